Background: an optimization exercise with open tools, aiming at small area, a short achievable clock period and few clock cycles per item. Do not read the settings as production practice.
At most, simulation tests tie the RTL to the original design; equivalence was not proved.
Order is by start time. A run may have started before the one above it ended, and the first run may already hold edits.
Some runs may be left out. An edit can pass the tests and still lose a function that they never use.
No functional check of the RTL was part of runs 2 to 4.
Power is estimated from default activity; no workload was simulated.

==> flow/config.mk <==
export PLATFORM = sky130hd
export DESIGN_NAME = axilxbar
export DESIGN_NICKNAME = axilxbar
export VERILOG_FILES = /design/flow/design.v
export SDC_FILE = /design/flow/constraint.sdc
export NUM_CORES = 4
export LEC_CHECK = 0
export CAP_MARGIN = 20
export CORE_MARGIN = 2
export CORE_UTILIZATION = 40
export PLACE_DENSITY = 0.6
export SLEW_MARGIN = 20
==> flow/constraint.sdc <==
create_clock -name core_clock -period 5.5 [get_ports {S_AXI_ACLK}]
set_input_delay 1.1000 -clock core_clock [delete_from_list [all_inputs] [get_ports {S_AXI_ACLK}]]
set_output_delay 1.1000 -clock core_clock [all_outputs]
set_load 0.01 [all_outputs]
==> flow/design.v <==
`resetall
`timescale 1ns / 1ps
`default_nettype none
module skidbuffer #(
		parameter	[0:0]	OPT_LOWPOWER = 0,
		parameter	[0:0]	OPT_OUTREG = 1,
		parameter	[0:0]	OPT_PASSTHROUGH = 0,
		parameter		DW = 8,
		parameter	[0:0]	OPT_INITIAL = 1'b1
	) (
		input	wire			i_clk, i_reset,
		input	wire			i_valid,
		output	wire			o_ready,
		input	wire	[DW-1:0]	i_data,
		output	wire			o_valid,
		input	wire			i_ready,
		output	reg	[DW-1:0]	o_data
	);
	wire	[DW-1:0]	w_data;
	generate if (OPT_PASSTHROUGH)
	begin : PASSTHROUGH
		assign	{ o_valid, o_ready } = { i_valid, i_ready };
		always @(*)
		if (!i_valid && OPT_LOWPOWER)
			o_data = 0;
		else
			o_data = i_data;
		assign	w_data = 0;
		/*verilator lint_off UNUSED*/
		wire	unused_passthrough;
		assign	unused_passthrough = &{ 1'b0, i_clk, i_reset };
		/*verilator lint_on UNUSED*/
	end else begin : LOGIC
		reg			r_valid;
		reg	[DW-1:0]	r_data;
		always @(posedge i_clk)
		if (i_reset)
			r_valid <= 0;
		else if ((i_valid && o_ready) && (o_valid && !i_ready))
			r_valid <= 1;
		else if (i_ready)
			r_valid <= 0;
		always @(posedge i_clk)
		if (OPT_LOWPOWER && i_reset)
			r_data <= 0;
		else if (OPT_LOWPOWER && (!o_valid || i_ready))
			r_data <= 0;
		else if ((!OPT_LOWPOWER || !OPT_OUTREG || i_valid) && o_ready)
			r_data <= i_data;
		assign	w_data = r_data;
		assign o_ready = !r_valid;
		if (!OPT_OUTREG)
		begin : NET_OUTPUT
			assign	o_valid = !i_reset && (i_valid || r_valid);
			always @(*)
			if (r_valid)
				o_data = r_data;
			else if (!OPT_LOWPOWER || i_valid)
				o_data = i_data;
			else
				o_data = 0;
		end else begin : REG_OUTPUT
			reg	ro_valid;
			always @(posedge i_clk)
			if (i_reset)
				ro_valid <= 0;
			else if (!o_valid || i_ready)
				ro_valid <= (i_valid || r_valid);
			assign	o_valid = ro_valid;
			always @(posedge i_clk)
			if (OPT_LOWPOWER && i_reset)
				o_data <= 0;
			else if (!o_valid || i_ready)
			begin
				if (r_valid)
					o_data <= r_data;
				else if (!OPT_LOWPOWER || i_valid)
					o_data <= i_data;
				else
					o_data <= 0;
			end
		end
	end endgenerate
	/*verilator lint_off UNUSED*/
	wire	unused;
	assign	unused = &{ 1'b0, w_data };
	/*verilator lint_on UNUSED*/
endmodule
`resetall
`timescale 1ns / 1ps
`default_nettype	none
module	addrdecode #(
		parameter	NS=8,
		parameter	AW = 32, DW=32+32/8+1+1,
		parameter	[NS*AW-1:0]	SLAVE_ADDR = {
				{ 3'b111,  {(AW-3){1'b0}} },
				{ 3'b110,  {(AW-3){1'b0}} },
				{ 3'b101,  {(AW-3){1'b0}} },
				{ 3'b100,  {(AW-3){1'b0}} },
				{ 3'b011,  {(AW-3){1'b0}} },
				{ 3'b010,  {(AW-3){1'b0}} },
				{ 4'b0010, {(AW-4){1'b0}} },
				{ 4'b0000, {(AW-4){1'b0}} }},
		parameter	[NS*AW-1:0]	SLAVE_MASK = (NS <= 1) ? 0
			: { {(NS-2){ 3'b111, {(AW-3){1'b0}} }},
				{(2){ 4'b1111, {(AW-4){1'b0}} }} },
		parameter	[NS-1:0]	ACCESS_ALLOWED = -1,
		parameter [0:0]	OPT_REGISTERED = 0,
		parameter [0:0]	OPT_LOWPOWER = 0
	) (
		input	wire			i_clk, i_reset,
		input	wire			i_valid,
		output	reg			o_stall,
		input	wire	[AW-1:0]	i_addr,
		input	wire	[DW-1:0]	i_data,
		output	reg			o_valid,
		input	wire			i_stall,
		output	reg	[NS:0]		o_decode,
		output	reg	[AW-1:0]	o_addr,
		output	reg	[DW-1:0]	o_data
	);
	localparam [0:0] OPT_NONESEL = (!ACCESS_ALLOWED[0])
					|| (SLAVE_MASK[AW-1:0] != 0);
	wire	[NS:0]		request;
	reg	[NS-1:0]	prerequest;
	integer			iM;
	always @(*)
	for(iM=0; iM<NS; iM=iM+1)
		prerequest[iM] = (((i_addr ^ SLAVE_ADDR[iM*AW +: AW])
				&SLAVE_MASK[iM*AW +: AW])==0)
			&&(ACCESS_ALLOWED[iM]);
	generate if (OPT_NONESEL)
	begin : NO_DEFAULT_REQUEST
		reg	[NS-1:0]	r_request;
		always @(*)
		begin
			for(iM=0; iM<NS; iM=iM+1)
				r_request[iM] = i_valid && prerequest[iM];
			if (!OPT_NONESEL && (NS > 1 && |prerequest[NS-1:1]))
				r_request[0] = 1'b0;
		end
		assign	request[NS-1:0] = r_request;
	end else if (NS == 1)
	begin : SINGLE_SLAVE
		assign request[0] = i_valid;
	end else begin : GENERAL_CASE
		reg	[NS-1:0]	r_request;
		always @(*)
		begin
			for(iM=0; iM<NS; iM=iM+1)
				r_request[iM] = i_valid && prerequest[iM];
			if (!OPT_NONESEL && (NS > 1 && |prerequest[NS-1:1]))
				r_request[0] = 1'b0;
		end
		assign	request[NS-1:0] = r_request;
	end endgenerate
	generate if (OPT_NONESEL)
	begin : GENERATE_NONSEL_SLAVE
		reg	r_request_NS, r_none_sel;
		always @(*)
		begin
			r_none_sel = i_valid && (prerequest == 0);
			r_request_NS = r_none_sel;
		end
		assign request[NS] = r_request_NS;
	end else begin : NO_NONESEL_SLAVE
		assign request[NS] = 1'b0;
	end endgenerate
	generate if (OPT_REGISTERED)
	begin : GEN_REG_OUTPUTS
		always @(posedge i_clk)
		if (i_reset)
			o_valid <= 0;
		else if (!o_stall)
			o_valid <= i_valid;
		always @(posedge i_clk)
		if (i_reset && OPT_LOWPOWER)
		begin
			o_addr   <= 0;
			o_data   <= 0;
		end else if ((!o_valid || !i_stall)
				 && (i_valid || !OPT_LOWPOWER))
		begin
			o_addr   <= i_addr;
			o_data   <= i_data;
		end else if (OPT_LOWPOWER && !i_stall)
		begin
			o_addr   <= 0;
			o_data   <= 0;
		end
		always @(posedge i_clk)
		if (i_reset)
			o_decode <= 0;
		else if ((!o_valid || !i_stall)
				 && (i_valid || !OPT_LOWPOWER))
			o_decode <= request;
		else if (OPT_LOWPOWER && !i_stall)
			o_decode <= 0;
		always @(*)
			o_stall = (o_valid && i_stall);
	end else begin : GEN_COMBINATORIAL_OUTPUTS
		always @(*)
		begin
			o_valid = i_valid;
			o_stall = i_stall;
			o_addr  = i_addr;
			o_data  = i_data;
			o_decode = request;
		end
		/*verilator lint_off UNUSED*/
		wire	unused;
		assign	unused = &{ 1'b0,
				i_clk,
				i_reset };
		/*verilator lint_on UNUSED*/
	end endgenerate
endmodule
`default_nettype wire
`default_nettype none
module	axilxbar #(
		parameter integer C_AXI_DATA_WIDTH = 32,
		parameter integer C_AXI_ADDR_WIDTH = 32,
		parameter	NM = 4,
		parameter	NS = 8
	) (
		input	wire	S_AXI_ACLK,
		input	wire	S_AXI_ARESETN,
		input	wire	[NM-1:0]			S_AXI_AWVALID,
		output	wire	[NM-1:0]			S_AXI_AWREADY,
		input	wire	[NM*C_AXI_ADDR_WIDTH-1:0]	S_AXI_AWADDR,
		input	wire	[NM*3-1:0]			S_AXI_AWPROT,
		input	wire	[NM-1:0]			S_AXI_WVALID,
		output	wire	[NM-1:0]			S_AXI_WREADY,
		input	wire	[NM*C_AXI_DATA_WIDTH-1:0]	S_AXI_WDATA,
		input	wire	[NM*C_AXI_DATA_WIDTH/8-1:0]	S_AXI_WSTRB,
		output	wire	[NM-1:0]			S_AXI_BVALID,
		input	wire	[NM-1:0]			S_AXI_BREADY,
		output	wire	[NM*2-1:0]			S_AXI_BRESP,
		input	wire	[NM-1:0]			S_AXI_ARVALID,
		output	wire	[NM-1:0]			S_AXI_ARREADY,
		input	wire	[NM*C_AXI_ADDR_WIDTH-1:0]	S_AXI_ARADDR,
		input	wire	[NM*3-1:0]			S_AXI_ARPROT,
		output	wire	[NM-1:0]			S_AXI_RVALID,
		input	wire	[NM-1:0]			S_AXI_RREADY,
		output	wire	[NM*C_AXI_DATA_WIDTH-1:0]	S_AXI_RDATA,
		output	wire	[NM*2-1:0]			S_AXI_RRESP,
		output	wire	[NS*C_AXI_ADDR_WIDTH-1:0]	M_AXI_AWADDR,
		output	wire	[NS*3-1:0]			M_AXI_AWPROT,
		output	wire	[NS-1:0]			M_AXI_AWVALID,
		input	wire	[NS-1:0]			M_AXI_AWREADY,
		output	wire	[NS*C_AXI_DATA_WIDTH-1:0]	M_AXI_WDATA,
		output	wire	[NS*C_AXI_DATA_WIDTH/8-1:0]	M_AXI_WSTRB,
		output	wire	[NS-1:0]			M_AXI_WVALID,
		input	wire	[NS-1:0]			M_AXI_WREADY,
		input	wire	[NS*2-1:0]			M_AXI_BRESP,
		input	wire	[NS-1:0]			M_AXI_BVALID,
		output	wire	[NS-1:0]			M_AXI_BREADY,
		output	wire	[NS*C_AXI_ADDR_WIDTH-1:0]	M_AXI_ARADDR,
		output	wire	[NS*3-1:0]			M_AXI_ARPROT,
		output	wire	[NS-1:0]			M_AXI_ARVALID,
		input	wire	[NS-1:0]			M_AXI_ARREADY,
		input	wire	[NS*C_AXI_DATA_WIDTH-1:0]	M_AXI_RDATA,
		input	wire	[NS*2-1:0]			M_AXI_RRESP,
		input	wire	[NS-1:0]			M_AXI_RVALID,
		output	wire	[NS-1:0]			M_AXI_RREADY
	);
	localparam	AW = C_AXI_ADDR_WIDTH;
	localparam	DW = C_AXI_DATA_WIDTH;
	localparam	SW = DW/8;
	localparam	NT = NS+1;	 
	localparam	ERR = NS;
	integer	m, s, k;
	function [NT-1:0] decode;
		input	[3:0]	a;
		begin
			decode = 0;
			casez (a)
			4'b0000: decode[0] = 1'b1;
			4'b0001: decode[1] = 1'b1;
			4'b001?: decode[ERR] = 1'b1;
			default: decode[a[3:1]] = 1'b1;
			endcase
		end
	endfunction
	reg	[NT-1:0]	wt	[0:NM-1];	 
	reg	[1:0]		acnt	[0:NM-1];	 
	reg	[1:0]		wd	[0:NM-1];	 
	reg	[NM-1:0]	wlead;			 
	reg	[NM-1:0]	apend;			 
	reg	[NM-1:0]	wrr	[0:NS-1];	 
	reg	[NS-1:0]	wwait;			 
	reg	[NT-1:0]	wdec	[0:NM-1];
	reg	[NM-1:0]	wbound, wbvalid, wbhs, wdrain, wfree;
	reg	[NS-1:0]	wown	[0:NM-1];
	reg	[NS-1:0]	woexist, wodrain, wsfree;
	reg	[NT-1:0]	wcand	[0:NM-1];
	reg	[NT-1:0]	wgrant	[0:NM-1];
	reg	[NT-1:0]	wsel	[0:NM-1];
	reg	[NM-1:0]	awready, wready, awhs, whs;
	reg	[NS-1:0]	mawvalid, mwvalid, mbready;
	reg	[1:0]		bresp	[0:NM-1];
	reg	[NM-1:0]	rq, cd, gr;
	always @(*)
	begin
		for(m=0; m<NM; m=m+1)
		begin
			wdec[m]   = decode(S_AXI_AWADDR[m*AW+AW-4 +: 4]);
			wbound[m] = (acnt[m] != 0) || apend[m];
			wown[m]   = (acnt[m] != 0) ? wt[m][NS-1:0] : {(NS){1'b0}};
			if (wt[m][ERR])
				wbvalid[m] = (acnt[m] > wd[m]);
			else
				wbvalid[m] = (acnt[m] != 0)
					&& |(wt[m][NS-1:0] & M_AXI_BVALID);
			bresp[m] = 2'b11;
			for(s=0; s<NS; s=s+1)
			if (wt[m][s])
				bresp[m] = M_AXI_BRESP[s*2 +: 2];
			wbhs[m]   = wbvalid[m] && S_AXI_BREADY[m];
			wdrain[m] = (acnt[m] == 1) && (wd[m] == 0) && !apend[m]
					&& wbhs[m];
			wfree[m]  = !wbound[m] || wdrain[m];
		end
		for(s=0; s<NS; s=s+1)
		begin
			woexist[s] = 1'b0;
			wodrain[s] = 1'b0;
			for(m=0; m<NM; m=m+1)
			begin
				woexist[s] = woexist[s] || (wbound[m] && wt[m][s]);
				wodrain[s] = wodrain[s] || (wown[m][s] && wdrain[m]);
			end
			wsfree[s] = !woexist[s] || wodrain[s];
		end
		for(m=0; m<NM; m=m+1)
		begin
			for(s=0; s<NS; s=s+1)
			begin
				if (apend[m])
					wcand[m][s] = wt[m][s];
				else if (wown[m][s])
					wcand[m][s] = (!wwait[s] && acnt[m] != 3)
							|| wdrain[m];
				else
					wcand[m][s] = wfree[m] && wsfree[s];
			end
			if (wbound[m] && wt[m][ERR])
				wcand[m][ERR] = (acnt[m] != 3);
			else
				wcand[m][ERR] = wfree[m];
			wcand[m] = wcand[m] & wdec[m]
					& {(NT){S_AXI_AWVALID[m]}};
		end
		for(s=0; s<NS; s=s+1)
		begin
			for(m=0; m<NM; m=m+1)
				cd[m] = wcand[m][s];
			gr = 0;
			for(k=NM-1; k>=0; k=k-1)
			for(m=0; m<NM; m=m+1)
			if (wrr[s][(m+NM-k)%NM] && cd[m])
				gr = 0 | (1 << m);
			for(m=0; m<NM; m=m+1)
				wgrant[m][s] = gr[m];
		end
		for(m=0; m<NM; m=m+1)
			wgrant[m][ERR] = wcand[m][ERR];
		for(s=0; s<NS; s=s+1)
		begin
			mawvalid[s] = 1'b0;
			for(m=0; m<NM; m=m+1)
				mawvalid[s] = mawvalid[s] || wgrant[m][s];
		end
		for(m=0; m<NM; m=m+1)
		begin
			awready[m] = wgrant[m][ERR]
				|| |(wgrant[m][NS-1:0] & M_AXI_AWREADY);
			awhs[m] = awready[m];
			if (wd[m] != 0)
				wsel[m] = wt[m];
			else if (!wlead[m])
				wsel[m] = wgrant[m];
			else
				wsel[m] = 0;
			wready[m] = wsel[m][ERR]
				|| |(wsel[m][NS-1:0] & M_AXI_WREADY);
			whs[m] = wready[m] && S_AXI_WVALID[m];
		end
		for(s=0; s<NS; s=s+1)
		begin
			mwvalid[s] = 1'b0;
			mbready[s] = 1'b0;
			for(m=0; m<NM; m=m+1)
			begin
				mwvalid[s] = mwvalid[s]
					|| (wsel[m][s] && S_AXI_WVALID[m]);
				mbready[s] = mbready[s]
					|| (wown[m][s] && S_AXI_BREADY[m]);
			end
		end
	end
	always @(posedge S_AXI_ACLK)
	if (!S_AXI_ARESETN)
	begin
		for(m=0; m<NM; m=m+1)
		begin
			wt[m]   <= 0;
			acnt[m] <= 0;
			wd[m]   <= 0;
		end
		wlead <= 0;
		apend <= 0;
		wwait <= 0;
		for(s=0; s<NS; s=s+1)
			wrr[s] <= 1;
	end else begin
		for(m=0; m<NM; m=m+1)
		begin
			if (|wgrant[m])
				wt[m] <= wdec[m];
			acnt[m] <= acnt[m] + (awhs[m] ? 2'd1 : 2'd0)
					- (wbhs[m] ? 2'd1 : 2'd0);
			if (wlead[m])
			begin
				if (awhs[m])
					wlead[m] <= 1'b0;
			end else if (wd[m] == 0 && whs[m] && !awhs[m])
				wlead[m] <= 1'b1;
			else
				wd[m] <= wd[m] + (awhs[m] ? 2'd1 : 2'd0)
					- (whs[m] ? 2'd1 : 2'd0);
			apend[m] <= |(wgrant[m][NS-1:0] & ~M_AXI_AWREADY);
		end
		for(s=0; s<NS; s=s+1)
		begin
			wwait[s] <= 1'b0;
			for(m=0; m<NM; m=m+1)
			begin
				if (S_AXI_AWVALID[m] && wdec[m][s] && !wgrant[m][s]
						&& !wown[m][s])
					wwait[s] <= 1'b1;
				if (wgrant[m][s] && M_AXI_AWREADY[s])
					wrr[s] <= 1 << ((m+1)%NM);
			end
		end
	end
	reg	[NT-1:0]	rt	[0:NM-1];
	reg	[1:0]		rcnt	[0:NM-1];
	reg	[NM-1:0]	rpend;
	reg	[NM-1:0]	rrr	[0:NS-1];
	reg	[NS-1:0]	rwait;
	reg	[NT-1:0]	rdec	[0:NM-1];
	reg	[NM-1:0]	rbound, rrvalid, rrhs, rdrain, rfree;
	reg	[NS-1:0]	rown	[0:NM-1];
	reg	[NS-1:0]	roexist, rodrain, rsfree;
	reg	[NT-1:0]	rcand	[0:NM-1];
	reg	[NT-1:0]	rgrant	[0:NM-1];
	reg	[NM-1:0]	arready;
	reg	[NS-1:0]	marvalid, mrready;
	reg	[1:0]		rresp	[0:NM-1];
	reg	[DW-1:0]	rdata	[0:NM-1];
	reg	[NM-1:0]	rcd, rgr;
	always @(*)
	begin
		for(m=0; m<NM; m=m+1)
		begin
			rdec[m]   = decode(S_AXI_ARADDR[m*AW+AW-4 +: 4]);
			rbound[m] = (rcnt[m] != 0) || rpend[m];
			rown[m]   = (rcnt[m] != 0) ? rt[m][NS-1:0] : {(NS){1'b0}};
			if (rt[m][ERR])
				rrvalid[m] = (rcnt[m] != 0);
			else
				rrvalid[m] = (rcnt[m] != 0)
					&& |(rt[m][NS-1:0] & M_AXI_RVALID);
			rresp[m] = 2'b11;
			rdata[m] = 0;
			for(s=0; s<NS; s=s+1)
			if (rt[m][s])
			begin
				rresp[m] = M_AXI_RRESP[s*2 +: 2];
				rdata[m] = M_AXI_RDATA[s*DW +: DW];
			end
			rrhs[m]   = rrvalid[m] && S_AXI_RREADY[m];
			rdrain[m] = (rcnt[m] == 1) && !rpend[m] && rrhs[m];
			rfree[m]  = !rbound[m] || rdrain[m];
		end
		for(s=0; s<NS; s=s+1)
		begin
			roexist[s] = 1'b0;
			rodrain[s] = 1'b0;
			for(m=0; m<NM; m=m+1)
			begin
				roexist[s] = roexist[s] || (rbound[m] && rt[m][s]);
				rodrain[s] = rodrain[s] || (rown[m][s] && rdrain[m]);
			end
			rsfree[s] = !roexist[s] || rodrain[s];
		end
		for(m=0; m<NM; m=m+1)
		begin
			for(s=0; s<NS; s=s+1)
			begin
				if (rpend[m])
					rcand[m][s] = rt[m][s];
				else if (rown[m][s])
					rcand[m][s] = (!rwait[s] && rcnt[m] != 3)
							|| rdrain[m];
				else
					rcand[m][s] = rfree[m] && rsfree[s];
			end
			if (rbound[m] && rt[m][ERR])
				rcand[m][ERR] = (rcnt[m] != 3);
			else
				rcand[m][ERR] = rfree[m];
			rcand[m] = rcand[m] & rdec[m]
					& {(NT){S_AXI_ARVALID[m]}};
		end
		for(s=0; s<NS; s=s+1)
		begin
			for(m=0; m<NM; m=m+1)
				rcd[m] = rcand[m][s];
			rgr = 0;
			for(k=NM-1; k>=0; k=k-1)
			for(m=0; m<NM; m=m+1)
			if (rrr[s][(m+NM-k)%NM] && rcd[m])
				rgr = 0 | (1 << m);
			for(m=0; m<NM; m=m+1)
				rgrant[m][s] = rgr[m];
		end
		for(m=0; m<NM; m=m+1)
			rgrant[m][ERR] = rcand[m][ERR];
		for(s=0; s<NS; s=s+1)
		begin
			marvalid[s] = 1'b0;
			mrready[s] = 1'b0;
			for(m=0; m<NM; m=m+1)
			begin
				marvalid[s] = marvalid[s] || rgrant[m][s];
				mrready[s] = mrready[s]
					|| (rown[m][s] && S_AXI_RREADY[m]);
			end
		end
		for(m=0; m<NM; m=m+1)
			arready[m] = rgrant[m][ERR]
				|| |(rgrant[m][NS-1:0] & M_AXI_ARREADY);
	end
	always @(posedge S_AXI_ACLK)
	if (!S_AXI_ARESETN)
	begin
		for(m=0; m<NM; m=m+1)
		begin
			rt[m]   <= 0;
			rcnt[m] <= 0;
		end
		rpend <= 0;
		rwait <= 0;
		for(s=0; s<NS; s=s+1)
			rrr[s] <= 1;
	end else begin
		for(m=0; m<NM; m=m+1)
		begin
			if (|rgrant[m])
				rt[m] <= rdec[m];
			rcnt[m] <= rcnt[m] + (arready[m] ? 2'd1 : 2'd0)
					- (rrhs[m] ? 2'd1 : 2'd0);
			rpend[m] <= |(rgrant[m][NS-1:0] & ~M_AXI_ARREADY);
		end
		for(s=0; s<NS; s=s+1)
		begin
			rwait[s] <= 1'b0;
			for(m=0; m<NM; m=m+1)
			begin
				if (S_AXI_ARVALID[m] && rdec[m][s] && !rgrant[m][s]
						&& !rown[m][s])
					rwait[s] <= 1'b1;
				if (rgrant[m][s] && M_AXI_ARREADY[s])
					rrr[s] <= 1 << ((m+1)%NM);
			end
		end
	end
	reg	[AW-1:0]	awaddr	[0:NS-1];
	reg	[2:0]		awprot	[0:NS-1];
	reg	[DW-1:0]	wdata	[0:NS-1];
	reg	[SW-1:0]	wstrb	[0:NS-1];
	reg	[AW-1:0]	araddr	[0:NS-1];
	reg	[2:0]		arprot	[0:NS-1];
	always @(*)
	for(s=0; s<NS; s=s+1)
	begin
		awaddr[s] = 0; awprot[s] = 0;
		wdata[s]  = 0; wstrb[s]  = 0;
		araddr[s] = 0; arprot[s] = 0;
		for(m=0; m<NM; m=m+1)
		begin
			if (wgrant[m][s])
			begin
				awaddr[s] = awaddr[s] | S_AXI_AWADDR[m*AW +: AW];
				awprot[s] = awprot[s] | S_AXI_AWPROT[m*3 +: 3];
			end
			if (wsel[m][s])
			begin
				wdata[s] = wdata[s] | S_AXI_WDATA[m*DW +: DW];
				wstrb[s] = wstrb[s] | S_AXI_WSTRB[m*SW +: SW];
			end
			if (rgrant[m][s])
			begin
				araddr[s] = araddr[s] | S_AXI_ARADDR[m*AW +: AW];
				arprot[s] = arprot[s] | S_AXI_ARPROT[m*3 +: 3];
			end
		end
		if (s < 2)
		begin
			awaddr[s][AW-1:AW-4] = s;
			araddr[s][AW-1:AW-4] = s;
		end else begin
			awaddr[s][AW-1:AW-3] = s;
			araddr[s][AW-1:AW-3] = s;
		end
	end
	genvar	gs, gm;
	generate for(gs=0; gs<NS; gs=gs+1)
	begin : SLAVE_PORTS
		assign	M_AXI_AWVALID[gs]           = mawvalid[gs];
		assign	M_AXI_AWADDR[gs*AW +: AW]   = awaddr[gs];
		assign	M_AXI_AWPROT[gs*3 +: 3]     = awprot[gs];
		assign	M_AXI_WVALID[gs]            = mwvalid[gs];
		assign	M_AXI_WDATA[gs*DW +: DW]    = wdata[gs];
		assign	M_AXI_WSTRB[gs*SW +: SW]    = wstrb[gs];
		assign	M_AXI_BREADY[gs]            = mbready[gs];
		assign	M_AXI_ARVALID[gs]           = marvalid[gs];
		assign	M_AXI_ARADDR[gs*AW +: AW]   = araddr[gs];
		assign	M_AXI_ARPROT[gs*3 +: 3]     = arprot[gs];
		assign	M_AXI_RREADY[gs]            = mrready[gs];
	end endgenerate
	generate for(gm=0; gm<NM; gm=gm+1)
	begin : MASTER_PORTS
		assign	S_AXI_AWREADY[gm]           = awready[gm];
		assign	S_AXI_WREADY[gm]            = wready[gm];
		assign	S_AXI_BVALID[gm]            = wbvalid[gm];
		assign	S_AXI_BRESP[gm*2 +: 2]      = bresp[gm];
		assign	S_AXI_ARREADY[gm]           = arready[gm];
		assign	S_AXI_RVALID[gm]            = rrvalid[gm];
		assign	S_AXI_RDATA[gm*DW +: DW]    = rdata[gm];
		assign	S_AXI_RRESP[gm*2 +: 2]      = rresp[gm];
	end endgenerate
endmodule
==> flow/run.sh <==
#!/bin/bash
# synth_recipe.tcl (not shown) runs the flow's synth.tcl, then flattens the netlist and writes it again
# the make line also repeats each setting of config.mk as NAME=value (left out here)
make -C /OpenROAD-flow-scripts/flow DESIGN_CONFIG=/design/flow/config.mk WORK_HOME=/design/flow/orfs CLKGATE_MAP_FILE= SYNTH_SCRIPT=/design/flow/synth_recipe.tcl finish
==> impl_metrics.ini, run 1 <==
[synth]
yosysSeqAreaShare_pct = 7.82
yosys_warnings = 26
avgSynthCellArea_um2 = 5.92
synth-main-ff-cell = dfxtp_1
syn_area_um2 = 48100
synthArstFlopShare_pct = 0
ys_seq_elements = 188
syn_inst = 8120
synth-edff-count = 0
synth.distinct_cells = 116

[floorplanning]
rows = 127
die_h_um = 351
start_util_pct = 40.2
die_x_um = 351

[status]
status = did not finish
haltStage = 3_2_place_iop
error_line = [ERROR PPL-0024] Number of IO pins (1826) exceeds maximum number of available positions (1266). Increase the die perimeter from 1403.16um to 2483.36um.
cell families after synthesis:
logic type               Yosys count  synth area share (%)
AO/OA/AOI/OAI                   2944                  46.0
multiplexers                     140                  2.93
adder cells (fa/ha/maj)           62                  1.61
buffers and inverters           1455                  12.1
other                              2                0.0156
flip-flops                       188                  7.82
AND/OR/NAND/NOR                 3295                  28.9
XOR/XNOR                          34                 0.619
cell usage after synthesis, drive strengths merged (34+ instances only):
master / n / area [um2]
a221o: 76 / 761
buf: 323 / 1540
mux2i: 138 / 1380
nor3: 87 / 440
inv: 218 / 818
a21oi: 493 / 2470
clkbuf: 912 / 3470
nand2: 2099 / 7890
o211ai: 94 / 706
o31ai: 68 / 521
a22o: 34 / 298
o21ai: 585 / 2940
ha: 62 / 776
a211oi: 81 / 626
a31oi: 71 / 450
a22oi: 214 / 1610
and2: 61 / 385
o22ai: 37 / 238
nor2: 607 / 2290
dfxtp: 188 / 3760
nor4: 39 / 250
nand4: 39 / 244
nand3: 130 / 651
a222oi: 799 / 8000
Testbench counts, summed over its fixed seeds: cycles 1,071, items 6,144.
==> inputs of run 2 (changes only) <==
--- a/flow/design.v
+++ b/flow/design.v
@@ -312,10 +312,10 @@
 			else
 				wbvalid[m] = (acnt[m] != 0)
 					&& |(wt[m][NS-1:0] & M_AXI_BVALID);
-			bresp[m] = 2'b11;
+			bresp[m] = wt[m][ERR] ? 2'b11 : 2'b00;
 			for(s=0; s<NS; s=s+1)
-			if (wt[m][s])
-				bresp[m] = M_AXI_BRESP[s*2 +: 2];
+				bresp[m] = bresp[m]
+					| (M_AXI_BRESP[s*2 +: 2] & {(2){wt[m][s]}});
 			wbhs[m]   = wbvalid[m] && S_AXI_BREADY[m];
 			wdrain[m] = (acnt[m] == 1) && (wd[m] == 0) && !apend[m]
 					&& wbhs[m];
@@ -472,13 +472,14 @@
 			else
 				rrvalid[m] = (rcnt[m] != 0)
 					&& |(rt[m][NS-1:0] & M_AXI_RVALID);
-			rresp[m] = 2'b11;
+			rresp[m] = rt[m][ERR] ? 2'b11 : 2'b00;
 			rdata[m] = 0;
 			for(s=0; s<NS; s=s+1)
-			if (rt[m][s])
 			begin
-				rresp[m] = M_AXI_RRESP[s*2 +: 2];
-				rdata[m] = M_AXI_RDATA[s*DW +: DW];
+				rresp[m] = rresp[m]
+					| (M_AXI_RRESP[s*2 +: 2] & {(2){rt[m][s]}});
+				rdata[m] = rdata[m]
+					| (M_AXI_RDATA[s*DW +: DW] & {(DW){rt[m][s]}});
 			end
 			rrhs[m]   = rrvalid[m] && S_AXI_RREADY[m];
 			rdrain[m] = (rcnt[m] == 1) && !rpend[m] && rrhs[m];
==> flow/flow/run.sh (new file) <==
#!/bin/bash
# Standard ORFS layout, with plain buffers on the ports and pins placed at
# one-track spacing so that the die can be small.
set -euo pipefail
bash standard.sh \
  'BUFFER_PORTS_ARGS=-buffer_cell sky130_fd_sc_hd__buf_2' \
  'PLACE_PINS_ARGS=-min_distance 1 -min_distance_in_tracks' \
  finish > make_finish.log 2>&1
==> flow/standard.sh (new file) <==
#!/bin/bash
# synth_recipe.tcl (not shown) runs the flow's synth.tcl, then flattens the netlist and writes it again
# the make line also repeats each setting of config.mk as NAME=value (left out here)
make -C /OpenROAD-flow-scripts/flow DESIGN_CONFIG=/design/flow/config.mk WORK_HOME=/design/flow/orfs CLKGATE_MAP_FILE= SYNTH_SCRIPT=/design/flow/synth_recipe.tcl "${@:-finish}"
--- a/flow/config.mk
+++ b/flow/config.mk
@@ -6,7 +6,7 @@
 export NUM_CORES = 4
 export LEC_CHECK = 0
 export CAP_MARGIN = 20
-export CORE_MARGIN = 2
-export CORE_UTILIZATION = 40
+export CORE_AREA = 4 4 296 296
+export DIE_AREA = 0 0 300 300
 export PLACE_DENSITY = 0.6
 export SLEW_MARGIN = 20
removed: flow/run.sh
==> run 2 against run 1 <==
Net effect: area after synthesis shrank 11%; synthesized cell count shrank 14%; the run fails in 5_1_grt.
==> impl_metrics.ini, run 2 <==
[synth]
synth_top_area_share_pct = 18.8
avgSynthCellArea_um2 = 6.18
synth-main-ff-cell = dfxtp_1
synthTopCellsByCount = nand2_1 (1924), a222oi_1 (806), clkbuf_1 (794), a22oi_1 (677), nor2_1 (229)
yosysSeqAreaShare_pct = 8.77
synth-compound-area-share_pct = 46.9
synthArstFlopShare_pct = 0
synth-simple-area-share_pct = 28.7
synth-edff-count = 0
syn_area_um2 = 42900
synth.distinct_cells = 98
syn_inst = 6950
synth_top_family_by_area = compound AO/OA/AOI/OAI gates
synth.most_common_cell = nand2_1
synthMuxAreaShare_pct = 0.755
synth_xor_area_share_pct = 0.735
synth_area_leaders = a222oi_1 (19%), nand2_1 (17%), a22oi_1 (12%)
synth-adder-area-share_pct = 1.81
yosys_warnings = 26
synth_largest_area_cell = a222oi_1
ys_seq_elements = 188

[status]
haltStage = 5_1_grt
error_line = [ERROR GRT-0116] Global routing finished with congestion. Check the congestion regions in the DRC Viewer.
status = did not finish

[cts]
clockBufferDepth = 2
cts_root_buf = clkbuf_16
cts_buffers = 17
htree_levels = 4
clkSinkCount = 188
cts_hold_buf = 0

[floorplanning]
rows = 106
die_x_um = 300
start_util_pct = 51.0
die_h_um = 300
boundaryPins = 1826

[global_routing]
grt_first_pass_wirelength_um = 524000
track_usage_pct = 76.3
grt_start_max_net_pins = 61
grt_overflow = 140
first_global_vias = 77200

[place]
io_buffer_count = 1773
place_inst = 9689
place.gp.congestion = 1.32
hpwl_um = 246000
[run 2: worst max path at each step]
stage | start | to | slack (ns) | depth (start not counted)
after floorplan | M_AXI_BVALID[3] | M_AXI_WDATA[1] | 0.09 | 14
after CTS | S_AXI_AWADDR[62] | M_AXI_WDATA[82] | -0.09 | 20
after global placement | M_AXI_BVALID[5] | M_AXI_WDATA[116] | -0.50 | 18
after detailed placement | S_AXI_AWADDR[62] | M_AXI_WDATA[82] | -0.47 | 20
[run 2: logic make-up after synthesis]
group                      Yosys count
DFF                                188
xor gates and xnor gates            36
AOI/OAI and AO/OA                 2481
other                                2
adders and majority gates           62
buffers and inverters             1307
muxes                               32
and+or+nand+nor                   2842
[run 2: power groups by stage]
stage	clock network (mW)	logic [mW]	registers [mW]
floorplan	0	4.60	1.59
global placement	0	8.91	1.68
detailed placement	0	9.00	1.69
CTS	1.34	9.44	1.66
[run 2: timing repair]
| item | CTS |
|---|---|
| setup endpoints to repair | 797 |
| setup buffers | 52 |
| resized for setup | 310 |
| pin swaps | 156 |
| gates cloned | 20 |
[run 2: stage by stage]
stage	hold WS, ns	instance area, um2	util, %	setup slack [ns]
floorplan	0.449	43100	-	0.0861
global placement	0.476	57700	68.6	-0.497
detailed placement	0.478	57700	68.6	-0.468
CTS	0.499	60500	72.0	-0.0882
[run 2: per-layer routing]
metal	global-route usage [%]	overflow
met5	22.6	1
met4	68.9	64
met3	64.3	10
met2	91.3	59
met1	78.7	6
==> inputs of run 3 (changes only) <==
--- a/flow/config.mk
+++ b/flow/config.mk
@@ -6,7 +6,7 @@
 export NUM_CORES = 4
 export LEC_CHECK = 0
 export CAP_MARGIN = 20
-export CORE_AREA = 4 4 296 296
-export DIE_AREA = 0 0 300 300
+export CORE_AREA = 4 4 356 356
+export DIE_AREA = 0 0 360 360
 export PLACE_DENSITY = 0.6
 export SLEW_MARGIN = 20
==> run 3 against run 2 <==
Net effect: the run again fails in 5_1_grt; area after synthesis did not move; synthesized cell count did not move.
==> impl_metrics.ini, run 3 <==
[global_routing]
grt_overflow = 23
track_usage_pct = 61.1
first_global_vias = 79300
grt_start_max_net_pins = 81
grt_first_pass_wirelength_um = 590000

[cts]
htree_levels = 4
clockBufferDepth = 2
clkSinkCount = 188
cts_buffers = 17
cts_root_buf = clkbuf_16

[floorplanning]
rows = 128
die_x_um = 360
boundaryPins = 1826
start_util_pct = 35.1
die_h_um = 360

[place]
pre_cts_slack_ns = -0.556
io_buffer_count = 1773
hpwl_um = 295000
place_inst = 10300
place.gp.congestion = 1.23

[synth]
yosys_warnings = 26
synthArstFlopShare_pct = 0
synth_area_leaders = a222oi_1 (19%), nand2_1 (17%), a22oi_1 (12%)
syn_inst = 6950
synth_largest_area_cell = a222oi_1
synthTopCellsByCount = nand2_1 (1924), a222oi_1 (806), clkbuf_1 (794), a22oi_1 (677), nor2_1 (229)
ys_seq_elements = 188
synth.distinct_cells = 98
synth.most_common_cell = nand2_1
synth_top_area_share_pct = 18.8
avgSynthCellArea_um2 = 6.18
syn_area_um2 = 42900
synth-edff-count = 0
synth-main-ff-cell = dfxtp_1
yosysSeqAreaShare_pct = 8.77

[status]
status = did not finish
error_line = [ERROR GRT-0116] Global routing finished with congestion. Check the congestion regions in the DRC Viewer.
haltStage = 5_1_grt
## run 3: cell counts after synthesis
No cell type changed its count.
## run 3: timing repair
| action | CTS |
|---|---|
| cloned | 35 |
| resized for setup | 546 |
| endpoints found under the setup margin | 832 |
| buffers inserted | 130 |
| pin swaps | 184 |
| hold buffers | 0 |
## run 3: power groups by stage
stage | Combinational [mW] | Clock, mW | Sequential (mW)
after CTS | 10.5 | 1.43 | 1.65
after detailed placement | 9.72 | 0 | 1.67
after global placement | 9.68 | 0 | 1.67
after floorplan | 4.60 | 0 | 1.59
## run 3: how the worst min path moves through the flow
stage	startpoint	endpoint	cells after the start
floorplan	wrr[1][0]	wrr[1][0]	1
global placement	wrr[6][3]	wrr[6][3]	2
detailed placement	wrr[6][3]	wrr[6][3]	2
CTS	wrr[6][3]	wrr[6][3]	2
## run 3: routing by layer
metal  GRT overflow  track usage, %
met4              9            57.2
met5              0            12.2
met3              1            36.6
met1              0            65.5
met2             13            80.9
## run 3: kinds of logic after synthesis
logic type,synth area share [%]
AND/OR/NAND/NOR,28.7
AO/OA/AOI/OAI,46.9
buffers and inverters,12.3
flip-flops,8.77
adder cells (fa/ha/maj),1.81
XOR/XNOR,0.735
multiplexers,0.755
other,0.0175
## run 3: per-stage QoR
stage	total power [mW]	area, um2
after floorplan	6.19	43100
after detailed placement	11.4	60000
after CTS	13.6	64800
after global placement	11.3	60000
==> inputs of run 4 (changes only) <==
--- a/flow/design.v
+++ b/flow/design.v
@@ -269,313 +269,389 @@
 	localparam	SW = DW/8;
 	localparam	NT = NS+1;	 
 	localparam	ERR = NS;
-	integer	m, s, k;
+	integer	m, s, j;
 	function [NT-1:0] decode;
 		input	[3:0]	a;
+		integer	k;
 		begin
-			decode = 0;
-			casez (a)
-			4'b0000: decode[0] = 1'b1;
-			4'b0001: decode[1] = 1'b1;
-			4'b001?: decode[ERR] = 1'b1;
-			default: decode[a[3:1]] = 1'b1;
-			endcase
+			decode[0] = (a == 4'b0000);
+			decode[1] = (a == 4'b0001);
+			for(k=2; k<NS; k=k+1)
+				decode[k] = (a[3:1] == k);
+			decode[ERR] = (a[3:1] == 3'b001);
 		end
 	endfunction
-	reg	[NT-1:0]	wt	[0:NM-1];	 
-	reg	[1:0]		acnt	[0:NM-1];	 
-	reg	[1:0]		wd	[0:NM-1];	 
-	reg	[NM-1:0]	wlead;			 
-	reg	[NM-1:0]	apend;			 
-	reg	[NM-1:0]	wrr	[0:NS-1];	 
-	reg	[NS-1:0]	wwait;			 
-	reg	[NT-1:0]	wdec	[0:NM-1];
-	reg	[NM-1:0]	wbound, wbvalid, wbhs, wdrain, wfree;
-	reg	[NS-1:0]	wown	[0:NM-1];
-	reg	[NS-1:0]	woexist, wodrain, wsfree;
-	reg	[NT-1:0]	wcand	[0:NM-1];
-	reg	[NT-1:0]	wgrant	[0:NM-1];
+	function beats;
+		input	[1:0]	p;
+		input	integer	jj, mm;
+		integer	q;
+		reg	[3:0]	tbl;
+		begin
+			for(q=0; q<4; q=q+1)
+				tbl[q] = (((jj-q)&3) < ((mm-q)&3));
+			beats = tbl[p];
+		end
+	endfunction
+	reg	[NM-1:0]	wmv0, wmv1, wmd0, wmd1;
+	reg	[3:0]		wmt0	[0:NM-1];
+	reg	[3:0]		wmt1	[0:NM-1];
+	reg	[NM-1:0]	wmlead;			 
+	reg	[NS-1:0]	wsv0, wsv1, wsd0, wsd1;
+	reg	[1:0]		wsm0	[0:NS-1];
+	reg	[1:0]		wsm1	[0:NS-1];
+	reg	[NS-1:0]	wslead;
+	reg	[NS-1:0]	awlock;			 
+	reg	[1:0]		awptr	[0:NS-1];	 
+	reg	[NT-1:0]	awdec	[0:NM-1];
+	reg	[NT-1:0]	awelig	[0:NM-1];
+	reg	[NT-1:0]	awcand	[0:NM-1];
+	reg	[NT-1:0]	awgrant	[0:NM-1];
 	reg	[NT-1:0]	wsel	[0:NM-1];
-	reg	[NM-1:0]	awready, wready, awhs, whs;
-	reg	[NS-1:0]	mawvalid, mwvalid, mbready;
+	reg	[NT-1:0]	bsel	[0:NM-1];
+	reg	[NM-1:0]	awready, wready, awhs, whs, bvalid, bhs;
+	reg	[NM-1:0]	wmneed, wmnew;
+	reg	[NS-1:0]	mawvalid, mawhs, mwvalid, mwhs, mbready, mbhs;
+	reg	[NS-1:0]	wsneed;
 	reg	[1:0]		bresp	[0:NM-1];
-	reg	[NM-1:0]	rq, cd, gr;
+	reg	[3:0]		wtgt	[0:NM-1];	 
+	reg	[1:0]		wmst	[0:NS-1];	 
+	reg	[NS-1:0]	wsnew;
+	reg	[3:0]		newt	[0:NM-1];
+	reg	[1:0]		newm	[0:NS-1];
 	always @(*)
 	begin
 		for(m=0; m<NM; m=m+1)
 		begin
-			wdec[m]   = decode(S_AXI_AWADDR[m*AW+AW-4 +: 4]);
-			wbound[m] = (acnt[m] != 0) || apend[m];
-			wown[m]   = (acnt[m] != 0) ? wt[m][NS-1:0] : {(NS){1'b0}};
-			if (wt[m][ERR])
-				wbvalid[m] = (acnt[m] > wd[m]);
-			else
-				wbvalid[m] = (acnt[m] != 0)
-					&& |(wt[m][NS-1:0] & M_AXI_BVALID);
-			bresp[m] = wt[m][ERR] ? 2'b11 : 2'b00;
-			for(s=0; s<NS; s=s+1)
-				bresp[m] = bresp[m]
-					| (M_AXI_BRESP[s*2 +: 2] & {(2){wt[m][s]}});
-			wbhs[m]   = wbvalid[m] && S_AXI_BREADY[m];
-			wdrain[m] = (acnt[m] == 1) && (wd[m] == 0) && !apend[m]
-					&& wbhs[m];
-			wfree[m]  = !wbound[m] || wdrain[m];
+			wmneed[m] = (wmv0[m] && !wmd0[m]) || (wmv1[m] && !wmd1[m]);
+			wtgt[m] = (!wmd0[m]) ? wmt0[m] : wmt1[m];
 		end
 		for(s=0; s<NS; s=s+1)
 		begin
-			woexist[s] = 1'b0;
-			wodrain[s] = 1'b0;
-			for(m=0; m<NM; m=m+1)
-			begin
-				woexist[s] = woexist[s] || (wbound[m] && wt[m][s]);
-				wodrain[s] = wodrain[s] || (wown[m][s] && wdrain[m]);
-			end
-			wsfree[s] = !woexist[s] || wodrain[s];
+			wsneed[s] = (wsv0[s] && !wsd0[s]) || (wsv1[s] && !wsd1[s]);
+			wmst[s] = (!wsd0[s]) ? wsm0[s] : wsm1[s];
 		end
 		for(m=0; m<NM; m=m+1)
 		begin
 			for(s=0; s<NS; s=s+1)
-			begin
-				if (apend[m])
-					wcand[m][s] = wt[m][s];
-				else if (wown[m][s])
-					wcand[m][s] = (!wwait[s] && acnt[m] != 3)
-							|| wdrain[m];
-				else
-					wcand[m][s] = wfree[m] && wsfree[s];
-			end
-			if (wbound[m] && wt[m][ERR])
-				wcand[m][ERR] = (acnt[m] != 3);
-			else
-				wcand[m][ERR] = wfree[m];
-			wcand[m] = wcand[m] & wdec[m]
-					& {(NT){S_AXI_AWVALID[m]}};
+				awelig[m][s] = !wmv1[m] && !wsv1[s]
+					&& (!awlock[s] || awptr[s] == m);
+			awelig[m][ERR] = !wmv1[m];
 		end
-		for(s=0; s<NS; s=s+1)
+		for(m=0; m<NM; m=m+1)
 		begin
-			for(m=0; m<NM; m=m+1)
-				cd[m] = wcand[m][s];
-			gr = 0;
-			for(k=NM-1; k>=0; k=k-1)
-			for(m=0; m<NM; m=m+1)
-			if (wrr[s][(m+NM-k)%NM] && cd[m])
-				gr = 0 | (1 << m);
-			for(m=0; m<NM; m=m+1)
-				wgrant[m][s] = gr[m];
+			awdec[m]  = decode(S_AXI_AWADDR[m*AW+AW-4 +: 4]);
+			awcand[m] = awdec[m] & awelig[m] & {(NT){S_AXI_AWVALID[m]}};
 		end
 		for(m=0; m<NM; m=m+1)
-			wgrant[m][ERR] = wcand[m][ERR];
+		begin
+			for(s=0; s<NS; s=s+1)
+			begin
+				awgrant[m][s] = awcand[m][s];
+				for(j=0; j<NM; j=j+1)
+				if (j != m && awcand[j][s] && beats(awptr[s], j, m))
+					awgrant[m][s] = 1'b0;
+			end
+			awgrant[m][ERR] = awcand[m][ERR];
+		end
 		for(s=0; s<NS; s=s+1)
 		begin
 			mawvalid[s] = 1'b0;
 			for(m=0; m<NM; m=m+1)
-				mawvalid[s] = mawvalid[s] || wgrant[m][s];
+				mawvalid[s] = mawvalid[s] || awgrant[m][s];
+			mawhs[s] = mawvalid[s] && M_AXI_AWREADY[s];
 		end
 		for(m=0; m<NM; m=m+1)
 		begin
-			awready[m] = wgrant[m][ERR]
-				|| |(wgrant[m][NS-1:0] & M_AXI_AWREADY);
+			awready[m] = awgrant[m][ERR]
+				|| |(awgrant[m][NS-1:0] & M_AXI_AWREADY);
 			awhs[m] = awready[m];
-			if (wd[m] != 0)
-				wsel[m] = wt[m];
-			else if (!wlead[m])
-				wsel[m] = wgrant[m];
-			else
-				wsel[m] = 0;
+			wsel[m] = 0;
+			if (wmneed[m])
+			begin
+				if (wtgt[m] == ERR)
+					wsel[m][ERR] = 1'b1;
+				for(s=0; s<NS; s=s+1)
+				if (wtgt[m] == s && wsneed[s] && wmst[s] == m)
+					wsel[m][s] = 1'b1;
+			end else if (!wmlead[m])
+			begin
+				wsel[m][ERR] = awgrant[m][ERR];
+				for(s=0; s<NS; s=s+1)
+					wsel[m][s] = awgrant[m][s] && !wsneed[s]
+							&& !wslead[s];
+			end
 			wready[m] = wsel[m][ERR]
 				|| |(wsel[m][NS-1:0] & M_AXI_WREADY);
 			whs[m] = wready[m] && S_AXI_WVALID[m];
+			wmnew[m] = whs[m] && !wmneed[m];
+			bsel[m] = 0;
+			if (wmv0[m])
+			begin
+				if (wmt0[m] == ERR)
+					bsel[m][ERR] = wmd0[m];
+				for(s=0; s<NS; s=s+1)
+				if (wmt0[m] == s && wsv0[s] && wsm0[s] == m)
+					bsel[m][s] = 1'b1;
+			end
+			bvalid[m] = bsel[m][ERR]
+				|| |(bsel[m][NS-1:0] & M_AXI_BVALID);
+			bhs[m] = bvalid[m] && S_AXI_BREADY[m];
+			bresp[m] = bsel[m][ERR] ? 2'b11 : 2'b00;
+			for(s=0; s<NS; s=s+1)
+				bresp[m] = bresp[m]
+					| (M_AXI_BRESP[s*2 +: 2] & {(2){bsel[m][s]}});
+			newt[m] = 0;
+			for(s=0; s<NT; s=s+1)
+			if (awgrant[m][s])
+				newt[m] = newt[m] | s;
 		end
 		for(s=0; s<NS; s=s+1)
 		begin
 			mwvalid[s] = 1'b0;
 			mbready[s] = 1'b0;
+			wsnew[s] = 1'b0;
+			newm[s] = 0;
 			for(m=0; m<NM; m=m+1)
 			begin
 				mwvalid[s] = mwvalid[s]
 					|| (wsel[m][s] && S_AXI_WVALID[m]);
 				mbready[s] = mbready[s]
-					|| (wown[m][s] && S_AXI_BREADY[m]);
-			end
+					|| (bsel[m][s] && S_AXI_BREADY[m]);
+				if (awgrant[m][s])
+					newm[s] = newm[s] | m;
+			end
+			mwhs[s] = mwvalid[s] && M_AXI_WREADY[s];
+			mbhs[s] = mbready[s] && M_AXI_BVALID[s];
+			wsnew[s] = mwhs[s] && !wsneed[s];
 		end
 	end
+	reg	v0, v1, d0, d1;
 	always @(posedge S_AXI_ACLK)
-	if (!S_AXI_ARESETN)
 	begin
 		for(m=0; m<NM; m=m+1)
 		begin
-			wt[m]   <= 0;
-			acnt[m] <= 0;
-			wd[m]   <= 0;
-		end
-		wlead <= 0;
-		apend <= 0;
-		wwait <= 0;
-		for(s=0; s<NS; s=s+1)
-			wrr[s] <= 1;
-	end else begin
-		for(m=0; m<NM; m=m+1)
-		begin
-			if (|wgrant[m])
-				wt[m] <= wdec[m];
-			acnt[m] <= acnt[m] + (awhs[m] ? 2'd1 : 2'd0)
-					- (wbhs[m] ? 2'd1 : 2'd0);
-			if (wlead[m])
-			begin
-				if (awhs[m])
-					wlead[m] <= 1'b0;
-			end else if (wd[m] == 0 && whs[m] && !awhs[m])
-				wlead[m] <= 1'b1;
-			else
-				wd[m] <= wd[m] + (awhs[m] ? 2'd1 : 2'd0)
-					- (whs[m] ? 2'd1 : 2'd0);
-			apend[m] <= |(wgrant[m][NS-1:0] & ~M_AXI_AWREADY);
+			v0 = wmv0[m]; v1 = wmv1[m]; d0 = wmd0[m]; d1 = wmd1[m];
+			if (bhs[m])
+			begin
+				v0 = v1; d0 = d1; v1 = 1'b0;
+				wmt0[m] <= wmt1[m];
+			end
+			if (whs[m] && !wmnew[m])
+			begin
+				if (!d0) d0 = 1'b1; else d1 = 1'b1;
+			end
+			if (awhs[m])
+			begin
+				if (!v0)
+				begin
+					v0 = 1'b1; d0 = wmnew[m] || wmlead[m];
+					wmt0[m] <= newt[m];
+				end else begin
+					v1 = 1'b1; d1 = wmnew[m] || wmlead[m];
+					wmt1[m] <= newt[m];
+				end
+			end
+			if (!S_AXI_ARESETN)
+			begin
+				v0 = 1'b0; v1 = 1'b0; wmlead[m] <= 1'b0;
+			end else if (wmnew[m] && !awhs[m])
+				wmlead[m] <= 1'b1;
+			else if (awhs[m])
+				wmlead[m] <= 1'b0;
+			wmv0[m] <= v0; wmv1[m] <= v1; wmd0[m] <= d0; wmd1[m] <= d1;
 		end
 		for(s=0; s<NS; s=s+1)
 		begin
-			wwait[s] <= 1'b0;
-			for(m=0; m<NM; m=m+1)
+			v0 = wsv0[s]; v1 = wsv1[s]; d0 = wsd0[s]; d1 = wsd1[s];
+			if (mbhs[s])
+			begin
+				v0 = v1; d0 = d1; v1 = 1'b0;
+				wsm0[s] <= wsm1[s];
+			end
+			if (mwhs[s] && !wsnew[s])
+			begin
+				if (!d0) d0 = 1'b1; else d1 = 1'b1;
+			end
+			if (mawhs[s])
+			begin
+				if (!v0)
+				begin
+					v0 = 1'b1; d0 = wsnew[s] || wslead[s];
+					wsm0[s] <= newm[s];
+				end else begin
+					v1 = 1'b1; d1 = wsnew[s] || wslead[s];
+					wsm1[s] <= newm[s];
+				end
+			end
+			if (!S_AXI_ARESETN)
 			begin
-				if (S_AXI_AWVALID[m] && wdec[m][s] && !wgrant[m][s]
-						&& !wown[m][s])
-					wwait[s] <= 1'b1;
-				if (wgrant[m][s] && M_AXI_AWREADY[s])
-					wrr[s] <= 1 << ((m+1)%NM);
+				v0 = 1'b0; v1 = 1'b0; wslead[s] <= 1'b0;
+				awlock[s] <= 1'b0; awptr[s] <= 0;
+			end else begin
+				if (wsnew[s] && !mawhs[s])
+					wslead[s] <= 1'b1;
+				else if (mawhs[s])
+					wslead[s] <= 1'b0;
+				awlock[s] <= mawvalid[s] && !M_AXI_AWREADY[s];
+				if (mawvalid[s])
+					awptr[s] <= M_AXI_AWREADY[s] ? newm[s]+1 : newm[s];
 			end
+			wsv0[s] <= v0; wsv1[s] <= v1; wsd0[s] <= d0; wsd1[s] <= d1;
 		end
 	end
-	reg	[NT-1:0]	rt	[0:NM-1];
-	reg	[1:0]		rcnt	[0:NM-1];
-	reg	[NM-1:0]	rpend;
-	reg	[NM-1:0]	rrr	[0:NS-1];
-	reg	[NS-1:0]	rwait;
-	reg	[NT-1:0]	rdec	[0:NM-1];
-	reg	[NM-1:0]	rbound, rrvalid, rrhs, rdrain, rfree;
-	reg	[NS-1:0]	rown	[0:NM-1];
-	reg	[NS-1:0]	roexist, rodrain, rsfree;
-	reg	[NT-1:0]	rcand	[0:NM-1];
-	reg	[NT-1:0]	rgrant	[0:NM-1];
-	reg	[NM-1:0]	arready;
-	reg	[NS-1:0]	marvalid, mrready;
+	reg	[NM-1:0]	rmv0, rmv1;
+	reg	[3:0]		rmt0	[0:NM-1];
+	reg	[3:0]		rmt1	[0:NM-1];
+	reg	[NS-1:0]	rsv0, rsv1;
+	reg	[1:0]		rsm0	[0:NS-1];
+	reg	[1:0]		rsm1	[0:NS-1];
+	reg	[NS-1:0]	arlock;
+	reg	[1:0]		arptr	[0:NS-1];
+	reg	[NT-1:0]	ardec	[0:NM-1];
+	reg	[NT-1:0]	arelig	[0:NM-1];
+	reg	[NT-1:0]	arcand	[0:NM-1];
+	reg	[NT-1:0]	argrant	[0:NM-1];
+	reg	[NT-1:0]	rsel	[0:NM-1];
+	reg	[NM-1:0]	arready, arhs, rvalid, rhs;
+	reg	[NS-1:0]	marvalid, marhs, mrready, mrhs;
 	reg	[1:0]		rresp	[0:NM-1];
 	reg	[DW-1:0]	rdata	[0:NM-1];
-	reg	[NM-1:0]	rcd, rgr;
+	reg	[3:0]		rnewt	[0:NM-1];
+	reg	[1:0]		rnewm	[0:NS-1];
 	always @(*)
 	begin
 		for(m=0; m<NM; m=m+1)
 		begin
-			rdec[m]   = decode(S_AXI_ARADDR[m*AW+AW-4 +: 4]);
-			rbound[m] = (rcnt[m] != 0) || rpend[m];
-			rown[m]   = (rcnt[m] != 0) ? rt[m][NS-1:0] : {(NS){1'b0}};
-			if (rt[m][ERR])
-				rrvalid[m] = (rcnt[m] != 0);
-			else
-				rrvalid[m] = (rcnt[m] != 0)
-					&& |(rt[m][NS-1:0] & M_AXI_RVALID);
-			rresp[m] = rt[m][ERR] ? 2'b11 : 2'b00;
-			rdata[m] = 0;
+			for(s=0; s<NS; s=s+1)
+				arelig[m][s] = !rmv1[m] && !rsv1[s]
+					&& (!arlock[s] || arptr[s] == m);
+			arelig[m][ERR] = !rmv1[m];
+		end
+		for(m=0; m<NM; m=m+1)
+		begin
+			ardec[m]  = decode(S_AXI_ARADDR[m*AW+AW-4 +: 4]);
+			arcand[m] = ardec[m] & arelig[m] & {(NT){S_AXI_ARVALID[m]}};
+		end
+		for(m=0; m<NM; m=m+1)
+		begin
 			for(s=0; s<NS; s=s+1)
 			begin
-				rresp[m] = rresp[m]
-					| (M_AXI_RRESP[s*2 +: 2] & {(2){rt[m][s]}});
-				rdata[m] = rdata[m]
-					| (M_AXI_RDATA[s*DW +: DW] & {(DW){rt[m][s]}});
+				argrant[m][s] = arcand[m][s];
+				for(j=0; j<NM; j=j+1)
+				if (j != m && arcand[j][s] && beats(arptr[s], j, m))
+					argrant[m][s] = 1'b0;
 			end
-			rrhs[m]   = rrvalid[m] && S_AXI_RREADY[m];
-			rdrain[m] = (rcnt[m] == 1) && !rpend[m] && rrhs[m];
-			rfree[m]  = !rbound[m] || rdrain[m];
+			argrant[m][ERR] = arcand[m][ERR];
 		end
 		for(s=0; s<NS; s=s+1)
 		begin
-			roexist[s] = 1'b0;
-			rodrain[s] = 1'b0;
+			marvalid[s] = 1'b0;
+			rnewm[s] = 0;
 			for(m=0; m<NM; m=m+1)
 			begin
-				roexist[s] = roexist[s] || (rbound[m] && rt[m][s]);
-				rodrain[s] = rodrain[s] || (rown[m][s] && rdrain[m]);
+				marvalid[s] = marvalid[s] || argrant[m][s];
+				if (argrant[m][s])
+					rnewm[s] = rnewm[s] | m;
 			end
-			rsfree[s] = !roexist[s] || rodrain[s];
+			marhs[s] = marvalid[s] && M_AXI_ARREADY[s];
 		end
 		for(m=0; m<NM; m=m+1)
 		begin
+			arready[m] = argrant[m][ERR]
+				|| |(argrant[m][NS-1:0] & M_AXI_ARREADY);
+			arhs[m] = arready[m];
+			rnewt[m] = 0;
+			for(s=0; s<NT; s=s+1)
+			if (argrant[m][s])
+				rnewt[m] = rnewt[m] | s;
+			rsel[m] = 0;
+			if (rmv0[m])
+			begin
+				if (rmt0[m] == ERR)
+					rsel[m][ERR] = 1'b1;
+				for(s=0; s<NS; s=s+1)
+				if (rmt0[m] == s && rsv0[s] && rsm0[s] == m)
+					rsel[m][s] = 1'b1;
+			end
+			rvalid[m] = rsel[m][ERR]
+				|| |(rsel[m][NS-1:0] & M_AXI_RVALID);
+			rhs[m] = rvalid[m] && S_AXI_RREADY[m];
+			rresp[m] = rsel[m][ERR] ? 2'b11 : 2'b00;
+			rdata[m] = 0;
 			for(s=0; s<NS; s=s+1)
 			begin
-				if (rpend[m])
-					rcand[m][s] = rt[m][s];
-				else if (rown[m][s])
-					rcand[m][s] = (!rwait[s] && rcnt[m] != 3)
-							|| rdrain[m];
-				else
-					rcand[m][s] = rfree[m] && rsfree[s];
-			end
-			if (rbound[m] && rt[m][ERR])
-				rcand[m][ERR] = (rcnt[m] != 3);
-			else
-				rcand[m][ERR] = rfree[m];
-			rcand[m] = rcand[m] & rdec[m]
-					& {(NT){S_AXI_ARVALID[m]}};
+				rresp[m] = rresp[m]
+					| (M_AXI_RRESP[s*2 +: 2] & {(2){rsel[m][s]}});
+				rdata[m] = rdata[m]
+					| (M_AXI_RDATA[s*DW +: DW] & {(DW){rsel[m][s]}});
+			end
 		end
 		for(s=0; s<NS; s=s+1)
 		begin
-			for(m=0; m<NM; m=m+1)
-				rcd[m] = rcand[m][s];
-			rgr = 0;
-			for(k=NM-1; k>=0; k=k-1)
-			for(m=0; m<NM; m=m+1)
-			if (rrr[s][(m+NM-k)%NM] && rcd[m])
-				rgr = 0 | (1 << m);
-			for(m=0; m<NM; m=m+1)
-				rgrant[m][s] = rgr[m];
-		end
-		for(m=0; m<NM; m=m+1)
-			rgrant[m][ERR] = rcand[m][ERR];
-		for(s=0; s<NS; s=s+1)
-		begin
-			marvalid[s] = 1'b0;
 			mrready[s] = 1'b0;
 			for(m=0; m<NM; m=m+1)
-			begin
-				marvalid[s] = marvalid[s] || rgrant[m][s];
 				mrready[s] = mrready[s]
-					|| (rown[m][s] && S_AXI_RREADY[m]);
-			end
+					|| (rsel[m][s] && S_AXI_RREADY[m]);
+			mrhs[s] = mrready[s] && M_AXI_RVALID[s];
 		end
-		for(m=0; m<NM; m=m+1)
-			arready[m] = rgrant[m][ERR]
-				|| |(rgrant[m][NS-1:0] & M_AXI_ARREADY);
 	end
+	reg	u0, u1;
 	always @(posedge S_AXI_ACLK)
-	if (!S_AXI_ARESETN)
 	begin
 		for(m=0; m<NM; m=m+1)
 		begin
-			rt[m]   <= 0;
-			rcnt[m] <= 0;
-		end
-		rpend <= 0;
-		rwait <= 0;
-		for(s=0; s<NS; s=s+1)
-			rrr[s] <= 1;
-	end else begin
-		for(m=0; m<NM; m=m+1)
-		begin
-			if (|rgrant[m])
-				rt[m] <= rdec[m];
-			rcnt[m] <= rcnt[m] + (arready[m] ? 2'd1 : 2'd0)
-					- (rrhs[m] ? 2'd1 : 2'd0);
-			rpend[m] <= |(rgrant[m][NS-1:0] & ~M_AXI_ARREADY);
+			u0 = rmv0[m]; u1 = rmv1[m];
+			if (rhs[m])
+			begin
+				u0 = u1; u1 = 1'b0;
+				rmt0[m] <= rmt1[m];
+			end
+			if (arhs[m])
+			begin
+				if (!u0)
+				begin
+					u0 = 1'b1;
+					rmt0[m] <= rnewt[m];
+				end else begin
+					u1 = 1'b1;
+					rmt1[m] <= rnewt[m];
+				end
+			end
+			if (!S_AXI_ARESETN)
+			begin
+				u0 = 1'b0; u1 = 1'b0;
+			end
+			rmv0[m] <= u0; rmv1[m] <= u1;
 		end
 		for(s=0; s<NS; s=s+1)
 		begin
-			rwait[s] <= 1'b0;
-			for(m=0; m<NM; m=m+1)
+			u0 = rsv0[s]; u1 = rsv1[s];
+			if (mrhs[s])
+			begin
+				u0 = u1; u1 = 1'b0;
+				rsm0[s] <= rsm1[s];
+			end
+			if (marhs[s])
+			begin
+				if (!u0)
+				begin
+					u0 = 1'b1;
+					rsm0[s] <= rnewm[s];
+				end else begin
+					u1 = 1'b1;
+					rsm1[s] <= rnewm[s];
+				end
+			end
+			if (!S_AXI_ARESETN)
 			begin
-				if (S_AXI_ARVALID[m] && rdec[m][s] && !rgrant[m][s]
-						&& !rown[m][s])
-					rwait[s] <= 1'b1;
-				if (rgrant[m][s] && M_AXI_ARREADY[s])
-					rrr[s] <= 1 << ((m+1)%NM);
+				u0 = 1'b0; u1 = 1'b0;
+				arlock[s] <= 1'b0; arptr[s] <= 0;
+			end else begin
+				arlock[s] <= marvalid[s] && !M_AXI_ARREADY[s];
+				if (marvalid[s])
+					arptr[s] <= M_AXI_ARREADY[s] ? rnewm[s]+1 : rnewm[s];
 			end
+			rsv0[s] <= u0; rsv1[s] <= u1;
 		end
 	end
 	reg	[AW-1:0]	awaddr	[0:NS-1];
@@ -592,7 +668,7 @@
 		araddr[s] = 0; arprot[s] = 0;
 		for(m=0; m<NM; m=m+1)
 		begin
-			if (wgrant[m][s])
+			if (awgrant[m][s])
 			begin
 				awaddr[s] = awaddr[s] | S_AXI_AWADDR[m*AW +: AW];
 				awprot[s] = awprot[s] | S_AXI_AWPROT[m*3 +: 3];
@@ -602,7 +678,7 @@
 				wdata[s] = wdata[s] | S_AXI_WDATA[m*DW +: DW];
 				wstrb[s] = wstrb[s] | S_AXI_WSTRB[m*SW +: SW];
 			end
-			if (rgrant[m][s])
+			if (argrant[m][s])
 			begin
 				araddr[s] = araddr[s] | S_AXI_ARADDR[m*AW +: AW];
 				arprot[s] = arprot[s] | S_AXI_ARPROT[m*3 +: 3];
@@ -636,10 +712,10 @@
 	begin : MASTER_PORTS
 		assign	S_AXI_AWREADY[gm]           = awready[gm];
 		assign	S_AXI_WREADY[gm]            = wready[gm];
-		assign	S_AXI_BVALID[gm]            = wbvalid[gm];
+		assign	S_AXI_BVALID[gm]            = bvalid[gm];
 		assign	S_AXI_BRESP[gm*2 +: 2]      = bresp[gm];
 		assign	S_AXI_ARREADY[gm]           = arready[gm];
-		assign	S_AXI_RVALID[gm]            = rrvalid[gm];
+		assign	S_AXI_RVALID[gm]            = rvalid[gm];
 		assign	S_AXI_RDATA[gm*DW +: DW]    = rdata[gm];
 		assign	S_AXI_RRESP[gm*2 +: 2]      = rresp[gm];
 	end endgenerate
==> flow/flow/run.sh (replaced) <==
#!/bin/bash
# Standard ORFS layout with three changes:
#  - plain buf_1 buffers on the ports (the flow still buffers every port),
#  - pins at one-track spacing, so that the die can be small,
#  - the combinational logic of the standard synthesis re-mapped with ABC's
#    default (area-leaning) script; registers are left untouched.
# Each tool's output goes to a log file of its own in this folder.
set -euo pipefail
ARGS=('BUFFER_PORTS_ARGS=-buffer_cell sky130_fd_sc_hd__buf_1'
      'PLACE_PINS_ARGS=-min_distance 1 -min_distance_in_tracks')
bash standard.sh "${ARGS[@]}" synth > make_synth.log 2>&1
R=orfs/results/${FLOW_PLATFORM}/axilxbar/base
cp $R/1_2_yosys.v standard_1_2_yosys.v
REMAP_LIB=$FLOW_HOME/platforms/sky130hd/lib/sky130_fd_sc_hd__tt_025C_1v80.lib \
REMAP_DONT_USE=flow/dont_use.txt REMAP_IN=standard_1_2_yosys.v \
REMAP_TOP=$FLOW_TOP REMAP_OUT=remapped.v REMAP_STAT=remap_stat.txt \
  yosys -c flow/remap.tcl > yosys_remap.log 2>&1
cp remapped.v $R/1_2_yosys.v
bash standard.sh "${ARGS[@]}" finish > make_finish.log 2>&1
==> flow/flow/dont_use.txt (new file) <==
DONT_USE_CELLS:
sky130_fd_sc_hd__probe_p_8
sky130_fd_sc_hd__probec_p_8
sky130_fd_sc_hd__lpflow_bleeder_1
sky130_fd_sc_hd__lpflow_clkbufkapwr_1
sky130_fd_sc_hd__lpflow_clkbufkapwr_16
sky130_fd_sc_hd__lpflow_clkbufkapwr_2
sky130_fd_sc_hd__lpflow_clkbufkapwr_4
sky130_fd_sc_hd__lpflow_clkbufkapwr_8
sky130_fd_sc_hd__lpflow_clkinvkapwr_1
sky130_fd_sc_hd__lpflow_clkinvkapwr_16
sky130_fd_sc_hd__lpflow_clkinvkapwr_2
sky130_fd_sc_hd__lpflow_clkinvkapwr_4
sky130_fd_sc_hd__lpflow_clkinvkapwr_8
sky130_fd_sc_hd__lpflow_decapkapwr_12
sky130_fd_sc_hd__lpflow_decapkapwr_3
sky130_fd_sc_hd__lpflow_decapkapwr_4
sky130_fd_sc_hd__lpflow_decapkapwr_6
sky130_fd_sc_hd__lpflow_decapkapwr_8
sky130_fd_sc_hd__lpflow_inputiso0n_1
sky130_fd_sc_hd__lpflow_inputiso0p_1
sky130_fd_sc_hd__lpflow_inputiso1n_1
sky130_fd_sc_hd__lpflow_inputiso1p_1
sky130_fd_sc_hd__lpflow_inputisolatch_1
sky130_fd_sc_hd__lpflow_isobufsrc_1
sky130_fd_sc_hd__lpflow_isobufsrc_16
sky130_fd_sc_hd__lpflow_isobufsrc_2
sky130_fd_sc_hd__lpflow_isobufsrc_4
sky130_fd_sc_hd__lpflow_isobufsrc_8
sky130_fd_sc_hd__lpflow_isobufsrckapwr_16
sky130_fd_sc_hd__lpflow_lsbuf_lh_hl_isowell_tap_1
sky130_fd_sc_hd__lpflow_lsbuf_lh_hl_isowell_tap_2
sky130_fd_sc_hd__lpflow_lsbuf_lh_hl_isowell_tap_4
sky130_fd_sc_hd__lpflow_lsbuf_lh_isowell_4
sky130_fd_sc_hd__lpflow_lsbuf_lh_isowell_tap_1
sky130_fd_sc_hd__lpflow_lsbuf_lh_isowell_tap_2
sky130_fd_sc_hd__lpflow_lsbuf_lh_isowell_tap_4
==> flow/flow/remap.tcl (new file) <==
# Yosys script: re-map the combinational logic of the standard synthesis
# netlist with ABC's default script.  Every flip-flop and tie cell instance
# is kept as it is (same name, same cell), so the registers still pair with
# the standard synthesis.
yosys -import
set lib $::env(REMAP_LIB)
set dont_use {}
set f [open $::env(REMAP_DONT_USE)]
foreach c [split [read $f] "\n"] {
  if {$c ne ""} { lappend dont_use -dont_use $c }
}
close $f
read_liberty -ignore_miss_func $lib
read_verilog $::env(REMAP_IN)
hierarchy -top $::env(REMAP_TOP)
setattr -mod -set keep_hierarchy 1 sky130_fd_sc_hd__*df* sky130_fd_sc_hd__conb_1
flatten
opt_clean
abc -liberty $lib {*}$dont_use
splitnets
opt_clean -purge
hilomap -singleton -hicell sky130_fd_sc_hd__conb_1 HI -locell sky130_fd_sc_hd__conb_1 LO
insbuf -buf sky130_fd_sc_hd__buf_4 A X
delete sky130_fd_sc_hd__*
tee -o $::env(REMAP_STAT) stat -liberty $lib
write_verilog -noattr -noexpr -nohex -nodec $::env(REMAP_OUT)
--- a/flow/config.mk
+++ b/flow/config.mk
@@ -9,4 +9,5 @@
 export CORE_AREA = 4 4 356 356
 export DIE_AREA = 0 0 360 360
 export PLACE_DENSITY = 0.6
+export SETUP_SLACK_MARGIN = 1.0
 export SLEW_MARGIN = 20
==> run 4 against run 3 <==
Net effect: the flow again stops in 5_1_grt; synthesized cell count shrank 22%; area after synthesis shrank 11%.
==> impl_metrics.ini, run 4 <==
[cts]
clockBufferDepth = 3
cts_hold_buf = 0
htree_levels = 1
cts_buffers = 31
cts_root_buf = clkbuf_16

[status]
haltStage = 5_1_grt
status = did not finish
error_line = [ERROR GRT-0232] Routing congestion too high. Check the congestion heatmap in the GUI.

[place]
place_inst = 9119
hpwl_um = 275000
io_buffer_count = 1773
place.gp.congestion = 1.22

[global_routing]
grt_start_max_net_pins = 57
grt_overflow = 1
track_usage_pct = 62.3

[floorplanning]
start_util_pct = 31.4
die_h_um = 360
boundaryPins = 1826
die_x_um = 360
rows = 128

[synth]
yosys_warnings = 37
avgSynthCellArea_um2 = 7.05
syn_inst = 5450
syn_area_um2 = 38400
==> run 4: timing repair <==
action | 4_1_cts
endpoints found under the setup margin | 819
pin swaps | 365
endpoints found under the hold margin | 0
resized for setup | 1022
cloned | 82
buffers inserted | 226
==> run 4: how the worst max path moves through the flow <==
stage / slack [ns] / depth (start not counted) / endpoint / startpoint
4_1_cts: 0.65 / 11 / S_AXI_WREADY[0] / S_AXI_AWADDR[63]
3_5_place_dp: 0.24 / 10 / S_AXI_WREADY[0] / S_AXI_AWADDR[93]
3_3_place_gp: 0.28 / 10 / M_AXI_WSTRB[15] / S_AXI_AWADDR[93]
2_1_floorplan: 0.09 / 7 / M_AXI_WDATA[32] / S_AXI_AWADDR[30]
==> run 4: power groups by stage <==
stage                     Clock, mW  Combinational (mW)  Sequential (mW)
after global placement            0                4.57             2.74
after CTS                      2.27                5.38             2.72
after floorplan                   0                2.20             2.55
after detailed placement          0                4.57             2.75
==> run 4: metrics by stage <==
stage,setup WS [ns],cell area [um2]
4_1_cts,0.647,59300
3_5_place_dp,0.241,50700
3_3_place_gp,0.284,50700
2_1_floorplan,0.0877,39500
==> run 4: metal layers <==
metal,overflow,track usage (%)
met1,0,67.4
met2,1,78.7
met3,0,42.9
met4,0,54.4
met5,0,22.7
==> inputs of run 5 (changes only) <==
--- a/flow/design.v
+++ b/flow/design.v
@@ -281,17 +281,47 @@
 			decode[ERR] = (a[3:1] == 3'b001);
 		end
 	endfunction
-	function beats;
-		input	[1:0]	p;
-		input	integer	jj, mm;
-		integer	q;
-		reg	[3:0]	tbl;
-		begin
-			for(q=0; q<4; q=q+1)
-				tbl[q] = (((jj-q)&3) < ((mm-q)&3));
-			beats = tbl[p];
+	reg	[2:0]		awserved	[0:NM-1];
+	reg	[2:0]		arserved	[0:NM-1];
+	reg	[NM-1:0]	awpri	[0:NM-1];	 
+	reg	[NM-1:0]	arpri	[0:NM-1];
+	reg	[2:0]		nserved;
+	always @(*)
+	for(j=0; j<NM; j=j+1)
+	for(m=0; m<NM; m=m+1)
+	begin
+		awpri[j][m] = (awserved[j] < awserved[m])
+			|| (awserved[j] == awserved[m] && j < m);
+		arpri[j][m] = (arserved[j] < arserved[m])
+			|| (arserved[j] == arserved[m] && j < m);
+	end
+	always @(posedge S_AXI_ACLK)
+	if (!S_AXI_ARESETN)
+	begin
+		for(m=0; m<NM; m=m+1)
+		begin
+			awserved[m] <= 0;
+			arserved[m] <= 0;
 		end
-	endfunction
+	end else begin
+		for(m=0; m<NM; m=m+1)
+		begin
+			nserved = awserved[m];
+			if (awhs[m] && nserved != 7)
+				nserved = nserved + 1;
+			if (awserved[0] != 0 && awserved[1] != 0
+				&& awserved[2] != 0 && awserved[3] != 0)
+				nserved = nserved - 1;
+			awserved[m] <= nserved;
+			nserved = arserved[m];
+			if (arhs[m] && nserved != 7)
+				nserved = nserved + 1;
+			if (arserved[0] != 0 && arserved[1] != 0
+				&& arserved[2] != 0 && arserved[3] != 0)
+				nserved = nserved - 1;
+			arserved[m] <= nserved;
+		end
+	end
 	reg	[NM-1:0]	wmv0, wmv1, wmd0, wmd1;
 	reg	[3:0]		wmt0	[0:NM-1];
 	reg	[3:0]		wmt1	[0:NM-1];
@@ -348,7 +378,7 @@
 			begin
 				awgrant[m][s] = awcand[m][s];
 				for(j=0; j<NM; j=j+1)
-				if (j != m && awcand[j][s] && beats(awptr[s], j, m))
+				if (j != m && awcand[j][s] && awpri[j][m])
 					awgrant[m][s] = 1'b0;
 			end
 			awgrant[m][ERR] = awcand[m][ERR];
@@ -494,7 +524,7 @@
 					wslead[s] <= 1'b0;
 				awlock[s] <= mawvalid[s] && !M_AXI_AWREADY[s];
 				if (mawvalid[s])
-					awptr[s] <= M_AXI_AWREADY[s] ? newm[s]+1 : newm[s];
+					awptr[s] <= newm[s];
 			end
 			wsv0[s] <= v0; wsv1[s] <= v1; wsd0[s] <= d0; wsd1[s] <= d1;
 		end
@@ -538,7 +568,7 @@
 			begin
 				argrant[m][s] = arcand[m][s];
 				for(j=0; j<NM; j=j+1)
-				if (j != m && arcand[j][s] && beats(arptr[s], j, m))
+				if (j != m && arcand[j][s] && arpri[j][m])
 					argrant[m][s] = 1'b0;
 			end
 			argrant[m][ERR] = arcand[m][ERR];
@@ -649,7 +679,7 @@
 			end else begin
 				arlock[s] <= marvalid[s] && !M_AXI_ARREADY[s];
 				if (marvalid[s])
-					arptr[s] <= M_AXI_ARREADY[s] ? rnewm[s]+1 : rnewm[s];
+					arptr[s] <= rnewm[s];
 			end
 			rsv0[s] <= u0; rsv1[s] <= u1;
 		end
--- a/flow/flow/run.sh
+++ b/flow/flow/run.sh
@@ -1,13 +1,15 @@
 #!/bin/bash
-# Standard ORFS layout with three changes:
+# Standard ORFS layout with these changes:
 #  - plain buf_1 buffers on the ports (the flow still buffers every port),
-#  - pins at one-track spacing, so that the die can be small,
+#  - pins at one-track spacing, so that the die can be small, with the clock
+#    pin placed first and kept clear of its neighbours,
 #  - the combinational logic of the standard synthesis re-mapped with ABC's
 #    default (area-leaning) script; registers are left untouched.
 # Each tool's output goes to a log file of its own in this folder.
 set -euo pipefail
 ARGS=('BUFFER_PORTS_ARGS=-buffer_cell sky130_fd_sc_hd__buf_1'
-      'PLACE_PINS_ARGS=-min_distance 1 -min_distance_in_tracks')
+      'PLACE_PINS_ARGS=-min_distance 1 -min_distance_in_tracks -exclude bottom:176-184'
+      "PRE_IO_PLACEMENT_TCL=$PWD/flow/pre_io.tcl")
 bash standard.sh "${ARGS[@]}" synth > make_synth.log 2>&1
 R=orfs/results/${FLOW_PLATFORM}/axilxbar/base
 cp $R/1_2_yosys.v standard_1_2_yosys.v
==> flow/flow/pre_io.tcl (new file) <==
# Place the clock pin first, mid-way along the bottom edge; place_pins then
# keeps the other pins out of a short stretch around it (PLACE_PINS_ARGS).
place_pin -pin_name S_AXI_ACLK -layer met2 -location {180.09 0.242} -force_to_die_boundary
--- a/flow/config.mk
+++ b/flow/config.mk
@@ -9,5 +9,5 @@
 export CORE_AREA = 4 4 356 356
 export DIE_AREA = 0 0 360 360
 export PLACE_DENSITY = 0.6
-export SETUP_SLACK_MARGIN = 1.0
+export SETUP_SLACK_MARGIN = 0.3
 export SLEW_MARGIN = 20
==> run 5 against run 4 <==
Net effect: the run again fails in 5_1_grt; area after synthesis rose by 1.1%; synthesized cell count up 0.28%.
==> impl_metrics.ini, run 5 <==
[status]
status = did not finish
haltStage = 5_1_grt
error_line = [ERROR GRT-0116] Global routing finished with congestion. Check the congestion regions in the DRC Viewer.

[place]
place.gp.congestion = 1.18
hpwl_um = 238000
io_buffer_count = 1773
pre_cts_slack_ns = 0.189
place_area_um2 = 51000

[synth]
avgSynthCellArea_um2 = 7.10
syn_inst = 5465
yosys_warnings = 41
syn_area_um2 = 38800

[floorplanning]
rows = 128
start_util_pct = 31.7
die_x_um = 360
boundaryPins = 1825
die_h_um = 360

[global_routing]
grt_overflow = 72
grt_first_pass_wirelength_um = 504000
first_global_vias = 67200
grt_start_max_net_pins = 49
track_usage_pct = 51.7

[cts]
cts_root_buf = clkbuf_16
clockBufferDepth = 3
htree_levels = 2
cts_buffers = 34
post_cts_buffers = 0
cts-resized-gates = 7
cts_hold_buf = 0
## run 5: how the worst max path moves through the flow
stage	cells past startpoint	startpoint	slack, ns	end
floorplan	8	S_AXI_AWADDR[94]	-0.67	S_AXI_WREADY[2]
global placement	10	S_AXI_AWVALID[2]	0.07	M_AXI_AWVALID[3]
detailed placement	10	S_AXI_AWADDR[95]	0.19	M_AXI_AWVALID[3]
CTS	10	S_AXI_AWVALID[0]	0.31	M_AXI_WVALID[6]
## run 5: through the flow
step	instances	TNS, ns	hold WS (ns)	util (%)
after CTS	9221	0	0.496	42.6
after detailed placement	9159	0	0.485	41.7
after global placement	9156	0	0.474	41.6
after floorplan	5515	-25.31	0.458	-
## run 5: power groups by stage
stage / registers [mW] / logic [mW] / clock network, mW
after CTS: 2.86 / 4.41 / 2.31
after detailed placement: 2.91 / 4.39 / 0
after global placement: 2.89 / 4.35 / 0
after floorplan: 2.72 / 2.18 / 0
## run 5: layer usage
layer	GRT overflow	track usage, %
met3	2	34.5
met1	1	60.3
met2	37	66.3
met5	0	8.86
met4	32	35.3
Testbench counts for the RTL of run 5, summed over its fixed seeds: cycles 1,039, items 6,144.
==> inputs of run 6 (changes only) <==
==> flow/flow/run.sh (replaced) <==
#!/bin/bash
# Standard ORFS layout with these changes:
#  - plain buf_1 buffers on the ports (the flow still buffers every port),
#  - pins at one-track spacing, so that the die can be small, with the clock
#    pin placed first and kept clear of its neighbours.
# Each tool's output goes to a log file of its own in this folder.
set -euo pipefail
bash standard.sh \
  'BUFFER_PORTS_ARGS=-buffer_cell sky130_fd_sc_hd__buf_1' \
  'PLACE_PINS_ARGS=-min_distance 1 -min_distance_in_tracks -exclude bottom:176-184' \
  "PRE_IO_PLACEMENT_TCL=$PWD/flow/pre_io.tcl" \
  finish > make_finish.log 2>&1
removed: flow/flow/dont_use.txt
removed: flow/flow/remap.tcl
==> run 6 against run 5 <==
Net effect: the run now finishes clean; synthesized cell count is 18% higher; area after synthesis is 16% higher.
==> impl_metrics.ini, run 6 <==
[layout]
final_common_cell = a22oi_1
mostFrequentLayoutCells = a22oi_1 (1805), buf_1 (1767), nand2_1 (1056)
fin_cells = 9330
layout-drive-gt1-share_pct = 7.82
fill_cells = 13000
fin_nets = 8454
final_util_pct = 44.7
areaGrowthSynthToFinish_pct = 21.7

[power_and_ir_drop]
swShare_pct = 47.6
pwr-share-clk_pct = 23.8
power_leakage_nw = 20.5
ir_worst_vdd_v = 0.000202
p_seq_share_pct = 28.2
p_sw_mw = 4.82
internal_power_mw = 5.31
comb_power_share_pct = 48.0
p_total_mw = 10.1
pwr_density_cell_nw_per_um2 = 185

[synth]
syn_inst = 6450
synth.most_common_cell = a22oi_1
ys_seq_elements = 284
yosysSeqAreaShare_pct = 14.1
synth_largest_area_cell = a22oi_1
synth_area_leaders = a22oi_1 (30%), dfxtp_1 (9.8%), nand2_1 (8.8%)
syn_area_um2 = 44900
avgSynthCellArea_um2 = 6.96
synth.distinct_cells = 108
synth_top_area_share_pct = 30.2
synth-main-ff-cell = dfxtp_1
synth-edff-count = 64
synthArstFlopShare_pct = 0
yosys_warnings = 41
synthTopCellsByCount = a22oi_1 (1805), nand2_1 (1057), clkbuf_1 (658), nor2_1 (244), dfxtp_1 (220)

[place]
place_inst = 9195
io_buffer_count = 1773
place.gp.congestion = 1.09
hpwl_um = 222000

[floorplanning]
die_area_um2 = 130000
rows = 128
coreArea_um2 = 122000
die_x_um = 360
boundaryPins = 1825
start_util_pct = 36.7
die_h_um = 360

[timing]
fmax_mhz = 188
fin_crit_sh_pct = 96.6
tns_ns = 0
fin_worst_skew_ns = 0.0449
tightestPinTransition_ns = 1.16
rsz0062_at_grt = true
slew_headroom_pct = 21.6
finalHoldViolCount = 0
setup_viol = 0
finalMaxSlewViolations = 0
whs_ns = 0.504
post-route-min-period_ns = 5.31

[global_routing]
grt_start_max_net_pins = 98
grt_first_pass_wirelength_um = 458000
track_usage_pct = 45.7
grt_antenna_before_repair = 82
first_global_vias = 62900
grt_overflow = 0

[cts]
clk_latency_ns = 0.59
clkSinkCount = 284
cts_hold_buf = 0
clockBufferDepth = 3
cts_tree = yes
htree_levels = 2
path_clk_slew_ns = 0.06
cts_buffers = 34
cts_root_buf = clkbuf_16

[detailed_routing]
remaining_drc_errors = 0
drt_iter0_drc = 15200
via_count = 69200
wl_met2_um = 128000
routed.top_layer = met5
met3WireLength_um = 49700
wirelength_um = 322000
avgRoutedWirePerCell_um = 34.5
drt-met1-wl_um = 117000
ant_nets = 0
viasPerCell = 7.42
first_pass_iters = 17

[setup_path]
path_cells = buf_1, and3b_1, nand3_1, nor3_1, a2111oi_4, buf_4, a222oi_1, nand3_1, buf_1
cp.arrival_ns = 4.21
crit_fanout = 23
crit_family = simple AND/OR/NAND/NOR gates
crit_buf_inv = 3
critical_path_class = in2out
end_kind = output pin
worst_ep_required_time_ns = 4.40
cp-start-kind = primary input
slowest_delay_ns = 0.63
cpMaxStageDelayCell = a222oi_1

[hold_path]
min_path_type = reg2reg

[job]
maxCapViolations = 0

[status]
status = no timing/DRC/antenna violations
run 6: layout make-up:
type	instances	area, um2	area share (%)
well taps	1625	2030	3.72
clock inverters	16	219	0.401
diodes	67	168	0.307
inverters	133	500	0.916
clock buffers	46	947	1.73
flip-flops and latches	284	6330	11.6
repair buffers	2033	9230	16.9
multi-input cells	5126	35200	64.5
run 6: power groups by stage:
stage               Combinational (mW)  Sequential, mW  Clock (mW)
floorplan                         2.77            2.64           0
global placement                  4.56            2.87           0
detailed placement                4.57            2.88           0
CTS                               4.59            2.84        2.44
global route                      5.05            2.89        2.51
finish                            4.86            2.86        2.41
run 6: through the flow:
step                      area (um2)  worst slack, ns
after floorplan                45100            0.958
after global placement         53100            0.272
after detailed placement       53100            0.307
after CTS                      54300            0.303
after global routing           54600            0.261
final                          54600            0.188
run 6: final timing paths:
check / endpoint / slack [ns] / startpoint / cells after the start
worst min-delay path: arptr[2][1] / 0.50 / arptr[2][1] / 2
worst max-delay path: S_AXI_AWREADY[2] / 0.19 / S_AXI_AWADDR[31] / 9
worst min register to register: arptr[2][1] / 0.50 / arptr[2][1] / 2
worst max register to register: awserved[1][2] / 1.01 / awserved[1][0] / 16
run 6: metal layers:
metal,global-route usage (%),up-vias
li1,-,27600
met1,57.8,32600
met2,64.6,7294
met3,17.6,1705
met4,28.7,42
met5,3.01,-
run 6: what timing repair did:
action	4_1_cts	5_1_grt
buffers inserted	0	5
gates cloned	0	1
resized for setup	2	28
pin swaps	0	2
endpoints found under the setup margin	2	124
run 6: tightest hold or removal path: stages (launching register included):
cell and delay (ns):
dfxtp_1 0.34, nand2_1 0.06, a21oi_1 0.06
run 6: cell families (layout without fill, tap and decap cells):
family / count (synthesis) / after routing / synth area share (%)
compound gates: 2729 / 2730 / 47.2
flops: 284 / 284 / 14.1
other cells: 2 / 119 / 0.0167
fa+ha+maj: 68 / 68 / 1.89
xor+xnor: 15 / 15 / 0.401
buf+inv: 1091 / 2228 / 10.0
mux: 160 / 160 / 3.91
simple gates: 2101 / 2101 / 22.5
==> inputs of run 7 (changes only) <==
--- a/flow/design.v
+++ b/flow/design.v
@@ -322,11 +322,13 @@
 			arserved[m] <= nserved;
 		end
 	end
-	reg	[NM-1:0]	wmv0, wmv1, wmd0, wmd1;
+	reg	[NM-1:0]	wmv0, wmv1;
+	reg	[NM-1:0]	wmwn;			 
 	reg	[3:0]		wmt0	[0:NM-1];
 	reg	[3:0]		wmt1	[0:NM-1];
 	reg	[NM-1:0]	wmlead;			 
-	reg	[NS-1:0]	wsv0, wsv1, wsd0, wsd1;
+	reg	[NS-1:0]	wsv0, wsv1;
+	reg	[NS-1:0]	wswn;			 
 	reg	[1:0]		wsm0	[0:NS-1];
 	reg	[1:0]		wsm1	[0:NS-1];
 	reg	[NS-1:0]	wslead;
@@ -344,7 +346,6 @@
 	reg	[NS-1:0]	wsneed;
 	reg	[1:0]		bresp	[0:NM-1];
 	reg	[3:0]		wtgt	[0:NM-1];	 
-	reg	[1:0]		wmst	[0:NS-1];	 
 	reg	[NS-1:0]	wsnew;
 	reg	[3:0]		newt	[0:NM-1];
 	reg	[1:0]		newm	[0:NS-1];
@@ -352,20 +353,17 @@
 	begin
 		for(m=0; m<NM; m=m+1)
 		begin
-			wmneed[m] = (wmv0[m] && !wmd0[m]) || (wmv1[m] && !wmd1[m]);
-			wtgt[m] = (!wmd0[m]) ? wmt0[m] : wmt1[m];
-		end
-		for(s=0; s<NS; s=s+1)
-		begin
-			wsneed[s] = (wsv0[s] && !wsd0[s]) || (wsv1[s] && !wsd1[s]);
-			wmst[s] = (!wsd0[s]) ? wsm0[s] : wsm1[s];
+			wmneed[m] = wmwn[m];
+			wtgt[m] = wmv1[m] ? wmt1[m] : wmt0[m];
 		end
+		wsneed = wswn;
 		for(m=0; m<NM; m=m+1)
 		begin
 			for(s=0; s<NS; s=s+1)
 				awelig[m][s] = !wmv1[m] && !wsv1[s]
+					&& !wmneed[m] && !wsneed[s]
 					&& (!awlock[s] || awptr[s] == m);
-			awelig[m][ERR] = !wmv1[m];
+			awelig[m][ERR] = !wmv1[m] && !wmneed[m];
 		end
 		for(m=0; m<NM; m=m+1)
 		begin
@@ -401,7 +399,7 @@
 				if (wtgt[m] == ERR)
 					wsel[m][ERR] = 1'b1;
 				for(s=0; s<NS; s=s+1)
-				if (wtgt[m] == s && wsneed[s] && wmst[s] == m)
+				if (wtgt[m] == s)
 					wsel[m][s] = 1'b1;
 			end else if (!wmlead[m])
 			begin
@@ -418,7 +416,7 @@
 			if (wmv0[m])
 			begin
 				if (wmt0[m] == ERR)
-					bsel[m][ERR] = wmd0[m];
+					bsel[m][ERR] = !wmneed[m] || wmv1[m];
 				for(s=0; s<NS; s=s+1)
 				if (wmt0[m] == s && wsv0[s] && wsm0[s] == m)
 					bsel[m][s] = 1'b1;
@@ -455,78 +453,86 @@
 			wsnew[s] = mwhs[s] && !wsneed[s];
 		end
 	end
-	reg	v0, v1, d0, d1;
+	reg	v0, v1;
 	always @(posedge S_AXI_ACLK)
 	begin
 		for(m=0; m<NM; m=m+1)
 		begin
-			v0 = wmv0[m]; v1 = wmv1[m]; d0 = wmd0[m]; d1 = wmd1[m];
+			v0 = wmv0[m]; v1 = wmv1[m];
 			if (bhs[m])
 			begin
-				v0 = v1; d0 = d1; v1 = 1'b0;
+				v0 = v1; v1 = 1'b0;
 				wmt0[m] <= wmt1[m];
 			end
-			if (whs[m] && !wmnew[m])
-			begin
-				if (!d0) d0 = 1'b1; else d1 = 1'b1;
-			end
 			if (awhs[m])
 			begin
 				if (!v0)
 				begin
-					v0 = 1'b1; d0 = wmnew[m] || wmlead[m];
+					v0 = 1'b1;
 					wmt0[m] <= newt[m];
 				end else begin
-					v1 = 1'b1; d1 = wmnew[m] || wmlead[m];
+					v1 = 1'b1;
 					wmt1[m] <= newt[m];
 				end
 			end
 			if (!S_AXI_ARESETN)
 			begin
-				v0 = 1'b0; v1 = 1'b0; wmlead[m] <= 1'b0;
-			end else if (wmnew[m] && !awhs[m])
-				wmlead[m] <= 1'b1;
-			else if (awhs[m])
-				wmlead[m] <= 1'b0;
-			wmv0[m] <= v0; wmv1[m] <= v1; wmd0[m] <= d0; wmd1[m] <= d1;
+				v0 = 1'b0; v1 = 1'b0;
+				wmwn[m] <= 1'b0; wmlead[m] <= 1'b0;
+			end else begin
+				if (awhs[m])
+				begin
+					wmwn[m] <= !wmnew[m] && !wmlead[m];
+					wmlead[m] <= 1'b0;
+				end else begin
+					if (whs[m])
+						wmwn[m] <= 1'b0;
+					if (wmnew[m])
+						wmlead[m] <= 1'b1;
+				end
+			end
+			wmv0[m] <= v0; wmv1[m] <= v1;
 		end
 		for(s=0; s<NS; s=s+1)
 		begin
-			v0 = wsv0[s]; v1 = wsv1[s]; d0 = wsd0[s]; d1 = wsd1[s];
+			v0 = wsv0[s]; v1 = wsv1[s];
 			if (mbhs[s])
 			begin
-				v0 = v1; d0 = d1; v1 = 1'b0;
+				v0 = v1; v1 = 1'b0;
 				wsm0[s] <= wsm1[s];
 			end
-			if (mwhs[s] && !wsnew[s])
-			begin
-				if (!d0) d0 = 1'b1; else d1 = 1'b1;
-			end
 			if (mawhs[s])
 			begin
 				if (!v0)
 				begin
-					v0 = 1'b1; d0 = wsnew[s] || wslead[s];
+					v0 = 1'b1;
 					wsm0[s] <= newm[s];
 				end else begin
-					v1 = 1'b1; d1 = wsnew[s] || wslead[s];
+					v1 = 1'b1;
 					wsm1[s] <= newm[s];
 				end
 			end
 			if (!S_AXI_ARESETN)
 			begin
-				v0 = 1'b0; v1 = 1'b0; wslead[s] <= 1'b0;
+				v0 = 1'b0; v1 = 1'b0;
+				wswn[s] <= 1'b0; wslead[s] <= 1'b0;
 				awlock[s] <= 1'b0; awptr[s] <= 0;
 			end else begin
-				if (wsnew[s] && !mawhs[s])
-					wslead[s] <= 1'b1;
-				else if (mawhs[s])
+				if (mawhs[s])
+				begin
+					wswn[s] <= !wsnew[s] && !wslead[s];
 					wslead[s] <= 1'b0;
+				end else begin
+					if (mwhs[s])
+						wswn[s] <= 1'b0;
+					if (wsnew[s])
+						wslead[s] <= 1'b1;
+				end
 				awlock[s] <= mawvalid[s] && !M_AXI_AWREADY[s];
 				if (mawvalid[s])
 					awptr[s] <= newm[s];
 			end
-			wsv0[s] <= v0; wsv1[s] <= v1; wsd0[s] <= d0; wsd1[s] <= d1;
+			wsv0[s] <= v0; wsv1[s] <= v1;
 		end
 	end
 	reg	[NM-1:0]	rmv0, rmv1;
==> flow/flow/run.sh (replaced) <==
#!/bin/bash
# Standard ORFS layout with these changes:
#  - plain buf_1 buffers on the ports (the flow still buffers every port),
#  - pins at one-track spacing, so that the die can be small, with the clock
#    pin placed first and kept clear of its neighbours,
#  - the combinational logic of the standard synthesis re-mapped with ABC's
#    default (area-leaning) script; registers are left untouched.
# Each tool's output goes to a log file of its own in this folder.
set -euo pipefail
ARGS=('BUFFER_PORTS_ARGS=-buffer_cell sky130_fd_sc_hd__buf_1'
      'PLACE_PINS_ARGS=-min_distance 1 -min_distance_in_tracks -exclude bottom:181-189'
      "PRE_IO_PLACEMENT_TCL=$PWD/flow/pre_io.tcl")
bash standard.sh "${ARGS[@]}" synth > make_synth.log 2>&1
R=orfs/results/${FLOW_PLATFORM}/axilxbar/base
cp $R/1_2_yosys.v standard_1_2_yosys.v
REMAP_LIB=$FLOW_HOME/platforms/sky130hd/lib/sky130_fd_sc_hd__tt_025C_1v80.lib \
REMAP_DONT_USE=flow/dont_use.txt REMAP_IN=standard_1_2_yosys.v \
REMAP_TOP=$FLOW_TOP REMAP_OUT=remapped.v REMAP_STAT=remap_stat.txt \
  yosys -c flow/remap.tcl > yosys_remap.log 2>&1
cp remapped.v $R/1_2_yosys.v
bash standard.sh "${ARGS[@]}" finish > make_finish.log 2>&1
==> flow/flow/dont_use.txt (new file) <==
DONT_USE_CELLS:
sky130_fd_sc_hd__probe_p_8
sky130_fd_sc_hd__probec_p_8
sky130_fd_sc_hd__lpflow_bleeder_1
sky130_fd_sc_hd__lpflow_clkbufkapwr_1
sky130_fd_sc_hd__lpflow_clkbufkapwr_16
sky130_fd_sc_hd__lpflow_clkbufkapwr_2
sky130_fd_sc_hd__lpflow_clkbufkapwr_4
sky130_fd_sc_hd__lpflow_clkbufkapwr_8
sky130_fd_sc_hd__lpflow_clkinvkapwr_1
sky130_fd_sc_hd__lpflow_clkinvkapwr_16
sky130_fd_sc_hd__lpflow_clkinvkapwr_2
sky130_fd_sc_hd__lpflow_clkinvkapwr_4
sky130_fd_sc_hd__lpflow_clkinvkapwr_8
sky130_fd_sc_hd__lpflow_decapkapwr_12
sky130_fd_sc_hd__lpflow_decapkapwr_3
sky130_fd_sc_hd__lpflow_decapkapwr_4
sky130_fd_sc_hd__lpflow_decapkapwr_6
sky130_fd_sc_hd__lpflow_decapkapwr_8
sky130_fd_sc_hd__lpflow_inputiso0n_1
sky130_fd_sc_hd__lpflow_inputiso0p_1
sky130_fd_sc_hd__lpflow_inputiso1n_1
sky130_fd_sc_hd__lpflow_inputiso1p_1
sky130_fd_sc_hd__lpflow_inputisolatch_1
sky130_fd_sc_hd__lpflow_isobufsrc_1
sky130_fd_sc_hd__lpflow_isobufsrc_16
sky130_fd_sc_hd__lpflow_isobufsrc_2
sky130_fd_sc_hd__lpflow_isobufsrc_4
sky130_fd_sc_hd__lpflow_isobufsrc_8
sky130_fd_sc_hd__lpflow_isobufsrckapwr_16
sky130_fd_sc_hd__lpflow_lsbuf_lh_hl_isowell_tap_1
sky130_fd_sc_hd__lpflow_lsbuf_lh_hl_isowell_tap_2
sky130_fd_sc_hd__lpflow_lsbuf_lh_hl_isowell_tap_4
sky130_fd_sc_hd__lpflow_lsbuf_lh_isowell_4
sky130_fd_sc_hd__lpflow_lsbuf_lh_isowell_tap_1
sky130_fd_sc_hd__lpflow_lsbuf_lh_isowell_tap_2
sky130_fd_sc_hd__lpflow_lsbuf_lh_isowell_tap_4
==> flow/flow/pre_io.tcl (replaced) <==
# Place the clock pin first, mid-way along the bottom edge; place_pins then
# keeps the other pins out of a short stretch around it (PLACE_PINS_ARGS).
place_pin -pin_name S_AXI_ACLK -layer met2 -location {185.15 0.242} -force_to_die_boundary
==> flow/flow/remap.tcl (new file) <==
# Yosys script: re-map the combinational logic of the standard synthesis
# netlist with ABC's default script.  Every flip-flop and tie cell instance
# is kept as it is (same name, same cell), so the registers still pair with
# the standard synthesis.
yosys -import
set lib $::env(REMAP_LIB)
set dont_use {}
set f [open $::env(REMAP_DONT_USE)]
foreach c [split [read $f] "\n"] {
  if {$c ne ""} { lappend dont_use -dont_use $c }
}
close $f
read_liberty -ignore_miss_func $lib
read_verilog $::env(REMAP_IN)
hierarchy -top $::env(REMAP_TOP)
setattr -mod -set keep_hierarchy 1 sky130_fd_sc_hd__*df* sky130_fd_sc_hd__conb_1
flatten
opt_clean
abc -liberty $lib {*}$dont_use
splitnets
opt_clean -purge
hilomap -singleton -hicell sky130_fd_sc_hd__conb_1 HI -locell sky130_fd_sc_hd__conb_1 LO
insbuf -buf sky130_fd_sc_hd__buf_4 A X
delete sky130_fd_sc_hd__*
tee -o $::env(REMAP_STAT) stat -liberty $lib
write_verilog -noattr -noexpr -nohex -nodec $::env(REMAP_OUT)
--- a/flow/config.mk
+++ b/flow/config.mk
@@ -6,8 +6,8 @@
 export NUM_CORES = 4
 export LEC_CHECK = 0
 export CAP_MARGIN = 20
-export CORE_AREA = 4 4 356 356
-export DIE_AREA = 0 0 360 360
+export CORE_AREA = 4 4 366 366
+export DIE_AREA = 0 0 370 370
 export PLACE_DENSITY = 0.6
-export SETUP_SLACK_MARGIN = 0.3
+export SETUP_SLACK_MARGIN = 0.35
 export SLEW_MARGIN = 20
==> run 7 against run 6 <==
Net effect: the flow now stops in 5_1_grt; area after synthesis decreased by 15%; synthesized cell count shrank 15%.
==> impl_metrics.ini, run 7 <==
[cts]
htree_levels = 1
clockBufferDepth = 3
cts_buffers = 31
cts_root_buf = clkbuf_16

[floorplanning]
start_util_pct = 29.3
rows = 132
boundaryPins = 1825
die_x_um = 370
die_h_um = 370

[synth]
avgSynthCellArea_um2 = 6.95
syn_area_um2 = 38000
yosys_warnings = 40
syn_inst = 5462

[place]
pre_cts_slack_ns = -0.132
io_buffer_count = 1773
place.gp.congestion = 1.21
hpwl_um = 309000

[global_routing]
first_global_vias = 71000
grt_overflow = 7
grt_first_pass_wirelength_um = 579000
grt_start_max_net_pins = 60
track_usage_pct = 58.9

[status]
haltStage = 5_1_grt
status = did not finish
error_line = [ERROR GRT-0116] Global routing finished with congestion. Check the congestion regions in the DRC Viewer.
run 7: through the flow:
step | instance area, um2 | setup TNS, ns | std cells | power [mW] | util (%)
detailed placement | 51700 | -0.232 | 9337 | 8.68 | 39.8
global placement | 51700 | -0.442 | 9337 | 8.67 | 39.8
floorplan | 38900 | -1.47 | 5512 | 5.23 | -
CTS | 53100 | 0 | 9410 | 10.9 | 40.9
run 7: layer usage:
| metal | GRT usage [%] | overflow |
|---|---|---|
| met1 | 63.0 | 0 |
| met2 | 78.4 | 4 |
| met3 | 37.1 | 0 |
| met4 | 52.8 | 3 |
| met5 | 7.55 | 0 |
run 7: power by group through the flow:
stage | Sequential [mW] | Combinational, mW | Clock [mW]
after floorplan | 2.57 | 2.66 | 0
after global placement | 2.74 | 5.93 | 0
after detailed placement | 2.75 | 5.93 | 0
after CTS | 2.71 | 6.02 | 2.16
run 7: worst max-delay path by stage:
stage / start / endpoint / slack [ns] / cells after the start
2_1_floorplan: S_AXI_ARADDR[95] / S_AXI_ARREADY[2] / -0.30 / 7
3_3_place_gp: S_AXI_AWADDR[63] / M_AXI_WDATA[73] / -0.28 / 10
3_5_place_dp: S_AXI_AWADDR[63] / M_AXI_WDATA[73] / -0.13 / 10
4_1_cts: S_AXI_AWADDR[95] / M_AXI_WDATA[73] / 0.30 / 10
run 7: repair_timing:
item / 4_1_cts
endpoints found under the setup margin: 339
buffers inserted: 14
pin swaps: 13
cloned: 1
hold buffers: 0
gates resized for setup: 39
Testbench counts for the RTL of run 7, summed over its fixed seeds: cycles 1,039, items 6,144.

-- separate check: timing with driven ports --
The results above use ideal ports. As a check the final layout listed here was re-extracted and re-timed, cells and wires unchanged. Step 1 assumes that a clkbuf_16 drives the clock port and a buf_2 every other input. Step 2 times the ports against the registers' clock, not the clock port: input delays grow and output delays shrink by t, the midpoint of the rising clock arrivals with the driver on. Slacks: ideal / step 1 / step 2; pairs: ideal / step 1.
run: run 6
t, ns: 0.623
slack for setup (ns): 0.188 / 0.159 / 0.159
worst data-port slew with drivers (ns): 0.27
After both steps run 6 still meets setup and hold. The setup slack of run 6 moves by -0.029 ns with the drivers and by -0.029 ns with both steps.
